Source: an optimization exercise on an open RTL-to-GDS flow (aim: small area and few clock cycles). Production flows keep margins and buffers that such runs may drop.
Where RTL was checked, it was by simulation tests only, not by an equivalence proof against the original.
The runs stand in the order in which they began. Some may have run side by side, so a run need not build on the results above it, and the first need not be the original design.
Some runs may be left out. An edit can pass the tests and still lose a function that they never use.
No functional check of the RTL was part of run 3.
Power is estimated from default activity; no workload was simulated.

==> flow/design.v <==
module progCount(addressIn, addressOut, clk, rst);
  input logic clk;
  input logic rst;
  input logic [31:0] addressIn;
  output logic [31:0] addressOut;
  always @(posedge clk) begin
    if (rst)
      addressOut <= 32'h0;
    else
      addressOut <= addressIn;
  end
endmodule
module addInst(address, newAddress);
  input logic [31:0] address;
  output logic [31:0] newAddress;
  always @(*)
    newAddress = address + 32'h4;
endmodule
module Mux2t1(data0, data1, select, dataOut);
  input logic select;
  input logic [31:0] data0;
  input logic [31:0] data1;
  output logic [31:0] dataOut;
  always @(*) begin
    if (select == 1) dataOut = data1;
    else dataOut = data0;
  end
endmodule
module Mux3t1(data0, data1, data2, select, dataOut);
  input logic [1:0] select;
  input logic [31:0] data0;
  input logic [31:0] data1;
  input logic [31:0] data2;
  output logic [31:0] dataOut;
  always @(*) begin
    case(select)
      2'b00: dataOut = data0;
      2'b01: dataOut = data1;
      default: dataOut = data2;
    endcase
  end
endmodule
module RegUnit (
    input logic clk,            
    input logic rst,            
    input logic we,             
    input logic [4:0] wrAddr,   
    input logic [4:0] rdAddr1,  
    input logic [4:0] rdAddr2,  
    input logic [31:0] wrData,  
    output logic [31:0] rdData1,
    output logic [31:0] rdData2 
);
logic [31:0] regFile [31:0];
always_ff @(posedge clk) begin
    if (rst)  
        for (int i = 0; i < 32; i++) regFile[i] <= 32'b0;
    else if (we && wrAddr != 5'b0)  
        regFile[wrAddr] <= wrData;
end
assign rdData1 = (rdAddr1 == 5'b0) ? 32'b0 : regFile[rdAddr1]; 
assign rdData2 = (rdAddr2 == 5'b0) ? 32'b0 : regFile[rdAddr2]; 
endmodule
module ImmGen(immSrc, data, immExt);
  input logic [2:0] immSrc;
  input logic [24:0] data;
  output logic [31:0] immExt;
  always@(*) begin
    case(immSrc)
        3'b000:immExt= {{20{data[24]}}, data[24:13]};  
        3'b001:immExt= {{20{data[24]}}, data[24:18], data[4:0]};  
        3'b101:immExt= {{19{data[24]}}, data[24], data[0], data[23:18], data[4:1],1'b0};  
        3'b010:immExt= {data[24:5], 12'b0};  
        3'b110:immExt= {{11{data[24]}}, data[24],data[12:5],data[13], data[23:14], 1'b0};  
        default:immExt= 32'b0;
      endcase
  end
endmodule
module ALU(ASrc, BSrc, aluOp, alures);
  input logic [31:0] ASrc;
  input logic [31:0] BSrc;
  input logic [3:0] aluOp;
  output logic [31:0] alures;
  always @(*) begin
    case (aluOp)
      4'b0000: alures = ASrc + BSrc;  
      4'b1000: alures = ASrc - BSrc;  
      4'b0001: alures = ASrc << BSrc[4:0];  
      4'b0010: alures = {31'b0, $signed(ASrc) < $signed(BSrc)};  
      4'b0011: alures = {31'b0, ASrc < BSrc};  
      4'b0100: alures = ASrc ^ BSrc;  
      4'b0101: alures = ASrc >> BSrc[4:0];  
      4'b1101: alures = $signed(ASrc) >>> BSrc[4:0];  
      4'b0111: alures = ASrc & BSrc;  
      4'b0110: alures = ASrc | BSrc;  
      4'b1111: alures = BSrc;  
      default: alures = ASrc + BSrc;
    endcase
  end
endmodule
module branchUnit(brOp, Ru1, Ru2, nextPcSrc);
  input logic [4:0] brOp;
  input logic [31:0] Ru1;
  input logic [31:0] Ru2;
  output logic nextPcSrc;
  always @(*)begin
    nextPcSrc = 0;
    if (brOp[4] == 1)
      nextPcSrc = 1;
    else if (brOp[4:3] == 2'b01) begin
      case(brOp[2:0])
        3'b000:
          if (Ru1 == Ru2)
            nextPcSrc = 1;
        3'b001:
          if (Ru1 != Ru2)
            nextPcSrc = 1;
        3'b100:
          if ($signed(Ru1) < $signed(Ru2))
            nextPcSrc = 1;
        3'b101:
          if ($signed(Ru1) >= $signed(Ru2))
            nextPcSrc = 1;
        3'b110:
          if (Ru1 < Ru2)
            nextPcSrc = 1;
        3'b111:
          if (Ru1 >= Ru2)
            nextPcSrc = 1;
        default: nextPcSrc = 0;
      endcase
    end
  end
endmodule
module controlUnit(opCode, funct3, funct7, RUWr, ALUOp, IMMSrc,	ALUASrc, ALUBSrc, DMWr, DMCtrl, BrOp,RUDataWrSrc);
  input logic [6:0] opCode;
  input logic [2:0] funct3;
  input logic [6:0] funct7;
  output logic RUWr;
  output logic [3:0] ALUOp;
  output logic [2:0] IMMSrc;
  output logic ALUASrc;
  output logic ALUBSrc;
  output logic DMWr;
  output logic [2:0] DMCtrl;
  output logic [4:0] BrOp;
  output logic [1:0] RUDataWrSrc;
  always @(*) begin
    RUWr= 0;
    ALUOp= 4'b0000;
    IMMSrc= 3'b000;
    ALUASrc= 0;
    ALUBSrc= 0;
    DMWr= 0;
    DMCtrl= funct3;
    BrOp= 5'b00000;
    RUDataWrSrc= 2'b00;
    case(opCode)
        7'b0110011: begin   
          RUWr= 1;
          ALUOp= {funct7[5],funct3};
  		  ALUASrc= 0;
  		  ALUBSrc= 0;
        end
        7'b0010011: begin   
          RUWr= 1;
          ALUOp= {(funct3 == 3'b101) & funct7[5], funct3};
  		  IMMSrc= 3'b000;
  		  ALUASrc= 0;
  		  ALUBSrc= 1;
        end
        7'b0000011: begin   
          RUWr= 1;
          ALUOp= 4'b0;
  		  IMMSrc= 3'b000;
  		  ALUASrc= 0;
  		  ALUBSrc= 1;
          RUDataWrSrc= 2'b01;
        end
        7'b0100011:begin   
          ALUOp= 4'b0000;
  		  IMMSrc= 3'b001;
  		  ALUASrc= 0;
  		  ALUBSrc= 1;
  		  DMWr= 1;
        end
        7'b1100011: begin   
          ALUOp= 4'b0000;
  		  IMMSrc= 3'b101;
  		  ALUASrc= 1;
  		  ALUBSrc= 1;
          BrOp= {2'b01, funct3};
        end
        7'b1101111: begin  
          RUWr= 1;
          ALUOp= 4'b0000;
  		  IMMSrc= 3'b110;
  		  ALUASrc= 1;
  		  ALUBSrc= 1;
          BrOp= 5'b10000;
          RUDataWrSrc= 2'b10;
        end
      7'b1100111: begin  
          RUWr= 1;
          ALUOp= 4'b0000;
  		  IMMSrc= 3'b000;
  		  ALUASrc= 0;
  		  ALUBSrc= 1;
          BrOp= 5'b10000;
          RUDataWrSrc= 2'b10;
        end
      7'b0110111: begin   
          RUWr= 1;
          ALUOp= 4'b1111;
  		  IMMSrc= 3'b010;
  		  ALUBSrc= 1;
        end
      7'b0010111: begin   
          RUWr= 1;
          ALUOp= 4'b0000;
  		  IMMSrc= 3'b010;
  		  ALUASrc= 1;
  		  ALUBSrc= 1;
        end
      default: ;
      endcase
  end
endmodule
module ram(dmCtrl, address, dataRd, dmWr, dataWr, busAddr, busSize, busWe, busWData, busRData);
  input logic [2:0] dmCtrl;
  input logic [31:0] address;
  input logic dmWr;
  input logic [31:0] dataWr;
  output logic [31:0] dataRd;
  output logic [31:0] busAddr;
  output logic [1:0] busSize;
  output logic busWe;
  output logic [31:0] busWData;
  input logic [31:0] busRData;
  assign busAddr = address;
  assign busSize = dmCtrl[1:0];
  assign busWe = dmWr;
  assign busWData = dataWr;
  always @(*)
      case(dmCtrl)
        3'b000: dataRd = {{24{busRData[7]}}, busRData[7:0]};
        3'b001: dataRd = {{16{busRData[15]}}, busRData[15:0]};
        3'b010: dataRd = busRData;
        3'b100: dataRd = {24'h0, busRData[7:0]};
        3'b101: dataRd = {16'h0, busRData[15:0]};
        default:dataRd = busRData;
      endcase
endmodule
module procMonoc(
    input logic clk,
    input logic rst,
    output logic [31:0] imem_addr,
    input logic [31:0] imem_rdata,
    output logic [31:0] dmem_addr,
    output logic [1:0] dmem_size,
    output logic dmem_we,
    output logic [31:0] dmem_wdata,
    input logic [31:0] dmem_rdata
);
    wire [31:0] addrPC;
    wire [31:0] addrOutPC;
    wire [31:0] addrOutAdd;
    wire [31:0] inst;
    wire RuWr;
    wire [3:0] ALUOp;
    wire [2:0] IMMSrc;
    wire ALUASrc;
    wire ALUBSrc;
    wire DMWr;
    wire [2:0] DMCtrl;
    wire [4:0] BrOp;
    wire [1:0] RUDataWrSrc;
    wire [31:0] DataRd;
    wire [31:0] RU1;
    wire [31:0] RU2;
    wire [31:0] immExt;
    wire [31:0] dataA;
    wire [31:0] dataB;
    wire [31:0] dataOutAlu;
    wire [31:0] dataWr;
    wire NextPcSrc;
    assign imem_addr = addrOutPC;
    assign inst = imem_rdata;
    progCount PC(.addressIn(addrPC), .addressOut(addrOutPC), .clk(clk), .rst(rst));
    controlUnit CU(.opCode(inst[6:0]), .funct3(inst[14:12]), .funct7(inst[31:25]), .RUWr(RuWr), .ALUOp(ALUOp), .IMMSrc(IMMSrc), .ALUASrc(ALUASrc), .ALUBSrc(ALUBSrc), .DMWr(DMWr), .DMCtrl(DMCtrl), .BrOp(BrOp), .RUDataWrSrc(RUDataWrSrc));
    addInst adder(.address(addrOutPC), .newAddress(addrOutAdd));
    Mux2t1 MUXNextPC(.data0(addrOutAdd), .data1({dataOutAlu[31:1], 1'b0}), .select(NextPcSrc), .dataOut(addrPC));
    RegUnit RU(.rdAddr1(inst[19:15]), .rdAddr2(inst[24:20]), .wrAddr(inst[11:7]), .wrData(dataWr), .we(RuWr), .clk(clk), .rst(rst), .rdData1(RU1), .rdData2(RU2));
    ALU ALU(.ASrc(dataA), .BSrc(dataB), .aluOp(ALUOp), .alures(dataOutAlu));
    ImmGen IG(.immSrc(IMMSrc), .data(inst[31:7]), .immExt(immExt));
    Mux2t1 MUXA(.data0(RU1), .data1(addrOutPC), .select(ALUASrc), .dataOut(dataA));
    Mux2t1 MUXB(.data0(RU2), .data1(immExt), .select(ALUBSrc), .dataOut(dataB));
    branchUnit BU(.brOp(BrOp), .Ru1(RU1), .Ru2(RU2), .nextPcSrc(NextPcSrc));
    ram DM(.dmCtrl(DMCtrl), .address(dataOutAlu), .dataRd(DataRd), .dmWr(DMWr), .dataWr(RU2),
           .busAddr(dmem_addr), .busSize(dmem_size), .busWe(dmem_we), .busWData(dmem_wdata), .busRData(dmem_rdata));
    Mux3t1 MUXWB(.data0(dataOutAlu), .data1(DataRd), .data2(addrOutAdd), .select(RUDataWrSrc), .dataOut(dataWr));
endmodule
==> flow/run.sh <==
#!/bin/bash
# synth_recipe.tcl (not shown) runs the flow's synth.tcl, then flattens the netlist and writes it again
# the make line also repeats each setting of config.mk as NAME=value (left out here)
make -C /OpenROAD-flow-scripts/flow DESIGN_CONFIG=/design/flow/config.mk WORK_HOME=/design/flow/orfs CLKGATE_MAP_FILE= SYNTH_SCRIPT=/design/flow/synth_recipe.tcl finish
==> flow/config.mk <==
export PLATFORM = sky130hd
export DESIGN_NAME = procMonoc
export DESIGN_NICKNAME = procMonoc
export VERILOG_FILES = /design/flow/design.v
export SDC_FILE = /design/flow/constraint.sdc
export NUM_CORES = 4
export LEC_CHECK = 0
export CAP_MARGIN = 20
export CORE_MARGIN = 2
export CORE_UTILIZATION = 40
export PLACE_DENSITY = 0.6
export SETUP_SLACK_MARGIN = 0.5
export SLEW_MARGIN = 20
==> flow/constraint.sdc <==
create_clock -name core_clock -period 12.0 [get_ports {clk}]
set_input_delay 2.4000 -clock core_clock [delete_from_list [all_inputs] [get_ports {clk}]]
set_output_delay 2.4000 -clock core_clock [all_outputs]
set_load 0.01 [all_outputs]
==> impl_results.rst, run 1 <==
.. list-table::
   :header-rows: 1

   * - Metric
     - Value
   * - Outcome
     - timing/DRC/antenna clean
   * - Clk Latency, worst-skew pair
     - 780 ps
   * - Die Y
     - 413 um
   * - Final antenna-violating net count
     - 0
   * - Sum of routed wire length over all layers
     - 301000 um
   * - Critical Path AT
     - about 9000 ps
   * - 1st-iter DRT viols
     - 8438
   * - Fraction of layout instances using a drive strength above 1
     - 17.2%
   * - Via-per-instance ratio
     - 6.64
   * - Critical Path Source Type
     - input pin
   * - PD cells
     - between 150 and 200 mW/mm^2
   * - Portion of total power attributed to sequential cells
     - between 30% and 40%
   * - Maxcap violations
     - 0
   * - Antenna violations before repair
     - 11
   * - Setup repair after global routing missed its margin
     - no
   * - Distinct cells, synth
     - 97
   * - Initial core utilization
     - 40.4%
   * - Synthesized area per cell
     - 10.9 sq um
   * - Biggest fanout along the worst timing path
     - 21
   * - Via count of the routed design
     - ~57000
   * - Cell Area, Synth
     - ~0.067 sq mm
   * - Synth Register Bits
     - 1055
   * - Placed Area
     - 0.0724 sq mm
   * - Worst r2r src
     - RU.regFile[22][30]$_SDFFCE_PN0P_
   * - Crit share post-route
     - 95.3%
   * - Worst reg2reg setup slack
     - 5080 ps
   * - IO Pins
     - 165
   * - Hold WC Path Type
     - reg -> reg
   * - First-pass iteration count of the detailed router
     - 6
   * - End of the worst register-to-register path
     - PC.addressOut[10]$_SDFF_PP0_
   * - Number of nets in the final layout
     - 6465
   * - Post-route DRC violation count
     - 0
   * - Max Buffers Root-to-Sink
     - 3
   * - Clock Skew
     - 60.7 ps
   * - Minimum clock period after layout
     - 11440 ps
   * - LEAKAGE
     - between 20 and 30 nW
   * - Row count
     - 149
   * - Cell with the most instances after synthesis
     - sky130_fd_sc_hd__nor2_1
   * - Register-to-Register Path Depth
     - 20
   * - Number of H-tree levels
     - 3
   * - Final-layout fill cell count
     - between 15000 and 20000
   * - HPWL after detailed placement
     - 209000 um
   * - Switching Power
     - 0.00432 W
   * - Global placement routability congestion
     - ~1.1
   * - Port Buffers
     - 163
   * - Most used standard cells in the synthesized netlist
     - sky130_fd_sc_hd__nor2_1 (1107), sky130_fd_sc_hd__edfxtp_1 (1024), sky130_fd_sc_hd__mux2i_1 (560)
   * - Multi-input gate area in the final layout
     - 0.0329 sq mm
   * - Global route overflow
     - 0
   * - Clock group share of total power
     - between 20% and 30%
   * - End point of the critical path
     - dmem_addr[31]
   * - Area used by sequential logic in the layout
     - 0.0314 sq mm
   * - Number of slew-limit violations in the final report
     - 0
   * - Setup slack after placement
     - 10.8 ps
   * - TritonCTS clock tree
     - done
   * - Sequential share of the synthesized area
     - 47.0%
   * - Most area-consuming cells after synthesis
     - sky130_fd_sc_hd__edfxtp_1 (46%), sky130_fd_sc_hd__mux4_2 (9.6%), sky130_fd_sc_hd__mux2i_1 (8.4%), sky130_fd_sc_hd__nor2_1 (6.2%), sky130_fd_sc_hd__a21oi_1 (3.3%)
   * - Required @ worst endpoint
     - 9600 ps
   * - Buffer type at the clock tree root
     - sky130_fd_sc_hd__clkbuf_16
   * - Switching part of the total
     - 37.2%
   * - Internal power summed over all cells
     - roughly 0.0073 W
   * - CTS Sinks
     - 1055
   * - Number of endpoints failing setup at the final stage
     - 0
   * - Core Box Area
     - 0.165 sq mm
   * - Highest attainable clock frequency
     - roughly 0.087 GHz
   * - Die Outline Area
     - 0.170 sq mm
   * - Post-synth EDFFs
     - 1024
   * - Wire length per cell after detailed routing
     - between 30 and 40 um
   * - Relative contribution of combinational cells to total power
     - 33.8%
   * - Hold Fails Final Rpt
     - 0
   * - Yosys warns
     - 10
   * - Clock transition at the registers of the reported paths
     - about 70 ps
   * - Synth-to-Final Area Change
     - 14.1%
   * - Cells after Synth
     - 6117
   * - Async set-reset flop share out of synthesis
     - 0%
   * - Cts bufs inserted
     - 111
   * - Crit Path Category
     - in -> out
   * - Largest net degree at the start of global routing
     - 70
   * - Layout Cell Area excl Fill
     - 0.0763 sq mm
   * - Post-route core utilization
     - 46.1%
   * - Total power draw
     - 0.0116 W
   * - Relative slew slack
     - 21.7%
   * - First-pass GRT wire length
     - 416000 um
   * - Biggest area consumer among synthesized cells
     - sky130_fd_sc_hd__edfxtp_1
   * - Least-Margin Pin Slew
     - between 1000 and 1500 ps
   * - Total routing resource utilization after global routing
     - between 30% and 40%
   * - Dominant register cell in the synthesized netlist
     - sky130_fd_sc_hd__edfxtp_1
   * - Max IR drop VDD
     - 122 uV
   * - Endpoint class of the critical path
     - primary output
   * - Die width
     - 413 um
   * - Final setup slack of the worst path
     - 560 ps
   * - Number of global-route vias before repair
     - 54094
   * - Portion of synthesized cell area occupied by the leading cell type
     - 46.0%
   * - Startpoint of the worst setup timing path
     - imem_rdata[17]
cell usage in the layout (no fill, tap or decap), drive strengths merged, types with 31 or more instances in the layout:
cell	n
clkinv	51
clkbuf	137
a31oi	48
a21oi	445
a211oi	116
nor2b	38
clkdlybuf4s50	153
dfxtp	31
nor4	45
mux2i	560
a22oi	239
inv	143
nor3	81
conb	33
nand2	274
xnor2	32
buf	437
a21o	36
edfxtp	1024
mux2	54
a221oi	43
o221ai	37
nand2b	37
mux4	284
o22ai	53
nor2	1108
o21ai	131
nand3	81
and2	63
ha	130
layout make-up:
| class | count | share of cell area [%] |
|---|---|---|
| Clock buffer | 136 | 3.77 |
| Timing Repair Buffer | 592 | 6.72 |
| Antenna cell | 7 | 0.0230 |
| Inverter | 141 | 0.702 |
| Clock inverter | 64 | 0.873 |
| Sequential cell | 1055 | 41.1 |
| Multi-Input combinational cell | 4366 | 43.2 |
| Tap cell | 2189 | 3.59 |
flip-flops by register name, indices dropped and copies added, names as in the netlist:
name / cells
PC.addressOut: 31
RU.regFile: 1024
stage by stage:
stage	hold WS [ps]	setup TNS (ps)	instances
floorplan	551	0	6149
detailed placement	562	0	8334
global route	614	0	8546
global placement	557	-47.7	8333
CTS	572	0	8535
finish	570	0	8550
kinds of logic (layout without fill, tap and decap cells):
group / after synthesis / count (layout) / share of synthesized area (%)
AO/OA/AOI/OAI: 1399 / 1399 / 14.0
XOR/XNOR: 56 / 56 / 0.734
adder cells (fa/ha/maj): 132 / 132 / 2.49
buffers and inverters: 731 / 933 / 4.93
flip-flops: 1055 / 1055 / 47.0
multiplexers: 898 / 898 / 18.9
other: 1 / 40 / 0.00561
AND/OR/NAND/NOR: 1845 / 1848 / 12.0
power by group through the flow:
stage | clock [W] | sequential [W] | combinational [W]
2_1_floorplan | 0 | 0.00428 | 0.00212
3_3_place_gp | 0 | 0.00430 | 0.00376
3_5_place_dp | 0 | 0.00431 | 0.00375
4_1_cts | 0.00345 | 0.00423 | 0.00377
5_1_grt | 0.00359 | 0.00425 | 0.00406
6_report | 0.00345 | 0.00424 | 0.00392
worst max-delay path: stages:
cell	delay (ps)
sky130_fd_sc_hd__buf_2	440
sky130_fd_sc_hd__nor2b_4	170
sky130_fd_sc_hd__buf_4	270
sky130_fd_sc_hd__a22oi_1	210
sky130_fd_sc_hd__a21oi_1	180
sky130_fd_sc_hd__nor4_1	950
sky130_fd_sc_hd__a21oi_1	260
sky130_fd_sc_hd__inv_1	200
sky130_fd_sc_hd__ha_1	210
sky130_fd_sc_hd__a21oi_1	90
sky130_fd_sc_hd__o21ba_2	230
sky130_fd_sc_hd__o21ai_0	330
sky130_fd_sc_hd__a41oi_2	240
sky130_fd_sc_hd__a211oi_2	440
sky130_fd_sc_hd__nor4b_4	140
sky130_fd_sc_hd__buf_4	160
sky130_fd_sc_hd__o21ba_2	210
sky130_fd_sc_hd__buf_4	140
sky130_fd_sc_hd__and3_1	160
sky130_fd_sc_hd__o21a_1	180
sky130_fd_sc_hd__a2111o_1	390
sky130_fd_sc_hd__or3_1	490
sky130_fd_sc_hd__clkdlybuf4s50_1	530
routing by layer:
metal	vias to the layer above	wire, um	track usage, %
met2	3958	137000	54.6
met3	898	32400	7.14
li1	23446	-	-
met4	4	21400	20.4
met5	-	30	0
met1	28499	110000	43.4
how the worst min path moves through the flow:
stage                             startpoint                            end  slack [ps]  cells after the start
3_3_place_gp   PC.addressOut[1]$_SDFFE_PP0P_  PC.addressOut[1]$_SDFFE_PP0P_         560                      2
4_1_cts        PC.addressOut[1]$_SDFFE_PP0P_  PC.addressOut[1]$_SDFFE_PP0P_         570                      2
3_5_place_dp   PC.addressOut[1]$_SDFFE_PP0P_  PC.addressOut[1]$_SDFFE_PP0P_         560                      2
6_report       PC.addressOut[1]$_SDFFE_PP0P_  PC.addressOut[1]$_SDFFE_PP0P_         570                      2
5_1_grt        PC.addressOut[1]$_SDFFE_PP0P_  PC.addressOut[1]$_SDFFE_PP0P_         610                      2
2_1_floorplan  PC.addressOut[1]$_SDFFE_PP0P_  PC.addressOut[1]$_SDFFE_PP0P_         550                      2
repair_timing:
item / 4_1_cts / 5_1_grt
gates cloned: 1 / 3
pin swaps: 0 / 2
gates resized for setup: 10 / 29
hold buffers: 0 / 0
buffers inserted: 0 / 4
endpoints found under the setup margin: 6 / 10
Testbench counts, summed over its fixed seeds: cycles 43,719.
==> run 2: changes to the inputs <==
==> flow/design.v (replaced) <==
module rfBit (
    input  logic clk,
    input  logic we,
    input  logic wen,
    input  logic d,
    output logic q
);
  always_ff @(posedge clk) q <= (we & d) | (wen & q);
endmodule
module rfAoi3 (
    input  logic [2:0] sel,
    input  logic [2:0] data,
    output logic       outN
);
  assign outN = ~|(sel & data);
endmodule
module rfRead (
    input  logic [30:0] sel,
    input  logic [30:0] data,
    output logic        out
);
  logic [10:0] n;
  genvar g;
  generate
    for (g = 0; g < 10; g++) begin : g_aoi
      rfAoi3 a(.sel(sel[3*g +: 3]), .data(data[3*g +: 3]), .outN(n[g]));
    end
  endgenerate
  assign n[10] = ~(sel[30] & data[30]);
  assign out = ~&n;
endmodule
module RegUnit (
    input  logic        clk,
    input  logic        rst,
    input  logic        we,
    input  logic [4:0]  wrAddr,
    input  logic [4:0]  rdAddr1,
    input  logic [4:0]  rdAddr2,
    input  logic [31:0] wrData,
    output logic [31:0] rdData1,
    output logic [31:0] rdData2
);
  logic [30:0] q [0:31];      
  logic [31:1] wsel, sel1, sel2;
  logic [31:0] d;
  assign d = rst ? 32'b0 : wrData;
  genvar r, b;
  generate
    for (r = 1; r < 32; r++) begin : g_reg
      assign wsel[r] = rst || (we && (wrAddr == r));
      assign sel1[r] = (rdAddr1 == r);
      assign sel2[r] = (rdAddr2 == r);
      for (b = 0; b < 32; b++) begin : g_bit
        rfBit bc(.clk(clk), .we(wsel[r]), .wen(~wsel[r]), .d(d[b]), .q(q[b][r-1]));
      end
    end
    for (b = 0; b < 32; b++) begin : g_rd
      rfRead rd1(.sel(sel1), .data(q[b]), .out(rdData1[b]));
      rfRead rd2(.sel(sel2), .data(q[b]), .out(rdData2[b]));
    end
  endgenerate
endmodule
module procMonoc(
    input logic clk,
    input logic rst,
    output logic [31:0] imem_addr,
    input logic [31:0] imem_rdata,
    output logic [31:0] dmem_addr,
    output logic [1:0] dmem_size,
    output logic dmem_we,
    output logic [31:0] dmem_wdata,
    input logic [31:0] dmem_rdata
);
    logic [31:0] inst;
    assign inst = imem_rdata;
    logic [31:2] pc;
    assign imem_addr = {pc, 2'b00};
    logic i6, i5, i4, i3, i2;
    assign {i6, i5, i4, i3, i2} = inst[6:2];
    logic [2:0] f3;
    assign f3 = inst[14:12];
    logic isStore, isBranch, isJal, isJalr, isJump, isLoad, isLui, isUpper, isAlu, isOp, rfWe, useRs2;
    assign isStore  = ~i6 & i5 & ~i4;
    assign isBranch = i6 & ~i2;
    assign isJal    = i6 & i3;
    assign isJalr   = i6 & i2 & ~i3;
    assign isJump   = i6 & i2;
    assign isLoad   = ~i6 & ~i5 & ~i4;
    assign isLui    = i5 & i4 & i2;
    assign isUpper  = i4 & i2;
    assign isAlu    = i4 & ~i2;
    assign isOp     = i5 & i4 & ~i2;
    assign rfWe     = ~(i5 & ~i4 & ~i2);
    assign useRs2   = i5 & ~i2 & (i4 | i6);
    logic [31:0] rs1, rs2, wd;
    RegUnit RU(.clk(clk), .rst(rst), .we(rfWe), .wrAddr(inst[11:7]),
               .rdAddr1(inst[19:15]), .rdAddr2(inst[24:20]), .wrData(wd),
               .rdData1(rs1), .rdData2(rs2));
    logic [31:0] immIS, immT;
    assign immIS = {{21{inst[31]}}, inst[30:25], isStore ? inst[11:7] : inst[24:20]};
    always_comb begin
        if (isUpper)      immT = {inst[31:12], 12'b0};
        else if (isJal)   immT = {{12{inst[31]}}, inst[19:12], inst[20], inst[30:21], 1'b0};
        else              immT = {{20{inst[31]}}, inst[7], inst[30:25], inst[11:8], 1'b0};
    end
    logic [31:2] tgt, pcInc;
    assign tgt   = (isLui ? 30'b0 : pc) + immT[31:2];
    assign pcInc = pc + 30'd1;
    logic [31:0] a, b, bx, xorR, alu, sh;
    logic sub, cout, lt, ltu, eq;
    logic [31:0] sum;
    assign a   = rs1;
    assign b   = useRs2 ? rs2 : immIS;
    assign sub = isBranch | (isAlu & ~f3[2] & f3[1]) | (isOp & (f3 == 3'b000) & inst[30]);
    assign bx  = b ^ {32{sub}};
    assign {cout, sum} = {1'b0, a} + {1'b0, bx} + {32'b0, sub};
    assign ltu  = ~cout;
    assign lt   = (a[31] ^ b[31]) ? a[31] : sum[31];
    assign xorR = a ^ b;
    assign eq   = ~|xorR;
    logic [31:0] shIn, shOut;
    logic left;
    assign left = ~f3[2];
    always_comb begin
        for (int k = 0; k < 32; k++) shIn[k] = left ? a[31 - k] : a[k];
    end
    assign shOut = $signed({inst[30] & ~left & a[31], shIn}) >>> b[4:0];
    always_comb begin
        for (int k = 0; k < 32; k++) sh[k] = left ? shOut[31 - k] : shOut[k];
    end
    always_comb begin
        case (f3)
            3'b000: alu = sum;
            3'b010: alu = {31'b0, lt};
            3'b011: alu = {31'b0, ltu};
            3'b100: alu = xorR;
            3'b110: alu = a | b;
            3'b111: alu = a & b;
            default: alu = sh;
        endcase
    end
    logic cond, taken;
    assign cond  = f3[0] ^ (f3[2] ? (f3[1] ? ltu : lt) : eq);
    assign taken = (isBranch & cond) | isJal;
    always_ff @(posedge clk) begin
        if (rst)         pc <= 30'b0;
        else if (isJalr) pc <= sum[31:2];
        else if (taken)  pc <= tgt;
        else             pc <= pcInc;
    end
    logic [31:0] ld;
    logic sgn;
    assign sgn = ~f3[2] & (f3[0] ? dmem_rdata[15] : dmem_rdata[7]);
    assign ld[7:0]   = dmem_rdata[7:0];
    assign ld[15:8]  = (f3[0] | f3[1]) ? dmem_rdata[15:8] : {8{sgn}};
    assign ld[31:16] = f3[1] ? dmem_rdata[31:16] : {16{sgn}};
    always_comb begin
        if (isAlu)       wd = alu;
        else if (isLoad) wd = ld;
        else if (isJump) wd = {pcInc, 2'b00};
        else             wd = {tgt, 2'b00};
    end
    assign dmem_addr  = sum;
    assign dmem_size  = f3[1:0];
    assign dmem_we    = isStore;
    assign dmem_wdata = rs2;
endmodule
--- a/flow/config.mk
+++ b/flow/config.mk
@@ -11,3 +11,4 @@
 export PLACE_DENSITY = 0.6
 export SETUP_SLACK_MARGIN = 0.5
 export SLEW_MARGIN = 20
+export SYNTH_HIERARCHICAL = 1
==> run 2 against run 1 <==
Net effect: still clean; global-route usage up 4.2 points; via count down 6.7%; area after synthesis down 25%; combinational power down 15%; clock skew down 12 ps; power down 1.5%; cell area down 21%; flip-flop and latch count down 33; synthesized cell count down 21%; fmax down 2.1%; worst setup slack worse by 240 ps; largest power group unchanged.
==> impl_results.rst, run 2 <==
.. list-table::
   :header-rows: 1

   * - Metric
     - Value
   * - Biggest area consumer among synthesized cells
     - sky130_fd_sc_hd__dfxtp_1 (was sky130_fd_sc_hd__edfxtp_1)
   * - Die Y
     - 357 um (was 413 um)
   * - 1st-iter DRT viols
     - 11517 (was 8438)
   * - Number of flip-flops under the largest register name
     - 992 (was 1024)
   * - Cts bufs inserted
     - 108 (was 111)
   * - Maxcap violations
     - 0 (unchanged)
   * - Largest registers ranked by flip-flop count
     - RU.g.g_bit.bc.q: 992 flops, pc: 30 flops (was RU.regFile: 1024 flops, PC.addressOut: 31 flops)
   * - PD cells
     - 190 mW/mm^2 (was 152 mW/mm^2)
   * - HPWL after detailed placement
     - 167000 um (was 209000 um)
   * - Least-Margin Pin Slew
     - 1390 ps (was 1170 ps)
   * - Worst r2r src
     - RU.g_reg[28].g_bit[12].bc.q$_DFF_P_ (was RU.regFile[22][30]$_SDFFCE_PN0P_)
   * - LEAKAGE
     - 23.8 nW (was 28.6 nW)
   * - Core Box Area
     - 0.124 sq mm (was 0.165 sq mm)
   * - Dominant register cell in the synthesized netlist
     - sky130_fd_sc_hd__dfxtp_1 (was sky130_fd_sc_hd__edfxtp_1)
   * - Sequential share of the synthesized area
     - 41.1% (was 47.0%)
   * - Most used standard cells in the synthesized netlist
     - sky130_fd_sc_hd__dfxtp_1 (1022), sky130_fd_sc_hd__a22o_1 (994), sky130_fd_sc_hd__a222oi_1 (640) (was sky130_fd_sc_hd__nor2_1 (1107), sky130_fd_sc_hd__edfxtp_1 (1024), sky130_fd_sc_hd__mux2i_1 (560))
   * - Most area-consuming cells after synthesis
     - sky130_fd_sc_hd__dfxtp_1 (41%), sky130_fd_sc_hd__a22o_1 (17%), sky130_fd_sc_hd__a222oi_1 (13%), sky130_fd_sc_hd__ha_1 (3.1%), sky130_fd_sc_hd__a21oi_1 (2.1%) (was sky130_fd_sc_hd__edfxtp_1 (46%), sky130_fd_sc_hd__mux4_2 (9.6%), sky130_fd_sc_hd__mux2i_1 (8.4%), sky130_fd_sc_hd__nor2_1 (6.2%), sky130_fd_sc_hd__a21oi_1 (3.3%))
   * - Die width
     - 357 um (was 413 um)
   * - End point of the most critical hold path
     - RU.g_reg[2].g_bit[24].bc.q$_DFF_P_ (was PC.addressOut[1]$_SDFFE_PP0P_)
   * - Buffer type at the clock tree root
     - sky130_fd_sc_hd__clkbuf_16 (unchanged)
   * - Master of the slowest instance on the critical path
     - sky130_fd_sc_hd__clkdlybuf4s50_1 (was sky130_fd_sc_hd__nor4_1)
   * - Crit share post-route
     - 97.3% (was 95.3%)
   * - Fraction of synthesized cell area in xor and xnor cells
     - 1.88% (was 0.734%)
   * - Wire length per cell after detailed routing
     - 36.8 um (was 35.2 um)
   * - Register-to-Register Path Depth
     - 20 (unchanged)
   * - CTS Sinks
     - 1022 (was 1055)
   * - Register with the most flip-flops
     - RU.g.g_bit.bc.q (was RU.regFile)
   * - Row count
     - 129 (was 149)
   * - Post-Route Setup TNS
     - 0 ps (unchanged)
   * - Worst Hold Launch
     - RU.g_reg[2].g_bit[24].bc.q$_DFF_P_ (was PC.addressOut[1]$_SDFFE_PP0P_)
   * - Outcome
     - timing/DRC/antenna clean (unchanged)
   * - Combinational family with the most area after synthesis
     - compound AO/OA/AOI/OAI gates (was multiplexers)
   * - Portion of synthesized cell area occupied by the leading cell type
     - 41.1% (was 46.0%)
   * - Startpoint of the worst setup timing path
     - imem_rdata[18] (was imem_rdata[17])
   * - Sum of routed wire length over all layers
     - 259000 um (was 301000 um)
   * - Number of slew-limit violations in the final report
     - 0 (unchanged)
   * - Max IR drop VDD
     - 143 uV (was 122 uV)
   * - First-pass GRT wire length
     - 361000 um (was 416000 um)
   * - Yosys warns
     - 10 (unchanged)
   * - Number of nets in the final layout
     - 5487 (was 6465)
   * - Clk Latency, worst-skew pair
     - 780 ps (about the same)
   * - Die Outline Area
     - 0.127 sq mm (was 0.170 sq mm)
   * - End of the worst register-to-register path
     - RU.g_reg[16].g_bit[25].bc.q$_DFF_P_ (was PC.addressOut[10]$_SDFF_PP0_)
   * - Fraction of layout instances using a drive strength above 1
     - 13.5% (was 17.2%)
   * - Via count of the routed design
     - 53016 (was 56805)
   * - Post-synth EDFFs
     - 0 (was 1024)
   * - Required @ worst endpoint
     - 9600 ps (about the same)
   * - Hold Fails Final Rpt
     - 0 (unchanged)
   * - Highest attainable clock frequency
     - 0.0856 GHz (was 0.0874 GHz)
   * - Synthesized area per cell
     - 10.3 sq um (was 10.9 sq um)
   * - Minimum clock period after layout
     - 11680 ps (was 11440 ps)
   * - Largest net degree at the start of global routing
     - 83 (was 70)
   * - Crit Path Category
     - in -> out (unchanged)
   * - Synth Register Bits
     - 1022 (was 1055)
   * - IO Pins
     - 165 (unchanged)
   * - Most frequent standard cell in the layout excluding fill and tap cells
     - sky130_fd_sc_hd__dfxtp_1 (was sky130_fd_sc_hd__nor2_1)
   * - Clock Skew
     - 49.2 ps (was 60.7 ps)
   * - Synth Area in Compound Gates
     - 40.4% (was 14.0%)
   * - Initial core utilization
     - 40.3% (was 40.4%)
   * - Synth-to-Final Area Change
     - 20.9% (was 14.1%)
   * - Worst path max stage delay
     - 780 ps (was 950 ps)
   * - Cell with the most instances after synthesis
     - sky130_fd_sc_hd__dfxtp_1 (was sky130_fd_sc_hd__nor2_1)
   * - Placed Area
     - 0.0559 sq mm (was 0.0724 sq mm)
   * - Setup repair after global routing missed its margin
     - yes (was no)
   * - Async set-reset flop share out of synthesis
     - 0% (unchanged)
   * - Relative slew slack
     - 7.08% (was 21.7%)
   * - Global route overflow
     - 0 (unchanged)
   * - Number of endpoints failing setup at the final stage
     - 0 (unchanged)
   * - Worst reg2reg setup slack
     - 4630 ps (was 5080 ps)
   * - Critical Path Source Type
     - input pin (unchanged)
   * - Antenna violations before repair
     - 21 (was 11)
   * - Fraction of synthesized area in multiplexers
     - 2.20% (was 18.9%)
   * - Hold WC Path Type
     - reg -> reg (unchanged)
   * - Instance count along the most critical hold path
     - 1 (was 2)
   * - Via-per-instance ratio
     - 7.54 (was 6.64)
   * - Post-route DRC violation count
     - 0 (unchanged)
   * - Port Buffers
     - 160 (was 163)
   * - Area share of fa/ha/maj cells after synthesis
     - 3.22% (was 2.49%)
   * - Simple-gate area share of the yosys netlist
     - 9.13% (was 12.0%)
   * - Cells traversed along the worst timing path
     - clkdlybuf4s50_1, nand2b_2, nor3_2, buf_4, a222oi_1, nand4_1, a2111o_1, ha_1, nand4_1, or4b_1, a31oi_2, o21bai_1, a21oi_1, a21boi_0, xnor2_1, clkdlybuf4s50_1 (was buf_2, nor2b_4, buf_4, a22oi_1, a21oi_1, nor4_1, a21oi_1, inv_1, ha_1, a21oi_1, o21ba_2, o21ai_0, a41oi_2, a211oi_2, nor4b_4, buf_4, o21ba_2, buf_4, and3_1, o21a_1, a2111o_1, or3_1, clkdlybuf4s50_1)
   * - Max Buffers Root-to-Sink
     - 3 (unchanged)
   * - Critical Path AT
     - 9280 ps (was 9040 ps)
   * - Final antenna-violating net count
     - 0 (unchanged)
   * - Number of H-tree levels
     - 3 (unchanged)
   * - Cell Area, Synth
     - 0.0498 sq mm (was 0.0668 sq mm)
   * - Layout Cell Area excl Fill
     - 0.0602 sq mm (was 0.0763 sq mm)
   * - Distinct cells, synth
     - 95 (was 97)
   * - Total routing resource utilization after global routing
     - 38.6% (was 34.4%)
   * - Global placement routability congestion
     - 1.04 (was 1.06)
   * - Biggest fanout along the worst timing path
     - 32 (was 21)
   * - Number of global-route vias before repair
     - 48483 (was 54094)
   * - Post-route core utilization
     - 48.7% (was 46.1%)
   * - Leading cell types in the layout, fill and taps excluded
     - sky130_fd_sc_hd__dfxtp_1 (1022), sky130_fd_sc_hd__a22o_1 (994), sky130_fd_sc_hd__a222oi_1 (640) (was sky130_fd_sc_hd__nor2_1 (1102), sky130_fd_sc_hd__edfxtp_1 (1024), sky130_fd_sc_hd__mux2i_1 (560))
   * - Cells after Synth
     - 4853 (was 6117)
   * - Endpoint class of the critical path
     - primary output (unchanged)
   * - Clock transition at the registers of the reported paths
     - 60 ps (was 70 ps)
   * - TritonCTS clock tree
     - done (unchanged)
   * - First-pass iteration count of the detailed router
     - 14 (was 6)
==> run 2: power breakdown <==
| group | switching, W | leakage (nW) | total [W] | internal [W] |
|---|---|---|---|---|
| Combinational | 0.00206 | 13.5 | 0.00335 | 0.00129 |
| Sequential | 0.000490 | 8.46 | 0.00447 | 0.00398 |
| Clock | 0.00155 | 1.85 | 0.00362 | 0.00207 |
==> run 2: repair_timing <==
| action | 4_1_cts | 5_1_grt |
|---|---|---|
| gates resized for setup | 13 | 26 |
| hold buffers | 0 | 0 |
| endpoints found under the setup margin | 8 | 15 |
| gates cloned | 6 | 4 |
| pin swaps | 12 | 10 |
| buffers inserted | 15 | 11 |
==> run 2: metrics by stage <==
stage	std cells	setup WS, ps	hold slack (ps)	total power (W)
after floorplan	4854	1400	460	0.00615
after global placement	6785	247	473	0.00764
after detailed placement	6785	264	475	0.00767
after CTS	7008	505	494	0.0113
after global routing	7029	457	505	0.0117
final	7031	319	498	0.0114
==> run 2: layout make-up <==
| cell class | count | area (sq um) |
|---|---|---|
| clock buffers | 158 | 3150 |
| fillers | 11537 | 63400 |
| multi-input cells | 3600 | 29400 |
| diodes | 8 | 20.0 |
| well taps | 1637 | 2050 |
| inverters | 90 | 338 |
| flip-flops and latches | 1022 | 20500 |
| clock inverters | 44 | 639 |
| repair buffers | 472 | 4140 |
==> run 2: worst max-delay path by stage <==
stage                    endpoint  slack (ps)  depth (start not counted)
detailed placement  dmem_addr[23]         260                         18
CTS                 dmem_addr[22]         500                         23
global placement    dmem_addr[23]         250                         18
finish              dmem_addr[25]         320                         16
floorplan           dmem_addr[22]        1400                         20
global route        dmem_addr[22]         460                         26
==> run 2: logic make-up (layout without fill, tap and decap cells) <==
family / count (synthesis) / after routing
AO/OA/AOI/OAI: 2367 / 2367
flip-flops: 1022 / 1022
AND/OR/NAND/NOR: 884 / 894
buffers and inverters: 242 / 764
adder cells (fa/ha/maj): 127 / 127
XOR/XNOR: 107 / 107
multiplexers: 103 / 103
other: 1 / 10
==> run 2: per-layer routing <==
metal | up-vias | global-route usage, % | part of all wire (%)
met5 | - | 0.407 | 0.043
met1 | 25771 | 49.4 | 37
met4 | 8 | 26.5 | 8.4
met3 | 955 | 11.2 | 14
li1 | 21854 | - | -
met2 | 4428 | 55.9 | 41
==> run 2: per-module statistics from Yosys, one instance, submodules excluded <==
module / cells inside / copies in the design / cell area, sq um
procMonoc: 1749 / 1 / 11800
RegUnit: 224 / 1 / 1260
rfBit: 2 / 992 / 28.8
rfRead: 4 / 64 / 27.5
rfAoi3: 1 / 640 / 10.0
==> run 2: critical path: cells and delay by family <==
| kind | cells | cell delay (ps) |
|---|---|---|
| AOI/OAI and AO/OA | 6 | 2180 |
| xor gates and xnor gates | 1 | 480 |
| adders and majority gates | 1 | 440 |
| buffers and inverters | 3 | 1760 |
| and+or+nand+nor | 5 | 1980 |
Testbench counts for the RTL of run 2, summed over its fixed seeds: cycles 43,719.
==> run 3: changes to the inputs <==
--- a/flow/design.v
+++ b/flow/design.v
@@ -1,3 +1,265 @@
+module addBK32 (
+    input  logic [31:0] a,
+    input  logic [31:0] b,
+    input  logic        cin,
+    output logic [31:0] s,
+    output logic        cout,
+    output logic [31:0] p,
+    output logic [31:0] g
+);
+  assign p = a ^ b;
+  assign g = a & b;
+  logic g0c, gg0, gg1, pp1, gg2, pp2, gg3, pp3, gg4, pp4, gg5, pp5, gg6, pp6, gg7, pp7, gg8, pp8, gg9, pp9, gg10, pp10, gg11, pp11, gg12, pp12, gg13, pp13, gg14, pp14, gg15, pp15, gg16, gg17, pp17, gg18, pp18, gg19, pp19, gg20, pp20, gg21, pp21, gg22, pp22, gg23, pp23, gg24, gg25, pp25, gg26, pp26, gg27, pp27, gg28, gg29, pp29, gg30, gg31, gg32, gg33, gg34, gg35, gg36, gg37, gg38, gg39, gg40, gg41, gg42, gg43, gg44, gg45, gg46, gg47, gg48, gg49, gg50, gg51, gg52, gg53, gg54, gg55, gg56;
+  assign g0c = g[0] | (p[0] & cin);
+  assign gg0 = g[1] | (p[1] & g0c);
+  assign gg1 = g[3] | (p[3] & g[2]);
+  assign pp1 = p[3] & p[2];
+  assign gg2 = g[5] | (p[5] & g[4]);
+  assign pp2 = p[5] & p[4];
+  assign gg3 = g[7] | (p[7] & g[6]);
+  assign pp3 = p[7] & p[6];
+  assign gg4 = g[9] | (p[9] & g[8]);
+  assign pp4 = p[9] & p[8];
+  assign gg5 = g[11] | (p[11] & g[10]);
+  assign pp5 = p[11] & p[10];
+  assign gg6 = g[13] | (p[13] & g[12]);
+  assign pp6 = p[13] & p[12];
+  assign gg7 = g[15] | (p[15] & g[14]);
+  assign pp7 = p[15] & p[14];
+  assign gg8 = g[17] | (p[17] & g[16]);
+  assign pp8 = p[17] & p[16];
+  assign gg9 = g[19] | (p[19] & g[18]);
+  assign pp9 = p[19] & p[18];
+  assign gg10 = g[21] | (p[21] & g[20]);
+  assign pp10 = p[21] & p[20];
+  assign gg11 = g[23] | (p[23] & g[22]);
+  assign pp11 = p[23] & p[22];
+  assign gg12 = g[25] | (p[25] & g[24]);
+  assign pp12 = p[25] & p[24];
+  assign gg13 = g[27] | (p[27] & g[26]);
+  assign pp13 = p[27] & p[26];
+  assign gg14 = g[29] | (p[29] & g[28]);
+  assign pp14 = p[29] & p[28];
+  assign gg15 = g[31] | (p[31] & g[30]);
+  assign pp15 = p[31] & p[30];
+  assign gg16 = gg1 | (pp1 & gg0);
+  assign gg17 = gg3 | (pp3 & gg2);
+  assign pp17 = pp3 & pp2;
+  assign gg18 = gg5 | (pp5 & gg4);
+  assign pp18 = pp5 & pp4;
+  assign gg19 = gg7 | (pp7 & gg6);
+  assign pp19 = pp7 & pp6;
+  assign gg20 = gg9 | (pp9 & gg8);
+  assign pp20 = pp9 & pp8;
+  assign gg21 = gg11 | (pp11 & gg10);
+  assign pp21 = pp11 & pp10;
+  assign gg22 = gg13 | (pp13 & gg12);
+  assign pp22 = pp13 & pp12;
+  assign gg23 = gg15 | (pp15 & gg14);
+  assign pp23 = pp15 & pp14;
+  assign gg24 = gg17 | (pp17 & gg16);
+  assign gg25 = gg19 | (pp19 & gg18);
+  assign pp25 = pp19 & pp18;
+  assign gg26 = gg21 | (pp21 & gg20);
+  assign pp26 = pp21 & pp20;
+  assign gg27 = gg23 | (pp23 & gg22);
+  assign pp27 = pp23 & pp22;
+  assign gg28 = gg25 | (pp25 & gg24);
+  assign gg29 = gg27 | (pp27 & gg26);
+  assign pp29 = pp27 & pp26;
+  assign gg30 = gg29 | (pp29 & gg28);
+  assign gg31 = gg26 | (pp26 & gg28);
+  assign gg32 = gg18 | (pp18 & gg24);
+  assign gg33 = gg20 | (pp20 & gg28);
+  assign gg34 = gg22 | (pp22 & gg31);
+  assign gg35 = gg2 | (pp2 & gg16);
+  assign gg36 = gg4 | (pp4 & gg24);
+  assign gg37 = gg6 | (pp6 & gg32);
+  assign gg38 = gg8 | (pp8 & gg28);
+  assign gg39 = gg10 | (pp10 & gg33);
+  assign gg40 = gg12 | (pp12 & gg31);
+  assign gg41 = gg14 | (pp14 & gg34);
+  assign gg42 = g[2] | (p[2] & gg0);
+  assign gg43 = g[4] | (p[4] & gg16);
+  assign gg44 = g[6] | (p[6] & gg35);
+  assign gg45 = g[8] | (p[8] & gg24);
+  assign gg46 = g[10] | (p[10] & gg36);
+  assign gg47 = g[12] | (p[12] & gg32);
+  assign gg48 = g[14] | (p[14] & gg37);
+  assign gg49 = g[16] | (p[16] & gg28);
+  assign gg50 = g[18] | (p[18] & gg38);
+  assign gg51 = g[20] | (p[20] & gg33);
+  assign gg52 = g[22] | (p[22] & gg39);
+  assign gg53 = g[24] | (p[24] & gg31);
+  assign gg54 = g[26] | (p[26] & gg40);
+  assign gg55 = g[28] | (p[28] & gg34);
+  assign gg56 = g[30] | (p[30] & gg41);
+  assign s[0] = p[0] ^ cin;
+  assign s[1] = p[1] ^ g0c;
+  assign s[2] = p[2] ^ gg0;
+  assign s[3] = p[3] ^ gg42;
+  assign s[4] = p[4] ^ gg16;
+  assign s[5] = p[5] ^ gg43;
+  assign s[6] = p[6] ^ gg35;
+  assign s[7] = p[7] ^ gg44;
+  assign s[8] = p[8] ^ gg24;
+  assign s[9] = p[9] ^ gg45;
+  assign s[10] = p[10] ^ gg36;
+  assign s[11] = p[11] ^ gg46;
+  assign s[12] = p[12] ^ gg32;
+  assign s[13] = p[13] ^ gg47;
+  assign s[14] = p[14] ^ gg37;
+  assign s[15] = p[15] ^ gg48;
+  assign s[16] = p[16] ^ gg28;
+  assign s[17] = p[17] ^ gg49;
+  assign s[18] = p[18] ^ gg38;
+  assign s[19] = p[19] ^ gg50;
+  assign s[20] = p[20] ^ gg33;
+  assign s[21] = p[21] ^ gg51;
+  assign s[22] = p[22] ^ gg39;
+  assign s[23] = p[23] ^ gg52;
+  assign s[24] = p[24] ^ gg31;
+  assign s[25] = p[25] ^ gg53;
+  assign s[26] = p[26] ^ gg40;
+  assign s[27] = p[27] ^ gg54;
+  assign s[28] = p[28] ^ gg34;
+  assign s[29] = p[29] ^ gg55;
+  assign s[30] = p[30] ^ gg41;
+  assign s[31] = p[31] ^ gg56;
+  assign cout = gg30;
+endmodule
+module addBK30 (
+    input  logic [29:0] a,
+    input  logic [29:0] b,
+    input  logic        cin,
+    output logic [29:0] s,
+    output logic        cout,
+    output logic [29:0] p,
+    output logic [29:0] g
+);
+  assign p = a ^ b;
+  assign g = a & b;
+  logic g0c, gg0, gg1, pp1, gg2, pp2, gg3, pp3, gg4, pp4, gg5, pp5, gg6, pp6, gg7, pp7, gg8, pp8, gg9, pp9, gg10, pp10, gg11, pp11, gg12, pp12, gg13, pp13, gg14, pp14, gg15, gg16, pp16, gg17, pp17, gg18, pp18, gg19, pp19, gg20, pp20, gg21, pp21, gg22, gg23, pp23, gg24, pp24, gg25, gg26, gg27, gg28, gg29, gg30, gg31, gg32, gg33, gg34, gg35, gg36, gg37, gg38, gg39, gg40, gg41, gg42, gg43, gg44, gg45, gg46, gg47, gg48, gg49, gg50;
+  assign g0c = g[0] | (p[0] & cin);
+  assign gg0 = g[1] | (p[1] & g0c);
+  assign gg1 = g[3] | (p[3] & g[2]);
+  assign pp1 = p[3] & p[2];
+  assign gg2 = g[5] | (p[5] & g[4]);
+  assign pp2 = p[5] & p[4];
+  assign gg3 = g[7] | (p[7] & g[6]);
+  assign pp3 = p[7] & p[6];
+  assign gg4 = g[9] | (p[9] & g[8]);
+  assign pp4 = p[9] & p[8];
+  assign gg5 = g[11] | (p[11] & g[10]);
+  assign pp5 = p[11] & p[10];
+  assign gg6 = g[13] | (p[13] & g[12]);
+  assign pp6 = p[13] & p[12];
+  assign gg7 = g[15] | (p[15] & g[14]);
+  assign pp7 = p[15] & p[14];
+  assign gg8 = g[17] | (p[17] & g[16]);
+  assign pp8 = p[17] & p[16];
+  assign gg9 = g[19] | (p[19] & g[18]);
+  assign pp9 = p[19] & p[18];
+  assign gg10 = g[21] | (p[21] & g[20]);
+  assign pp10 = p[21] & p[20];
+  assign gg11 = g[23] | (p[23] & g[22]);
+  assign pp11 = p[23] & p[22];
+  assign gg12 = g[25] | (p[25] & g[24]);
+  assign pp12 = p[25] & p[24];
+  assign gg13 = g[27] | (p[27] & g[26]);
+  assign pp13 = p[27] & p[26];
+  assign gg14 = g[29] | (p[29] & g[28]);
+  assign pp14 = p[29] & p[28];
+  assign gg15 = gg1 | (pp1 & gg0);
+  assign gg16 = gg3 | (pp3 & gg2);
+  assign pp16 = pp3 & pp2;
+  assign gg17 = gg5 | (pp5 & gg4);
+  assign pp17 = pp5 & pp4;
+  assign gg18 = gg7 | (pp7 & gg6);
+  assign pp18 = pp7 & pp6;
+  assign gg19 = gg9 | (pp9 & gg8);
+  assign pp19 = pp9 & pp8;
+  assign gg20 = gg11 | (pp11 & gg10);
+  assign pp20 = pp11 & pp10;
+  assign gg21 = gg13 | (pp13 & gg12);
+  assign pp21 = pp13 & pp12;
+  assign gg22 = gg16 | (pp16 & gg15);
+  assign gg23 = gg18 | (pp18 & gg17);
+  assign pp23 = pp18 & pp17;
+  assign gg24 = gg20 | (pp20 & gg19);
+  assign pp24 = pp20 & pp19;
+  assign gg25 = gg23 | (pp23 & gg22);
+  assign gg26 = gg24 | (pp24 & gg25);
+  assign gg27 = gg17 | (pp17 & gg22);
+  assign gg28 = gg19 | (pp19 & gg25);
+  assign gg29 = gg21 | (pp21 & gg26);
+  assign gg30 = gg2 | (pp2 & gg15);
+  assign gg31 = gg4 | (pp4 & gg22);
+  assign gg32 = gg6 | (pp6 & gg27);
+  assign gg33 = gg8 | (pp8 & gg25);
+  assign gg34 = gg10 | (pp10 & gg28);
+  assign gg35 = gg12 | (pp12 & gg26);
+  assign gg36 = gg14 | (pp14 & gg29);
+  assign gg37 = g[2] | (p[2] & gg0);
+  assign gg38 = g[4] | (p[4] & gg15);
+  assign gg39 = g[6] | (p[6] & gg30);
+  assign gg40 = g[8] | (p[8] & gg22);
+  assign gg41 = g[10] | (p[10] & gg31);
+  assign gg42 = g[12] | (p[12] & gg27);
+  assign gg43 = g[14] | (p[14] & gg32);
+  assign gg44 = g[16] | (p[16] & gg25);
+  assign gg45 = g[18] | (p[18] & gg33);
+  assign gg46 = g[20] | (p[20] & gg28);
+  assign gg47 = g[22] | (p[22] & gg34);
+  assign gg48 = g[24] | (p[24] & gg26);
+  assign gg49 = g[26] | (p[26] & gg35);
+  assign gg50 = g[28] | (p[28] & gg29);
+  assign s[0] = p[0] ^ cin;
+  assign s[1] = p[1] ^ g0c;
+  assign s[2] = p[2] ^ gg0;
+  assign s[3] = p[3] ^ gg37;
+  assign s[4] = p[4] ^ gg15;
+  assign s[5] = p[5] ^ gg38;
+  assign s[6] = p[6] ^ gg30;
+  assign s[7] = p[7] ^ gg39;
+  assign s[8] = p[8] ^ gg22;
+  assign s[9] = p[9] ^ gg40;
+  assign s[10] = p[10] ^ gg31;
+  assign s[11] = p[11] ^ gg41;
+  assign s[12] = p[12] ^ gg27;
+  assign s[13] = p[13] ^ gg42;
+  assign s[14] = p[14] ^ gg32;
+  assign s[15] = p[15] ^ gg43;
+  assign s[16] = p[16] ^ gg25;
+  assign s[17] = p[17] ^ gg44;
+  assign s[18] = p[18] ^ gg33;
+  assign s[19] = p[19] ^ gg45;
+  assign s[20] = p[20] ^ gg28;
+  assign s[21] = p[21] ^ gg46;
+  assign s[22] = p[22] ^ gg34;
+  assign s[23] = p[23] ^ gg47;
+  assign s[24] = p[24] ^ gg26;
+  assign s[25] = p[25] ^ gg48;
+  assign s[26] = p[26] ^ gg35;
+  assign s[27] = p[27] ^ gg49;
+  assign s[28] = p[28] ^ gg29;
+  assign s[29] = p[29] ^ gg50;
+  assign cout = gg36;
+endmodule
+module inc30 (
+    input  logic [29:0] a,
+    output logic [29:0] s
+);
+  logic [30:0] c;
+  assign c[0] = 1'b1;
+  genvar i;
+  generate
+    for (i = 0; i < 30; i++) begin : g_ha
+      assign s[i] = a[i] ^ c[i];
+      assign c[i+1] = a[i] & c[i];
+    end
+  endgenerate
+endmodule
 module rfBit (
     input  logic clk,
     input  logic we,
@@ -79,7 +341,7 @@
     assign {i6, i5, i4, i3, i2} = inst[6:2];
     logic [2:0] f3;
     assign f3 = inst[14:12];
-    logic isStore, isBranch, isJal, isJalr, isJump, isLoad, isLui, isUpper, isAlu, isOp, rfWe, useRs2;
+    logic isStore, isBranch, isJal, isJalr, isJump, isLoad, isLui, isAuipc, isAlu, isOp, rfWe, useRs2;
     assign isStore  = ~i6 & i5 & ~i4;
     assign isBranch = i6 & ~i2;
     assign isJal    = i6 & i3;
@@ -87,7 +349,7 @@
     assign isJump   = i6 & i2;
     assign isLoad   = ~i6 & ~i5 & ~i4;
     assign isLui    = i5 & i4 & i2;
-    assign isUpper  = i4 & i2;
+    assign isAuipc  = ~i5 & i4 & i2;
     assign isAlu    = i4 & ~i2;
     assign isOp     = i5 & i4 & ~i2;
     assign rfWe     = ~(i5 & ~i4 & ~i2);
@@ -99,45 +361,58 @@
     logic [31:0] immIS, immT;
     assign immIS = {{21{inst[31]}}, inst[30:25], isStore ? inst[11:7] : inst[24:20]};
     always_comb begin
-        if (isUpper)      immT = {inst[31:12], 12'b0};
+        if (isAuipc)      immT = {inst[31:12], 12'b0};
         else if (isJal)   immT = {{12{inst[31]}}, inst[19:12], inst[20], inst[30:21], 1'b0};
         else              immT = {{20{inst[31]}}, inst[7], inst[30:25], inst[11:8], 1'b0};
     end
     logic [31:2] tgt, pcInc;
-    assign tgt   = (isLui ? 30'b0 : pc) + immT[31:2];
-    assign pcInc = pc + 30'd1;
-    logic [31:0] a, b, bx, xorR, alu, sh;
+    logic [29:0] tgtP, tgtG;
+    logic tgtCout;
+    addBK30 tgtAdd(.a(pc), .b(immT[31:2]), .cin(1'b0), .s(tgt), .cout(tgtCout), .p(tgtP), .g(tgtG));
+    inc30 pcAdd(.a(pc), .s(pcInc));
+    logic [31:0] b, bx, sum, p, g;
     logic sub, cout, lt, ltu, eq;
-    logic [31:0] sum;
-    assign a   = rs1;
     assign b   = useRs2 ? rs2 : immIS;
     assign sub = isBranch | (isAlu & ~f3[2] & f3[1]) | (isOp & (f3 == 3'b000) & inst[30]);
     assign bx  = b ^ {32{sub}};
-    assign {cout, sum} = {1'b0, a} + {1'b0, bx} + {32'b0, sub};
-    assign ltu  = ~cout;
-    assign lt   = (a[31] ^ b[31]) ? a[31] : sum[31];
-    assign xorR = a ^ b;
-    assign eq   = ~|xorR;
+    addBK32 aluAdd(.a(rs1), .b(bx), .cin(sub), .s(sum), .cout(cout), .p(p), .g(g));
+    assign ltu = ~cout;
+    assign lt  = (rs1[31] ^ b[31]) ? rs1[31] : sum[31];
+    assign eq  = &p;
     logic [31:0] shIn, shOut;
     logic left;
     assign left = ~f3[2];
     always_comb begin
-        for (int k = 0; k < 32; k++) shIn[k] = left ? a[31 - k] : a[k];
-    end
-    assign shOut = $signed({inst[30] & ~left & a[31], shIn}) >>> b[4:0];
+        for (int k = 0; k < 32; k++) shIn[k] = left ? rs1[31 - k] : rs1[k];
+    end
+    assign shOut = $signed({inst[30] & ~left & rs1[31], shIn}) >>> b[4:0];
+    logic [31:0] ld;
+    logic sgn;
+    assign sgn = ~f3[2] & (f3[0] ? dmem_rdata[15] : dmem_rdata[7]);
+    assign ld[7:0]   = dmem_rdata[7:0];
+    assign ld[15:8]  = (f3[0] | f3[1]) ? dmem_rdata[15:8] : {8{sgn}};
+    assign ld[31:16] = f3[1] ? dmem_rdata[31:16] : {16{sgn}};
+    logic selSum, selSl, selSr, selLt, selLtu, selP, selG, selLd, selInc, selTgt, selLui;
+    assign selSum = isAlu & (f3 == 3'b000);
+    assign selSl  = isAlu & (f3 == 3'b001);
+    assign selSr  = isAlu & (f3 == 3'b101);
+    assign selLt  = isAlu & (f3 == 3'b010);
+    assign selLtu = isAlu & (f3 == 3'b011);
+    assign selP   = isAlu & f3[2] & ~f3[0];            
+    assign selG   = isAlu & f3[2] & f3[1];             
+    assign selLd  = isLoad;
+    assign selInc = isJump;
+    assign selTgt = isAuipc;
+    assign selLui = isLui;
     always_comb begin
-        for (int k = 0; k < 32; k++) sh[k] = left ? shOut[31 - k] : shOut[k];
-    end
-    always_comb begin
-        case (f3)
-            3'b000: alu = sum;
-            3'b010: alu = {31'b0, lt};
-            3'b011: alu = {31'b0, ltu};
-            3'b100: alu = xorR;
-            3'b110: alu = a | b;
-            3'b111: alu = a & b;
-            default: alu = sh;
-        endcase
+        for (int k = 0; k < 32; k++)
+            wd[k] = (selSum & sum[k]) | (selSr & shOut[k]) | (selSl & shOut[31 - k]) |
+                    (selP & p[k]) | (selG & g[k]) | (selLd & ld[k]);
+        for (int k = 2; k < 32; k++)
+            wd[k] = wd[k] | (selInc & pcInc[k]) | (selTgt & tgt[k]);
+        for (int k = 12; k < 32; k++)
+            wd[k] = wd[k] | (selLui & inst[k]);
+        wd[0] = wd[0] | (selLt & lt) | (selLtu & ltu);
     end
     logic cond, taken;
     assign cond  = f3[0] ^ (f3[2] ? (f3[1] ? ltu : lt) : eq);
@@ -148,18 +423,6 @@
         else if (taken)  pc <= tgt;
         else             pc <= pcInc;
     end
-    logic [31:0] ld;
-    logic sgn;
-    assign sgn = ~f3[2] & (f3[0] ? dmem_rdata[15] : dmem_rdata[7]);
-    assign ld[7:0]   = dmem_rdata[7:0];
-    assign ld[15:8]  = (f3[0] | f3[1]) ? dmem_rdata[15:8] : {8{sgn}};
-    assign ld[31:16] = f3[1] ? dmem_rdata[31:16] : {16{sgn}};
-    always_comb begin
-        if (isAlu)       wd = alu;
-        else if (isLoad) wd = ld;
-        else if (isJump) wd = {pcInc, 2'b00};
-        else             wd = {tgt, 2'b00};
-    end
     assign dmem_addr  = sum;
     assign dmem_size  = f3[1:0];
     assign dmem_we    = isStore;
==> flow/flow/run.sh (new file) <==
#!/bin/bash
set -euo pipefail
export BUFFER_PORTS_ARGS="-buffer_cell sky130_fd_sc_hd__buf_1"
export CTS_ARGS="-sink_clustering_enable -repair_clock_nets -dont_use_dummy_load"
bash standard.sh > standard.log 2>&1
==> flow/standard.sh (new file) <==
#!/bin/bash
# synth_recipe.tcl (not shown) runs the flow's synth.tcl, then flattens the netlist and writes it again
# the make line also repeats each setting of config.mk as NAME=value (left out here)
make -C /OpenROAD-flow-scripts/flow DESIGN_CONFIG=/design/flow/config.mk WORK_HOME=/design/flow/orfs CLKGATE_MAP_FILE= SYNTH_SCRIPT=/design/flow/synth_recipe.tcl "${@:-finish}"
==> flow/config.mk (replaced) <==
export PLATFORM = sky130hd
export DESIGN_NAME = procMonoc
export DESIGN_NICKNAME = procMonoc
export VERILOG_FILES = /design/flow/design.v
export SDC_FILE = /design/flow/constraint.sdc
export NUM_CORES = 4
export LEC_CHECK = 0
export CAP_MARGIN = 10
export CORE_MARGIN = 2
export CORE_UTILIZATION = 40
export PLACE_DENSITY = 0.6
export SETUP_SLACK_MARGIN = 0.2
export SLEW_MARGIN = 10
export SYNTH_HIERARCHICAL = 1
removed: flow/run.sh
==> run 3 against run 2 <==
Net effect: largest cell class unchanged; sequential power shrank 6.5%; power is 18% lower; via count fell by 4.2%; cell count is 8.4% lower.
==> impl_results.rst, run 3 <==
.. list-table::
   :header-rows: 1

   * - Metric
     - Value
   * - First-pass iteration count of the detailed router
     - 14 (unchanged)
   * - Die Y
     - 351 um (was 357 um)
   * - 1st-iter DRT viols
     - 11510 (was 11517)
   * - Least-Margin Pin Slew
     - 1380 ps (was 1390 ps)
   * - Initial core utilization
     - 40.2% (was 40.3%)
   * - TritonCTS clock tree
     - done (unchanged)
   * - Most frequent standard cell in the layout excluding fill and tap cells
     - sky130_fd_sc_hd__dfxtp_1 (unchanged)
   * - Port Buffers
     - 160 (unchanged)
   * - Highest attainable clock frequency
     - 0.0852 GHz (was 0.0856 GHz)
   * - Relative slew slack
     - 8.01% (was 7.08%)
   * - Maxcap violations
     - 0 (unchanged)
   * - Placed Area
     - 0.0529 sq mm (was 0.0559 sq mm)
   * - Family with the most delay on the worst path
     - compound AO/OA/AOI/OAI gates (unchanged)
   * - Largest registers ranked by flip-flop count
     - RU.g.g_bit.bc.q: 992 flops, pc: 30 flops (unchanged)
   * - Internal power summed over all cells
     - 0.00616 W (was 0.00734 W)
   * - Endpoint class of the critical path
     - primary output (unchanged)
   * - Outcome
     - timing/DRC/antenna clean (unchanged)
   * - Fraction of layout instances using a drive strength above 1
     - 10.8% (was 13.5%)
   * - Clk Latency, worst-skew pair
     - 770 ps (was 780 ps)
   * - LEAKAGE
     - 21.2 nW (was 23.8 nW)
   * - Max IR drop VDD
     - 125 uV (was 143 uV)
   * - Biggest fanout along the worst timing path
     - 12 (was 32)
   * - Largest net degree at the start of global routing
     - 95 (was 83)
   * - Post-route core utilization
     - 46.4% (was 48.7%)
   * - Relative contribution of combinational cells to total power
     - 24.9% (was 29.2%)
   * - Wire length per cell after detailed routing
     - 39.3 um (was 36.8 um)
   * - Global placement routability congestion
     - 1.03 (was 1.04)
   * - Row count
     - 127 (was 129)
   * - Critical Path Source Type
     - input pin (unchanged)
   * - Die Outline Area
     - 0.123 sq mm (was 0.127 sq mm)
   * - Yosys warns
     - 10 (unchanged)
   * - Switching part of the total
     - 34.5% (was 35.8%)
   * - Leading cell types in the layout, fill and taps excluded
     - sky130_fd_sc_hd__dfxtp_1 (1022), sky130_fd_sc_hd__a22o_1 (1004), sky130_fd_sc_hd__a222oi_1 (669) (was sky130_fd_sc_hd__dfxtp_1 (1022), sky130_fd_sc_hd__a22o_1 (994), sky130_fd_sc_hd__a222oi_1 (640))
   * - Number of nets in the final layout
     - 5013 (was 5487)
   * - Number of H-tree levels
     - 3 (unchanged)
   * - Number of flip-flops under the largest register name
     - 992 (unchanged)
   * - Global route overflow
     - 0 (unchanged)
   * - Via count of the routed design
     - 50785 (was 53016)
   * - Worst path max stage delay
     - 590 ps (was 780 ps)
   * - Cells after Synth
     - 4473 (was 4853)
   * - Switching Power
     - 0.00325 W (was 0.00409 W)
   * - IO Pins
     - 165 (unchanged)
   * - Core Box Area
     - 0.120 sq mm (was 0.124 sq mm)
   * - HPWL after detailed placement
     - 164000 um (was 167000 um)
   * - Sum of routed wire length over all layers
     - 253000 um (was 259000 um)
   * - Cts bufs inserted
     - 107 (was 108)
   * - Number of hold-repair buffers added at the cts stage
     - 0 (unchanged)
   * - Clock transition at the registers of the reported paths
     - 50 ps (was 60 ps)
   * - Total power draw
     - 0.00941 W (was 0.0114 W)
   * - Setup repair after global routing missed its margin
     - no (was yes)
   * - Buffer type at the clock tree root
     - sky130_fd_sc_hd__clkbuf_16 (unchanged)
   * - Max Buffers Root-to-Sink
     - 3 (unchanged)
   * - Multi-input gate area in the final layout
     - 0.0279 sq mm (was 0.0294 sq mm)
   * - Required @ worst endpoint
     - 9600 ps (about the same)
   * - Hold WC Path Type
     - reg -> reg (unchanged)
   * - Number of global-route vias before repair
     - 45944 (was 48483)
   * - Minimum clock period after layout
     - 11740 ps (was 11680 ps)
   * - Total routing resource utilization after global routing
     - 39.3% (was 38.6%)
   * - Clock Skew
     - 102 ps (was 49.2 ps)
   * - Antenna violations before repair
     - 23 (was 21)
   * - Number of slew-limit violations in the final report
     - 0 (unchanged)
   * - Cell Area, Synth
     - 0.0481 sq mm (was 0.0498 sq mm)
   * - Critical Path AT
     - 9340 ps (was 9280 ps)
   * - Master of the slowest instance on the critical path
     - sky130_fd_sc_hd__nand2_1 (was sky130_fd_sc_hd__clkdlybuf4s50_1)
   * - Synthesized area per cell
     - 10.8 sq um (was 10.3 sq um)
   * - Die width
     - 351 um (was 357 um)
   * - First-pass GRT wire length
     - 352000 um (was 361000 um)
   * - Area used by sequential logic in the layout
     - 0.0205 sq mm (unchanged)
   * - Via-per-instance ratio
     - 7.88 (was 7.54)
   * - Hold Fails Final Rpt
     - 0 (unchanged)
   * - Crit share post-route
     - 97.8% (was 97.3%)
   * - Final antenna-violating net count
     - 0 (unchanged)
   * - Gates resized, CTS repair
     - 0 (was 13)
   * - Post-Route Setup TNS
     - 0 ps (unchanged)
   * - Register with the most flip-flops
     - RU.g.g_bit.bc.q (unchanged)
   * - PD cells
     - 169 mW/mm^2 (was 190 mW/mm^2)
   * - Post-route DRC violation count
     - 0 (unchanged)
   * - Final-layout fill cell count
     - 11206 (was 11537)
   * - Portion of total power attributed to sequential cells
     - 44.4% (was 39.1%)
   * - Clock group share of total power
     - 30.6% (was 31.6%)
   * - Synth-to-Final Area Change
     - 15.5% (was 20.9%)
   * - CTS Sinks
     - 1022 (unchanged)
   * - Layout Cell Area excl Fill
     - 0.0555 sq mm (was 0.0602 sq mm)
   * - Bufs and invs on worst path
     - 7 (was 3)
   * - Crit Path Category
     - in -> out (unchanged)
   * - Number of setup buffers added after CTS
     - 0 (was 15)
   * - Number of endpoints failing setup at the final stage
     - 0 (unchanged)
==> run 3: final cells by class <==
class / count / area share (%)
Tap cell: 1612 / 3.63
Clock buffer: 107 / 4.82
Antenna cell: 6 / 0.0270
Multi-Input combinational cell: 3272 / 50.3
Timing Repair Buffer: 385 / 4.16
Inverter: 39 / 0.264
Sequential cell: 1022 / 36.8
==> run 3: per-layer routing <==
metal  global-route usage [%]  routed length (um)
met5                    0.667                 279
met4                     21.4               16900
met3                     13.2               37500
met2                     56.2              103000
met1                     51.6               96000
==> run 3: metrics by stage <==
stage / cells / setup slack [ps] / hold slack (ps)
5_1_grt: 6438 / 244 / 507
4_1_cts: 6437 / 545 / 495
6_report: 6443 / 261 / 493
3_5_place_dp: 6330 / 551 / 478
3_3_place_gp: 6330 / 597 / 473
2_1_floorplan: 4475 / 1300 / 460
==> run 3: worst paths after layout <==
check	start	end	slack, ps	cells past startpoint
worst min-delay path	RU.g_reg[11].g_bit[25].bc.q$_DFF_P_	RU.g_reg[11].g_bit[25].bc.q$_DFF_P_	490	1
worst max-delay path	imem_rdata[22]	dmem_addr[19]	260	25
worst min register to register	RU.g_reg[11].g_bit[25].bc.q$_DFF_P_	RU.g_reg[11].g_bit[25].bc.q$_DFF_P_	490	1
worst max register to register	pc[2]$_SDFF_PP0_	RU.g_reg[11].g_bit[29].bc.q$_DFF_P_	3270	33
==> run 3: power groups by stage <==
stage | Combinational (W) | Sequential (W) | Clock, W
final | 0.00235 | 0.00418 | 0.00288
after global routing | 0.00240 | 0.00422 | 0.00300
after CTS | 0.00223 | 0.00416 | 0.00288
after detailed placement | 0.00222 | 0.00422 | 0
after global placement | 0.00221 | 0.00421 | 0
after floorplan | 0.00129 | 0.00414 | 0
==> run 3: worst register-to-register path: cells and delay by family, from the launching register on <==
family,cells,cell delay (ps)
AOI/OAI and AO/OA,3,2180
DFF,1,340
and+or+nand+nor,3,770
adders and majority gates,27,5280
==> run 4: changes to the inputs <==
==> flow/design.v (replaced) <==
module cHa (input logic a, input logic b, output logic s, output logic c);
  assign s = a ^ b;
  assign c = a & b;
endmodule
module cAoi21 (input logic a1, input logic a2, input logic b1, output logic y);
  assign y = ~((a1 & a2) | b1);
endmodule
module cOai21 (input logic a1, input logic a2, input logic b1, output logic y);
  assign y = ~((a1 | a2) & b1);
endmodule
module cNand2 (input logic a, input logic b, output logic y);
  assign y = ~(a & b);
endmodule
module cNor2 (input logic a, input logic b, output logic y);
  assign y = ~(a | b);
endmodule
module cInv (input logic a, output logic y);
  assign y = ~a;
endmodule
module cXor2 (input logic a, input logic b, output logic y);
  assign y = a ^ b;
endmodule
module cXnor2 (input logic a, input logic b, output logic y);
  assign y = ~(a ^ b);
endmodule
module addBK32 (
    input  logic [31:0] a,
    input  logic [31:0] b,
    input  logic        cin,
    output logic [31:0] s,
    output logic        cout,
    output logic [31:0] p,
    output logic [31:0] g
);
  logic x32, n34, G36, G38, P40, G42, P44, G46, P48, G50, P52, G54, P56, G58, P60, G62, P64, G66, P68, G70, P72, G74, P76, G78, P80, G82, P84, G86, P88, G90, P92, G94, P96, G98, G100, P102, G104, P106, G108, P110, G112, P114, G116, P118, G120, P122, G124, P126, G128, G130, P132, G134, P136, G138, P140, G142, G144, P146, G148, n150, G152, n154, G156, G158, G160, n162, G164, G166, G168, G170, G172, n174, G176, G178, n180, G182, G184, G186, G188, G190, n192, G194, G196, G198, G200, n202, G204, G206, G208, G210, n212, G214, G216;
  cHa u0(.a(a[0]), .b(b[0]), .s(p[0]), .c(g[0]));
  cHa u1(.a(a[1]), .b(b[1]), .s(p[1]), .c(g[1]));
  cHa u2(.a(a[2]), .b(b[2]), .s(p[2]), .c(g[2]));
  cHa u3(.a(a[3]), .b(b[3]), .s(p[3]), .c(g[3]));
  cHa u4(.a(a[4]), .b(b[4]), .s(p[4]), .c(g[4]));
  cHa u5(.a(a[5]), .b(b[5]), .s(p[5]), .c(g[5]));
  cHa u6(.a(a[6]), .b(b[6]), .s(p[6]), .c(g[6]));
  cHa u7(.a(a[7]), .b(b[7]), .s(p[7]), .c(g[7]));
  cHa u8(.a(a[8]), .b(b[8]), .s(p[8]), .c(g[8]));
  cHa u9(.a(a[9]), .b(b[9]), .s(p[9]), .c(g[9]));
  cHa u10(.a(a[10]), .b(b[10]), .s(p[10]), .c(g[10]));
  cHa u11(.a(a[11]), .b(b[11]), .s(p[11]), .c(g[11]));
  cHa u12(.a(a[12]), .b(b[12]), .s(p[12]), .c(g[12]));
  cHa u13(.a(a[13]), .b(b[13]), .s(p[13]), .c(g[13]));
  cHa u14(.a(a[14]), .b(b[14]), .s(p[14]), .c(g[14]));
  cHa u15(.a(a[15]), .b(b[15]), .s(p[15]), .c(g[15]));
  cHa u16(.a(a[16]), .b(b[16]), .s(p[16]), .c(g[16]));
  cHa u17(.a(a[17]), .b(b[17]), .s(p[17]), .c(g[17]));
  cHa u18(.a(a[18]), .b(b[18]), .s(p[18]), .c(g[18]));
  cHa u19(.a(a[19]), .b(b[19]), .s(p[19]), .c(g[19]));
  cHa u20(.a(a[20]), .b(b[20]), .s(p[20]), .c(g[20]));
  cHa u21(.a(a[21]), .b(b[21]), .s(p[21]), .c(g[21]));
  cHa u22(.a(a[22]), .b(b[22]), .s(p[22]), .c(g[22]));
  cHa u23(.a(a[23]), .b(b[23]), .s(p[23]), .c(g[23]));
  cHa u24(.a(a[24]), .b(b[24]), .s(p[24]), .c(g[24]));
  cHa u25(.a(a[25]), .b(b[25]), .s(p[25]), .c(g[25]));
  cHa u26(.a(a[26]), .b(b[26]), .s(p[26]), .c(g[26]));
  cHa u27(.a(a[27]), .b(b[27]), .s(p[27]), .c(g[27]));
  cHa u28(.a(a[28]), .b(b[28]), .s(p[28]), .c(g[28]));
  cHa u29(.a(a[29]), .b(b[29]), .s(p[29]), .c(g[29]));
  cHa u30(.a(a[30]), .b(b[30]), .s(p[30]), .c(g[30]));
  cHa u31(.a(a[31]), .b(b[31]), .s(p[31]), .c(g[31]));
  cAoi21 u33(.a1(p[0]), .a2(cin), .b1(g[0]), .y(x32));
  cInv u35(.a(x32), .y(n34));
  cAoi21 u37(.a1(p[1]), .a2(n34), .b1(g[1]), .y(G36));
  cAoi21 u39(.a1(p[3]), .a2(g[2]), .b1(g[3]), .y(G38));
  cNand2 u41(.a(p[3]), .b(p[2]), .y(P40));
  cAoi21 u43(.a1(p[5]), .a2(g[4]), .b1(g[5]), .y(G42));
  cNand2 u45(.a(p[5]), .b(p[4]), .y(P44));
  cAoi21 u47(.a1(p[7]), .a2(g[6]), .b1(g[7]), .y(G46));
  cNand2 u49(.a(p[7]), .b(p[6]), .y(P48));
  cAoi21 u51(.a1(p[9]), .a2(g[8]), .b1(g[9]), .y(G50));
  cNand2 u53(.a(p[9]), .b(p[8]), .y(P52));
  cAoi21 u55(.a1(p[11]), .a2(g[10]), .b1(g[11]), .y(G54));
  cNand2 u57(.a(p[11]), .b(p[10]), .y(P56));
  cAoi21 u59(.a1(p[13]), .a2(g[12]), .b1(g[13]), .y(G58));
  cNand2 u61(.a(p[13]), .b(p[12]), .y(P60));
  cAoi21 u63(.a1(p[15]), .a2(g[14]), .b1(g[15]), .y(G62));
  cNand2 u65(.a(p[15]), .b(p[14]), .y(P64));
  cAoi21 u67(.a1(p[17]), .a2(g[16]), .b1(g[17]), .y(G66));
  cNand2 u69(.a(p[17]), .b(p[16]), .y(P68));
  cAoi21 u71(.a1(p[19]), .a2(g[18]), .b1(g[19]), .y(G70));
  cNand2 u73(.a(p[19]), .b(p[18]), .y(P72));
  cAoi21 u75(.a1(p[21]), .a2(g[20]), .b1(g[21]), .y(G74));
  cNand2 u77(.a(p[21]), .b(p[20]), .y(P76));
  cAoi21 u79(.a1(p[23]), .a2(g[22]), .b1(g[23]), .y(G78));
  cNand2 u81(.a(p[23]), .b(p[22]), .y(P80));
  cAoi21 u83(.a1(p[25]), .a2(g[24]), .b1(g[25]), .y(G82));
  cNand2 u85(.a(p[25]), .b(p[24]), .y(P84));
  cAoi21 u87(.a1(p[27]), .a2(g[26]), .b1(g[27]), .y(G86));
  cNand2 u89(.a(p[27]), .b(p[26]), .y(P88));
  cAoi21 u91(.a1(p[29]), .a2(g[28]), .b1(g[29]), .y(G90));
  cNand2 u93(.a(p[29]), .b(p[28]), .y(P92));
  cAoi21 u95(.a1(p[31]), .a2(g[30]), .b1(g[31]), .y(G94));
  cNand2 u97(.a(p[31]), .b(p[30]), .y(P96));
  cOai21 u99(.a1(P40), .a2(G36), .b1(G38), .y(G98));
  cOai21 u101(.a1(P48), .a2(G42), .b1(G46), .y(G100));
  cNor2 u103(.a(P48), .b(P44), .y(P102));
  cOai21 u105(.a1(P56), .a2(G50), .b1(G54), .y(G104));
  cNor2 u107(.a(P56), .b(P52), .y(P106));
  cOai21 u109(.a1(P64), .a2(G58), .b1(G62), .y(G108));
  cNor2 u111(.a(P64), .b(P60), .y(P110));
  cOai21 u113(.a1(P72), .a2(G66), .b1(G70), .y(G112));
  cNor2 u115(.a(P72), .b(P68), .y(P114));
  cOai21 u117(.a1(P80), .a2(G74), .b1(G78), .y(G116));
  cNor2 u119(.a(P80), .b(P76), .y(P118));
  cOai21 u121(.a1(P88), .a2(G82), .b1(G86), .y(G120));
  cNor2 u123(.a(P88), .b(P84), .y(P122));
  cOai21 u125(.a1(P96), .a2(G90), .b1(G94), .y(G124));
  cNor2 u127(.a(P96), .b(P92), .y(P126));
  cAoi21 u129(.a1(P102), .a2(G98), .b1(G100), .y(G128));
  cAoi21 u131(.a1(P110), .a2(G104), .b1(G108), .y(G130));
  cNand2 u133(.a(P110), .b(P106), .y(P132));
  cAoi21 u135(.a1(P118), .a2(G112), .b1(G116), .y(G134));
  cNand2 u137(.a(P118), .b(P114), .y(P136));
  cAoi21 u139(.a1(P126), .a2(G120), .b1(G124), .y(G138));
  cNand2 u141(.a(P126), .b(P122), .y(P140));
  cOai21 u143(.a1(P132), .a2(G128), .b1(G130), .y(G142));
  cOai21 u145(.a1(P140), .a2(G134), .b1(G138), .y(G144));
  cNor2 u147(.a(P140), .b(P136), .y(P146));
  cAoi21 u149(.a1(P146), .a2(G142), .b1(G144), .y(G148));
  cInv u151(.a(G142), .y(n150));
  cOai21 u153(.a1(P136), .a2(n150), .b1(G134), .y(G152));
  cInv u155(.a(G128), .y(n154));
  cAoi21 u157(.a1(P106), .a2(n154), .b1(G104), .y(G156));
  cAoi21 u159(.a1(P114), .a2(G142), .b1(G112), .y(G158));
  cAoi21 u161(.a1(P122), .a2(G152), .b1(G120), .y(G160));
  cInv u163(.a(G98), .y(n162));
  cOai21 u165(.a1(P44), .a2(n162), .b1(G42), .y(G164));
  cOai21 u167(.a1(P52), .a2(G128), .b1(G50), .y(G166));
  cOai21 u169(.a1(P60), .a2(G156), .b1(G58), .y(G168));
  cOai21 u171(.a1(P68), .a2(n150), .b1(G66), .y(G170));
  cOai21 u173(.a1(P76), .a2(G158), .b1(G74), .y(G172));
  cInv u175(.a(G152), .y(n174));
  cOai21 u177(.a1(P84), .a2(n174), .b1(G82), .y(G176));
  cOai21 u179(.a1(P92), .a2(G160), .b1(G90), .y(G178));
  cInv u181(.a(G36), .y(n180));
  cAoi21 u183(.a1(p[2]), .a2(n180), .b1(g[2]), .y(G182));
  cAoi21 u185(.a1(p[4]), .a2(G98), .b1(g[4]), .y(G184));
  cAoi21 u187(.a1(p[6]), .a2(G164), .b1(g[6]), .y(G186));
  cAoi21 u189(.a1(p[8]), .a2(n154), .b1(g[8]), .y(G188));
  cAoi21 u191(.a1(p[10]), .a2(G166), .b1(g[10]), .y(G190));
  cInv u193(.a(G156), .y(n192));
  cAoi21 u195(.a1(p[12]), .a2(n192), .b1(g[12]), .y(G194));
  cAoi21 u197(.a1(p[14]), .a2(G168), .b1(g[14]), .y(G196));
  cAoi21 u199(.a1(p[16]), .a2(G142), .b1(g[16]), .y(G198));
  cAoi21 u201(.a1(p[18]), .a2(G170), .b1(g[18]), .y(G200));
  cInv u203(.a(G158), .y(n202));
  cAoi21 u205(.a1(p[20]), .a2(n202), .b1(g[20]), .y(G204));
  cAoi21 u207(.a1(p[22]), .a2(G172), .b1(g[22]), .y(G206));
  cAoi21 u209(.a1(p[24]), .a2(G152), .b1(g[24]), .y(G208));
  cAoi21 u211(.a1(p[26]), .a2(G176), .b1(g[26]), .y(G210));
  cInv u213(.a(G160), .y(n212));
  cAoi21 u215(.a1(p[28]), .a2(n212), .b1(g[28]), .y(G214));
  cAoi21 u217(.a1(p[30]), .a2(G178), .b1(g[30]), .y(G216));
  cXor2 u218(.a(p[0]), .b(cin), .y(s[0]));
  cXnor2 u219(.a(p[1]), .b(x32), .y(s[1]));
  cXnor2 u220(.a(p[2]), .b(G36), .y(s[2]));
  cXnor2 u221(.a(p[3]), .b(G182), .y(s[3]));
  cXor2 u222(.a(p[4]), .b(G98), .y(s[4]));
  cXnor2 u223(.a(p[5]), .b(G184), .y(s[5]));
  cXor2 u224(.a(p[6]), .b(G164), .y(s[6]));
  cXnor2 u225(.a(p[7]), .b(G186), .y(s[7]));
  cXnor2 u226(.a(p[8]), .b(G128), .y(s[8]));
  cXnor2 u227(.a(p[9]), .b(G188), .y(s[9]));
  cXor2 u228(.a(p[10]), .b(G166), .y(s[10]));
  cXnor2 u229(.a(p[11]), .b(G190), .y(s[11]));
  cXnor2 u230(.a(p[12]), .b(G156), .y(s[12]));
  cXnor2 u231(.a(p[13]), .b(G194), .y(s[13]));
  cXor2 u232(.a(p[14]), .b(G168), .y(s[14]));
  cXnor2 u233(.a(p[15]), .b(G196), .y(s[15]));
  cXor2 u234(.a(p[16]), .b(G142), .y(s[16]));
  cXnor2 u235(.a(p[17]), .b(G198), .y(s[17]));
  cXor2 u236(.a(p[18]), .b(G170), .y(s[18]));
  cXnor2 u237(.a(p[19]), .b(G200), .y(s[19]));
  cXnor2 u238(.a(p[20]), .b(G158), .y(s[20]));
  cXnor2 u239(.a(p[21]), .b(G204), .y(s[21]));
  cXor2 u240(.a(p[22]), .b(G172), .y(s[22]));
  cXnor2 u241(.a(p[23]), .b(G206), .y(s[23]));
  cXor2 u242(.a(p[24]), .b(G152), .y(s[24]));
  cXnor2 u243(.a(p[25]), .b(G208), .y(s[25]));
  cXor2 u244(.a(p[26]), .b(G176), .y(s[26]));
  cXnor2 u245(.a(p[27]), .b(G210), .y(s[27]));
  cXnor2 u246(.a(p[28]), .b(G160), .y(s[28]));
  cXnor2 u247(.a(p[29]), .b(G214), .y(s[29]));
  cXor2 u248(.a(p[30]), .b(G178), .y(s[30]));
  cXnor2 u249(.a(p[31]), .b(G216), .y(s[31]));
  cInv u250(.a(G148), .y(cout));
endmodule
module addBK30 (
    input  logic [29:0] a,
    input  logic [29:0] b,
    output logic [29:0] s,
    output logic        cout,
    output logic [29:0] p,
    output logic [29:0] g
);
  logic G30, G32, P34, G36, P38, G40, P42, G44, P46, G48, P50, G52, P54, G56, P58, G60, P62, G64, P66, G68, P70, G72, P74, G76, P78, G80, P82, G84, P86, G88, G90, P92, G94, P96, G98, P100, G102, P104, G106, P108, G110, P112, G114, G116, P118, G120, P122, G124, n126, G128, n130, G132, G134, G136, n138, G140, G142, G144, G146, G148, n150, G152, G154, n156, G158, G160, G162, G164, G166, n168, G170, G172, G174, G176, n178, G180, G182, G184, G186, n188, G190;
  cHa u0(.a(a[0]), .b(b[0]), .s(p[0]), .c(g[0]));
  cHa u1(.a(a[1]), .b(b[1]), .s(p[1]), .c(g[1]));
  cHa u2(.a(a[2]), .b(b[2]), .s(p[2]), .c(g[2]));
  cHa u3(.a(a[3]), .b(b[3]), .s(p[3]), .c(g[3]));
  cHa u4(.a(a[4]), .b(b[4]), .s(p[4]), .c(g[4]));
  cHa u5(.a(a[5]), .b(b[5]), .s(p[5]), .c(g[5]));
  cHa u6(.a(a[6]), .b(b[6]), .s(p[6]), .c(g[6]));
  cHa u7(.a(a[7]), .b(b[7]), .s(p[7]), .c(g[7]));
  cHa u8(.a(a[8]), .b(b[8]), .s(p[8]), .c(g[8]));
  cHa u9(.a(a[9]), .b(b[9]), .s(p[9]), .c(g[9]));
  cHa u10(.a(a[10]), .b(b[10]), .s(p[10]), .c(g[10]));
  cHa u11(.a(a[11]), .b(b[11]), .s(p[11]), .c(g[11]));
  cHa u12(.a(a[12]), .b(b[12]), .s(p[12]), .c(g[12]));
  cHa u13(.a(a[13]), .b(b[13]), .s(p[13]), .c(g[13]));
  cHa u14(.a(a[14]), .b(b[14]), .s(p[14]), .c(g[14]));
  cHa u15(.a(a[15]), .b(b[15]), .s(p[15]), .c(g[15]));
  cHa u16(.a(a[16]), .b(b[16]), .s(p[16]), .c(g[16]));
  cHa u17(.a(a[17]), .b(b[17]), .s(p[17]), .c(g[17]));
  cHa u18(.a(a[18]), .b(b[18]), .s(p[18]), .c(g[18]));
  cHa u19(.a(a[19]), .b(b[19]), .s(p[19]), .c(g[19]));
  cHa u20(.a(a[20]), .b(b[20]), .s(p[20]), .c(g[20]));
  cHa u21(.a(a[21]), .b(b[21]), .s(p[21]), .c(g[21]));
  cHa u22(.a(a[22]), .b(b[22]), .s(p[22]), .c(g[22]));
  cHa u23(.a(a[23]), .b(b[23]), .s(p[23]), .c(g[23]));
  cHa u24(.a(a[24]), .b(b[24]), .s(p[24]), .c(g[24]));
  cHa u25(.a(a[25]), .b(b[25]), .s(p[25]), .c(g[25]));
  cHa u26(.a(a[26]), .b(b[26]), .s(p[26]), .c(g[26]));
  cHa u27(.a(a[27]), .b(b[27]), .s(p[27]), .c(g[27]));
  cHa u28(.a(a[28]), .b(b[28]), .s(p[28]), .c(g[28]));
  cHa u29(.a(a[29]), .b(b[29]), .s(p[29]), .c(g[29]));
  cAoi21 u31(.a1(p[1]), .a2(g[0]), .b1(g[1]), .y(G30));
  cAoi21 u33(.a1(p[3]), .a2(g[2]), .b1(g[3]), .y(G32));
  cNand2 u35(.a(p[3]), .b(p[2]), .y(P34));
  cAoi21 u37(.a1(p[5]), .a2(g[4]), .b1(g[5]), .y(G36));
  cNand2 u39(.a(p[5]), .b(p[4]), .y(P38));
  cAoi21 u41(.a1(p[7]), .a2(g[6]), .b1(g[7]), .y(G40));
  cNand2 u43(.a(p[7]), .b(p[6]), .y(P42));
  cAoi21 u45(.a1(p[9]), .a2(g[8]), .b1(g[9]), .y(G44));
  cNand2 u47(.a(p[9]), .b(p[8]), .y(P46));
  cAoi21 u49(.a1(p[11]), .a2(g[10]), .b1(g[11]), .y(G48));
  cNand2 u51(.a(p[11]), .b(p[10]), .y(P50));
  cAoi21 u53(.a1(p[13]), .a2(g[12]), .b1(g[13]), .y(G52));
  cNand2 u55(.a(p[13]), .b(p[12]), .y(P54));
  cAoi21 u57(.a1(p[15]), .a2(g[14]), .b1(g[15]), .y(G56));
  cNand2 u59(.a(p[15]), .b(p[14]), .y(P58));
  cAoi21 u61(.a1(p[17]), .a2(g[16]), .b1(g[17]), .y(G60));
  cNand2 u63(.a(p[17]), .b(p[16]), .y(P62));
  cAoi21 u65(.a1(p[19]), .a2(g[18]), .b1(g[19]), .y(G64));
  cNand2 u67(.a(p[19]), .b(p[18]), .y(P66));
  cAoi21 u69(.a1(p[21]), .a2(g[20]), .b1(g[21]), .y(G68));
  cNand2 u71(.a(p[21]), .b(p[20]), .y(P70));
  cAoi21 u73(.a1(p[23]), .a2(g[22]), .b1(g[23]), .y(G72));
  cNand2 u75(.a(p[23]), .b(p[22]), .y(P74));
  cAoi21 u77(.a1(p[25]), .a2(g[24]), .b1(g[25]), .y(G76));
  cNand2 u79(.a(p[25]), .b(p[24]), .y(P78));
  cAoi21 u81(.a1(p[27]), .a2(g[26]), .b1(g[27]), .y(G80));
  cNand2 u83(.a(p[27]), .b(p[26]), .y(P82));
  cAoi21 u85(.a1(p[29]), .a2(g[28]), .b1(g[29]), .y(G84));
  cNand2 u87(.a(p[29]), .b(p[28]), .y(P86));
  cOai21 u89(.a1(P34), .a2(G30), .b1(G32), .y(G88));
  cOai21 u91(.a1(P42), .a2(G36), .b1(G40), .y(G90));
  cNor2 u93(.a(P42), .b(P38), .y(P92));
  cOai21 u95(.a1(P50), .a2(G44), .b1(G48), .y(G94));
  cNor2 u97(.a(P50), .b(P46), .y(P96));
  cOai21 u99(.a1(P58), .a2(G52), .b1(G56), .y(G98));
  cNor2 u101(.a(P58), .b(P54), .y(P100));
  cOai21 u103(.a1(P66), .a2(G60), .b1(G64), .y(G102));
  cNor2 u105(.a(P66), .b(P62), .y(P104));
  cOai21 u107(.a1(P74), .a2(G68), .b1(G72), .y(G106));
  cNor2 u109(.a(P74), .b(P70), .y(P108));
  cOai21 u111(.a1(P82), .a2(G76), .b1(G80), .y(G110));
  cNor2 u113(.a(P82), .b(P78), .y(P112));
  cAoi21 u115(.a1(P92), .a2(G88), .b1(G90), .y(G114));
  cAoi21 u117(.a1(P100), .a2(G94), .b1(G98), .y(G116));
  cNand2 u119(.a(P100), .b(P96), .y(P118));
  cAoi21 u121(.a1(P108), .a2(G102), .b1(G106), .y(G120));
  cNand2 u123(.a(P108), .b(P104), .y(P122));
  cOai21 u125(.a1(P118), .a2(G114), .b1(G116), .y(G124));
  cInv u127(.a(G124), .y(n126));
  cOai21 u129(.a1(P122), .a2(n126), .b1(G120), .y(G128));
  cInv u131(.a(G114), .y(n130));
  cAoi21 u133(.a1(P96), .a2(n130), .b1(G94), .y(G132));
  cAoi21 u135(.a1(P104), .a2(G124), .b1(G102), .y(G134));
  cAoi21 u137(.a1(P112), .a2(G128), .b1(G110), .y(G136));
  cInv u139(.a(G88), .y(n138));
  cOai21 u141(.a1(P38), .a2(n138), .b1(G36), .y(G140));
  cOai21 u143(.a1(P46), .a2(G114), .b1(G44), .y(G142));
  cOai21 u145(.a1(P54), .a2(G132), .b1(G52), .y(G144));
  cOai21 u147(.a1(P62), .a2(n126), .b1(G60), .y(G146));
  cOai21 u149(.a1(P70), .a2(G134), .b1(G68), .y(G148));
  cInv u151(.a(G128), .y(n150));
  cOai21 u153(.a1(P78), .a2(n150), .b1(G76), .y(G152));
  cOai21 u155(.a1(P86), .a2(G136), .b1(G84), .y(G154));
  cInv u157(.a(G30), .y(n156));
  cAoi21 u159(.a1(p[2]), .a2(n156), .b1(g[2]), .y(G158));
  cAoi21 u161(.a1(p[4]), .a2(G88), .b1(g[4]), .y(G160));
  cAoi21 u163(.a1(p[6]), .a2(G140), .b1(g[6]), .y(G162));
  cAoi21 u165(.a1(p[8]), .a2(n130), .b1(g[8]), .y(G164));
  cAoi21 u167(.a1(p[10]), .a2(G142), .b1(g[10]), .y(G166));
  cInv u169(.a(G132), .y(n168));
  cAoi21 u171(.a1(p[12]), .a2(n168), .b1(g[12]), .y(G170));
  cAoi21 u173(.a1(p[14]), .a2(G144), .b1(g[14]), .y(G172));
  cAoi21 u175(.a1(p[16]), .a2(G124), .b1(g[16]), .y(G174));
  cAoi21 u177(.a1(p[18]), .a2(G146), .b1(g[18]), .y(G176));
  cInv u179(.a(G134), .y(n178));
  cAoi21 u181(.a1(p[20]), .a2(n178), .b1(g[20]), .y(G180));
  cAoi21 u183(.a1(p[22]), .a2(G148), .b1(g[22]), .y(G182));
  cAoi21 u185(.a1(p[24]), .a2(G128), .b1(g[24]), .y(G184));
  cAoi21 u187(.a1(p[26]), .a2(G152), .b1(g[26]), .y(G186));
  cInv u189(.a(G136), .y(n188));
  cAoi21 u191(.a1(p[28]), .a2(n188), .b1(g[28]), .y(G190));
  assign s[0] = p[0];
  cXor2 u192(.a(p[1]), .b(g[0]), .y(s[1]));
  cXnor2 u193(.a(p[2]), .b(G30), .y(s[2]));
  cXnor2 u194(.a(p[3]), .b(G158), .y(s[3]));
  cXor2 u195(.a(p[4]), .b(G88), .y(s[4]));
  cXnor2 u196(.a(p[5]), .b(G160), .y(s[5]));
  cXor2 u197(.a(p[6]), .b(G140), .y(s[6]));
  cXnor2 u198(.a(p[7]), .b(G162), .y(s[7]));
  cXnor2 u199(.a(p[8]), .b(G114), .y(s[8]));
  cXnor2 u200(.a(p[9]), .b(G164), .y(s[9]));
  cXor2 u201(.a(p[10]), .b(G142), .y(s[10]));
  cXnor2 u202(.a(p[11]), .b(G166), .y(s[11]));
  cXnor2 u203(.a(p[12]), .b(G132), .y(s[12]));
  cXnor2 u204(.a(p[13]), .b(G170), .y(s[13]));
  cXor2 u205(.a(p[14]), .b(G144), .y(s[14]));
  cXnor2 u206(.a(p[15]), .b(G172), .y(s[15]));
  cXor2 u207(.a(p[16]), .b(G124), .y(s[16]));
  cXnor2 u208(.a(p[17]), .b(G174), .y(s[17]));
  cXor2 u209(.a(p[18]), .b(G146), .y(s[18]));
  cXnor2 u210(.a(p[19]), .b(G176), .y(s[19]));
  cXnor2 u211(.a(p[20]), .b(G134), .y(s[20]));
  cXnor2 u212(.a(p[21]), .b(G180), .y(s[21]));
  cXor2 u213(.a(p[22]), .b(G148), .y(s[22]));
  cXnor2 u214(.a(p[23]), .b(G182), .y(s[23]));
  cXor2 u215(.a(p[24]), .b(G128), .y(s[24]));
  cXnor2 u216(.a(p[25]), .b(G184), .y(s[25]));
  cXor2 u217(.a(p[26]), .b(G152), .y(s[26]));
  cXnor2 u218(.a(p[27]), .b(G186), .y(s[27]));
  cXnor2 u219(.a(p[28]), .b(G136), .y(s[28]));
  cXnor2 u220(.a(p[29]), .b(G190), .y(s[29]));
  assign cout = G154;
endmodule
module inc30 (
    input  logic [29:0] a,
    output logic [29:0] s
);
  logic [30:0] c;
  assign c[0] = 1'b1;
  genvar i;
  generate
    for (i = 0; i < 30; i++) begin : g_ha
      assign s[i] = a[i] ^ c[i];
      assign c[i+1] = a[i] & c[i];
    end
  endgenerate
endmodule
module rfBit (
    input  logic clk,
    input  logic we,
    input  logic wen,
    input  logic d,
    output logic q
);
  always_ff @(posedge clk) q <= (we & d) | (wen & q);
endmodule
module rfAoi3 (
    input  logic [2:0] sel,
    input  logic [2:0] data,
    output logic       outN
);
  assign outN = ~|(sel & data);
endmodule
module aoList #(parameter int N = 4) (
    input  logic [N-1:0] sel,
    input  logic [N-1:0] data,
    output logic         out
);
  localparam int G = (N + 2) / 3;
  logic [G-1:0] n;
  genvar i;
  generate
    for (i = 0; i < N / 3; i++) begin : g_aoi
      rfAoi3 a(.sel(sel[3*i +: 3]), .data(data[3*i +: 3]), .outN(n[i]));
    end
    if (N % 3 == 1) begin : g_one
      assign n[G-1] = ~(sel[N-1] & data[N-1]);
    end else if (N % 3 == 2) begin : g_two
      assign n[G-1] = ~((sel[N-1] & data[N-1]) | (sel[N-2] & data[N-2]));
    end
  endgenerate
  assign out = ~&n;
endmodule
module rfRead (
    input  logic [30:0] sel,
    input  logic [30:0] data,
    output logic        out
);
  logic [10:0] n;
  genvar g;
  generate
    for (g = 0; g < 10; g++) begin : g_aoi
      rfAoi3 a(.sel(sel[3*g +: 3]), .data(data[3*g +: 3]), .outN(n[g]));
    end
  endgenerate
  assign n[10] = ~(sel[30] & data[30]);
  assign out = ~&n;
endmodule
module RegUnit (
    input  logic        clk,
    input  logic        rst,
    input  logic        we,
    input  logic [4:0]  wrAddr,
    input  logic [4:0]  rdAddr1,
    input  logic [4:0]  rdAddr2,
    input  logic [31:0] wrData,
    output logic [31:0] rdData1,
    output logic [31:0] rdData2
);
  logic [30:0] q [0:31];      
  logic [31:1] wsel, sel1, sel2;
  logic [31:0] d;
  assign d = rst ? 32'b0 : wrData;
  genvar r, b;
  generate
    for (r = 1; r < 32; r++) begin : g_reg
      assign wsel[r] = rst || (we && (wrAddr == r));
      assign sel1[r] = (rdAddr1 == r);
      assign sel2[r] = (rdAddr2 == r);
      for (b = 0; b < 32; b++) begin : g_bit
        rfBit bc(.clk(clk), .we(wsel[r]), .wen(~wsel[r]), .d(d[b]), .q(q[b][r-1]));
      end
    end
    for (b = 0; b < 32; b++) begin : g_rd
      rfRead rd1(.sel(sel1), .data(q[b]), .out(rdData1[b]));
      rfRead rd2(.sel(sel2), .data(q[b]), .out(rdData2[b]));
    end
  endgenerate
endmodule
module mux2i (
    input  logic a,
    input  logic b,
    input  logic s,
    output logic y
);
    assign y = ~(s ? b : a);
endmodule
module shifter (
    input  logic [31:0] a,
    input  logic [4:0]  s,
    input  logic        left,
    input  logic        arith,
    output logic [31:0] y
);
    logic [31:0] x [0:5];
    logic f;
    assign f = arith & a[31];
    genvar k, i;
    generate
        for (i = 0; i < 32; i++) begin : g_rev
            mux2i m(.a(a[i]), .b(a[31 - i]), .s(left), .y(x[0][i]));
        end
        for (k = 0; k < 5; k++) begin : g_lvl
            for (i = 0; i < 32; i++) begin : g_bit
                if (i + (1 << k) < 32) begin : g_in
                    mux2i m(.a(x[k][i]), .b(x[k][i + (1 << k)]), .s(s[k]), .y(x[k+1][i]));
                end else begin : g_fill
                    mux2i m(.a(x[k][i]), .b((k % 2 == 0) ? ~f : f), .s(s[k]), .y(x[k+1][i]));
                end
            end
        end
    endgenerate
    assign y = x[5];
endmodule
module procMonoc(
    input logic clk,
    input logic rst,
    output logic [31:0] imem_addr,
    input logic [31:0] imem_rdata,
    output logic [31:0] dmem_addr,
    output logic [1:0] dmem_size,
    output logic dmem_we,
    output logic [31:0] dmem_wdata,
    input logic [31:0] dmem_rdata
);
    logic [31:0] inst;
    assign inst = imem_rdata;
    logic [31:2] pc;
    assign imem_addr = {pc, 2'b00};
    logic i6, i5, i4, i3, i2;
    assign {i6, i5, i4, i3, i2} = inst[6:2];
    logic [2:0] f3;
    assign f3 = inst[14:12];
    logic isStore, isBranch, isJal, isJalr, isJump, isLoad, isLui, isAuipc, isAlu, isOp, rfWe, useRs2;
    assign isStore  = ~i6 & i5 & ~i4;
    assign isBranch = i6 & ~i2;
    assign isJal    = i6 & i3;
    assign isJalr   = i6 & i2 & ~i3;
    assign isJump   = i6 & i2;
    assign isLoad   = ~i6 & ~i5 & ~i4;
    assign isLui    = i5 & i4 & i2;
    assign isAuipc  = ~i5 & i4 & i2;
    assign isAlu    = i4 & ~i2;
    assign isOp     = i5 & i4 & ~i2;
    assign rfWe     = ~(i5 & ~i4 & ~i2);
    assign useRs2   = i5 & ~i2 & (i4 | i6);
    logic [31:0] rs1, rs2, wd;
    RegUnit RU(.clk(clk), .rst(rst), .we(rfWe), .wrAddr(inst[11:7]),
               .rdAddr1(inst[19:15]), .rdAddr2(inst[24:20]), .wrData(wd),
               .rdData1(rs1), .rdData2(rs2));
    logic [31:0] immIS, immT;
    assign immIS = {{21{inst[31]}}, inst[30:25], isStore ? inst[11:7] : inst[24:20]};
    always_comb begin
        if (isAuipc)      immT = {inst[31:12], 12'b0};
        else if (isJal)   immT = {{12{inst[31]}}, inst[19:12], inst[20], inst[30:21], 1'b0};
        else              immT = {{20{inst[31]}}, inst[7], inst[30:25], inst[11:8], 1'b0};
    end
    logic [31:2] tgt, pcInc;
    logic [29:0] tgtP, tgtG;
    logic tgtCout;
    addBK30 tgtAdd(.a(pc), .b(immT[31:2]), .s(tgt), .cout(tgtCout), .p(tgtP), .g(tgtG));
    inc30 pcAdd(.a(pc), .s(pcInc));
    logic [31:0] b, bx, sum, p, g;
    logic sub, cout, lt, ltu, eq;
    assign b   = useRs2 ? rs2 : immIS;
    assign sub = isBranch | (isAlu & ~f3[2] & f3[1]) | (isOp & (f3 == 3'b000) & inst[30]);
    assign bx  = b ^ {32{sub}};
    addBK32 aluAdd(.a(rs1), .b(bx), .cin(sub), .s(sum), .cout(cout), .p(p), .g(g));
    assign ltu = ~cout;
    assign lt  = (rs1[31] ^ b[31]) ? rs1[31] : sum[31];
    assign eq  = &p;
    logic [31:0] shOut;
    shifter SH(.a(rs1), .s(b[4:0]), .left(~f3[2]), .arith(inst[30]), .y(shOut));
    logic sgn;
    assign sgn = ~f3[2] & (f3[0] ? dmem_rdata[15] : dmem_rdata[7]);
    logic selSum, selSl, selSr, selLt, selLtu, selP, selG, selInc, selTgt, selLui;
    logic selLdB, selLdH, selLdW, selSgnH, selSgnW;
    assign selSum  = isAlu & (f3 == 3'b000);
    assign selSl   = isAlu & (f3 == 3'b001);
    assign selSr   = isAlu & (f3 == 3'b101);
    assign selLt   = isAlu & (f3 == 3'b010);
    assign selLtu  = isAlu & (f3 == 3'b011);
    assign selP    = isAlu & f3[2] & ~f3[0];            
    assign selG    = isAlu & f3[2] & f3[1];             
    assign selInc  = isJump;
    assign selTgt  = isAuipc;
    assign selLui  = isLui;
    assign selLdB  = isLoad;                            
    assign selLdH  = isLoad & (f3[1] | f3[0]);          
    assign selLdW  = isLoad & f3[1];                    
    assign selSgnH = isLoad & ~(f3[1] | f3[0]);
    assign selSgnW = isLoad & ~f3[1];
    genvar k;
    generate
        for (k = 0; k < 32; k++) begin : g_wb
            if (k == 0) begin : g_b0
                aoList #(8) m(
                    .sel ({selSum, selSr, selSl, selP, selG, selLdB, selLt, selLtu}),
                    .data({sum[k], shOut[k], shOut[31-k], p[k], g[k], dmem_rdata[k], lt, ltu}),
                    .out (wd[k]));
            end else if (k == 1) begin : g_b1
                aoList #(6) m(
                    .sel ({selSum, selSr, selSl, selP, selG, selLdB}),
                    .data({sum[k], shOut[k], shOut[31-k], p[k], g[k], dmem_rdata[k]}),
                    .out (wd[k]));
            end else if (k < 8) begin : g_lo
                aoList #(8) m(
                    .sel ({selSum, selSr, selSl, selP, selG, selLdB, selInc, selTgt}),
                    .data({sum[k], shOut[k], shOut[31-k], p[k], g[k], dmem_rdata[k], pcInc[k], tgt[k]}),
                    .out (wd[k]));
            end else if (k < 12) begin : g_mid
                aoList #(9) m(
                    .sel ({selSum, selSr, selSl, selP, selG, selLdH, selSgnH, selInc, selTgt}),
                    .data({sum[k], shOut[k], shOut[31-k], p[k], g[k], dmem_rdata[k], sgn, pcInc[k], tgt[k]}),
                    .out (wd[k]));
            end else begin : g_hi
                aoList #(10) m(
                    .sel ({selSum, selSr, selSl, selP, selG, (k < 16) ? selLdH : selLdW,
                           (k < 16) ? selSgnH : selSgnW, selInc, selTgt, selLui}),
                    .data({sum[k], shOut[k], shOut[31-k], p[k], g[k], dmem_rdata[k], sgn,
                           pcInc[k], tgt[k], inst[k]}),
                    .out (wd[k]));
            end
        end
    endgenerate
    logic cond, taken;
    assign cond  = f3[0] ^ (f3[2] ? (f3[1] ? ltu : lt) : eq);
    assign taken = (isBranch & cond) | isJal;
    logic [2:0] pcSel;
    logic [31:2] npcN;
    assign pcSel[0] = ~rst & isJalr;
    assign pcSel[1] = ~rst & ~isJalr & taken;
    assign pcSel[2] = ~rst & ~isJalr & ~taken;
    generate
        for (k = 2; k < 32; k++) begin : g_npc
            rfAoi3 m(.sel(pcSel), .data({pcInc[k], tgt[k], sum[k]}), .outN(npcN[k]));
        end
    endgenerate
    always_ff @(posedge clk) pc <= ~npcN;
    assign dmem_addr  = sum;
    assign dmem_size  = f3[1:0];
    assign dmem_we    = isStore;
    assign dmem_wdata = rs2;
endmodule
==> flow/flow/run.sh (replaced) <==
#!/bin/bash
set -euo pipefail
export BUFFER_PORTS_ARGS="-buffer_cell sky130_fd_sc_hd__buf_1"
export CTS_ARGS="-sink_clustering_enable -repair_clock_nets -dont_use_dummy_load -sink_clustering_size 20 -sink_clustering_max_diameter 100"
bash standard.sh > standard.log 2>&1
--- a/flow/config.mk
+++ b/flow/config.mk
@@ -7,8 +7,8 @@
 export LEC_CHECK = 0
 export CAP_MARGIN = 10
 export CORE_MARGIN = 2
-export CORE_UTILIZATION = 40
-export PLACE_DENSITY = 0.6
+export CORE_UTILIZATION = 50
+export PLACE_DENSITY = 0.65
 export SETUP_SLACK_MARGIN = 0.2
 export SLEW_MARGIN = 10
 export SYNTH_HIERARCHICAL = 1
==> run 4 against run 3 <==
Net effect: first-iteration DRC count decreased by 6.5%; largest power group unchanged; fmax increased by 5.7%; combinational power is 3% lower; worst hold slack better by 10 ps; still clean; non-clock buffer count fell by 26; power down 9.1%.
==> impl_results.rst, run 4 <==
.. list-table::
   :header-rows: 1

   * - Metric
     - Value
   * - TritonCTS clock tree
     - done (unchanged)
   * - First-pass iteration count of the detailed router
     - 14 (unchanged)
   * - Crit Path Category
     - in -> out (unchanged)
   * - Setup slack after placement
     - 1250 ps (was 551 ps)
   * - Highest attainable clock frequency
     - 0.0900 GHz (was 0.0852 GHz)
   * - Via-per-instance ratio
     - 8.30 (was 7.88)
   * - Number of setup buffers added after CTS
     - 0 (unchanged)
   * - Cell Area, Synth
     - 0.0463 sq mm (was 0.0481 sq mm)
   * - Die Y
     - 308 um (was 351 um)
   * - Fraction of layout instances using a drive strength above 1
     - 11.1% (was 10.8%)
   * - HPWL after detailed placement
     - 143000 um (was 164000 um)
   * - Number of standard cells in the layout, taps in and fillers out
     - 5630 (was 6443)
   * - Maxcap violations
     - 0 (unchanged)
   * - Setup repair after global routing missed its margin
     - no (unchanged)
   * - Number of H-tree levels
     - 2 (was 3)
   * - Max IR drop VDD
     - 130 uV (was 125 uV)
   * - Synthesized area per cell
     - 11.3 sq um (was 10.8 sq um)
   * - Die width
     - 308 um (was 351 um)
   * - Relative slew slack
     - 10.6% (was 8.01%)
   * - Least-Margin Pin Slew
     - 1340 ps (was 1380 ps)
   * - Critical Path AT
     - 8710 ps (was 9340 ps)
   * - 1st-iter DRT viols
     - 10765 (was 11510)
   * - Critical Path Source Type
     - input pin (unchanged)
   * - Gates resized, CTS repair
     - 0 (unchanged)
   * - Register with the most flip-flops
     - RU.g.g_bit.bc.q (unchanged)
   * - Crit share post-route
     - 92.6% (was 97.8%)
   * - Endpoint class of the critical path
     - primary output (unchanged)
   * - Final setup slack of the worst path
     - 892 ps (was 261 ps)
   * - Number of slew-limit violations in the final report
     - 0 (unchanged)
   * - Global route overflow
     - 0 (unchanged)
   * - Hold WC Path Type
     - reg -> reg (unchanged)
   * - Max Buffers Root-to-Sink
     - 3 (unchanged)
   * - Yosys warns
     - 12 (was 10)
   * - Required @ worst endpoint
     - 9600 ps (about the same)
   * - Post-route core utilization
     - 56.7% (was 46.4%)
   * - Die Outline Area
     - 0.0950 sq mm (was 0.123 sq mm)
   * - Core Box Area
     - 0.0917 sq mm (was 0.120 sq mm)
   * - LEAKAGE
     - 20.3 nW (was 21.2 nW)
   * - Row count
     - 111 (was 127)
   * - Number of global-route vias before repair
     - 43224 (was 45944)
   * - Number of placed instances with taps included
     - 5571 (was 6330)
   * - Cells after Synth
     - 4079 (was 4473)
   * - Largest registers ranked by flip-flop count
     - RU.g.g_bit.bc.q: 992 flops, pc: 30 flops (unchanged)
   * - Number of nets in the final layout
     - 4600 (was 5013)
   * - Hold Fails Final Rpt
     - 0 (unchanged)
   * - Leading cell types in the layout, fill and taps excluded
     - sky130_fd_sc_hd__dfxtp_1 (1022), sky130_fd_sc_hd__a22o_1 (992), sky130_fd_sc_hd__a222oi_1 (758) (was sky130_fd_sc_hd__dfxtp_1 (1022), sky130_fd_sc_hd__a22o_1 (1004), sky130_fd_sc_hd__a222oi_1 (669))
   * - Number of hold-repair buffers added at the cts stage
     - 0 (unchanged)
   * - Outcome
     - timing/DRC/antenna clean (unchanged)
   * - Antenna violations before repair
     - 3 (was 23)
   * - Initial core utilization
     - 50.5% (was 40.2%)
   * - Hold slack final
     - 503 ps (was 493 ps)
   * - Clk Latency, worst-skew pair
     - 720 ps (was 770 ps)
   * - Largest net degree at the start of global routing
     - 61 (was 95)
   * - Via count of the routed design
     - 46718 (was 50785)
   * - Biggest fanout along the worst timing path
     - 32 (was 12)
   * - Post-route DRC violation count
     - 0 (unchanged)
   * - Buffer type at the clock tree root
     - sky130_fd_sc_hd__clkbuf_16 (unchanged)
   * - Cts bufs inserted
     - 57 (was 107)
   * - Synth-to-Final Area Change
     - 12.3% (was 15.5%)
   * - Wire length per cell after detailed routing
     - 39.3 um (about the same)
   * - IO Pins
     - 165 (unchanged)
   * - Number of flip-flops under the largest register name
     - 992 (unchanged)
   * - Port Buffers
     - 160 (unchanged)
   * - Sum of routed wire length over all layers
     - 221000 um (was 253000 um)
   * - Most frequent standard cell in the layout excluding fill and tap cells
     - sky130_fd_sc_hd__dfxtp_1 (unchanged)
   * - Number of endpoints failing setup at the final stage
     - 0 (unchanged)
   * - Minimum clock period after layout
     - 11110 ps (was 11740 ps)
   * - Final antenna-violating net count
     - 0 (unchanged)
   * - Post-Route Setup TNS
     - 0 ps (unchanged)
   * - Global placement routability congestion
     - 1.05 (was 1.03)
   * - Clock Skew
     - 71.3 ps (was 102 ps)
   * - Clock transition at the registers of the reported paths
     - 80 ps (was 50 ps)
   * - CTS Sinks
     - 1022 (unchanged)
   * - Total routing resource utilization after global routing
     - 44.3% (was 39.3%)
   * - First-pass GRT wire length
     - 309000 um (was 352000 um)
   * - PD cells
     - 165 mW/mm^2 (was 169 mW/mm^2)
==> run 4: worst max-delay path, stage by stage <==
cell and delay, ps:
sky130_fd_sc_hd__buf_1 400, sky130_fd_sc_hd__nand2b_1 610, sky130_fd_sc_hd__nor3_2 90, sky130_fd_sc_hd__buf_4 350
sky130_fd_sc_hd__a222oi_1 450, sky130_fd_sc_hd__nand4_1 370, sky130_fd_sc_hd__a2111o_1 560, sky130_fd_sc_hd__o22ai_1 270
sky130_fd_sc_hd__a21oi_4 120, sky130_fd_sc_hd__xnor2_1 190, sky130_fd_sc_hd__ha_1 400, sky130_fd_sc_hd__a21oi_2 250
sky130_fd_sc_hd__o21ai_1 110, sky130_fd_sc_hd__buf_4 170, sky130_fd_sc_hd__a21oi_2 270, sky130_fd_sc_hd__o21ai_1 120
sky130_fd_sc_hd__buf_4 170, sky130_fd_sc_hd__inv_1 90, sky130_fd_sc_hd__o21ai_1 80, sky130_fd_sc_hd__buf_4 170
sky130_fd_sc_hd__a21oi_2 200, sky130_fd_sc_hd__o21ai_1 160, sky130_fd_sc_hd__xor2_1 490, sky130_fd_sc_hd__buf_1 210
==> run 4: layout make-up <==
cell class	count	area, sq um
antenna	2	5.00
clock buffer	57	1430
fill	7981	39700
inverter	54	203
multi-input combinational	2950	26300
sequential	1022	20500
tap	1186	1480
timing repair buffer	359	2100
==> run 4: per-layer routing <==
| metal | vias to the layer above | GRT usage, % | share of wire [%] |
|---|---|---|---|
| li1 | 19131 | - | - |
| met2 | 4169 | 59.7 | 39 |
| met4 | 0 | 31.6 | 8.3 |
| met1 | 22617 | 57.1 | 36 |
| met3 | 801 | 17.3 | 17 |
| met5 | - | 0 | 0 |
==> run 4: path summary, 6_finish.rpt <==
check                                                         from                                   to  slack, ps  cells past startpoint
worst max-delay path                                imem_rdata[23]                        dmem_addr[30]        890                     24
worst min register to register  RU.g_reg[11].g_bit[6].bc.q$_DFF_P_   RU.g_reg[11].g_bit[6].bc.q$_DFF_P_        500                      1
worst min-delay path            RU.g_reg[11].g_bit[6].bc.q$_DFF_P_   RU.g_reg[11].g_bit[6].bc.q$_DFF_P_        500                      1
worst max register to register                       pc[2]$_DFF_P_  RU.g_reg[28].g_bit[30].bc.q$_DFF_P_       4570                     32
==> run 4: per-stage QoR <==
step           power, W  area [sq um]
6_report        0.00855         52000
5_1_grt         0.00878         51900
4_1_cts         0.00842         51900
3_5_place_dp    0.00649         50500
3_3_place_gp    0.00645         50500
2_1_floorplan   0.00559         46300
==> run 4: report_power, final <==
| group | switching (W) | internal (W) |
|---|---|---|
| Clock | 0.00117 | 0.000840 |
| Combinational | 0.00147 | 0.000814 |
| Sequential | 0.000390 | 0.00388 |
Testbench counts for the RTL of run 4, summed over its fixed seeds: cycles 43,719.
==> run 5: changes to the inputs <==
==> flow/flow/run.sh (replaced) <==
#!/bin/bash
set -euo pipefail
export BUFFER_PORTS_ARGS="-buffer_cell sky130_fd_sc_hd__buf_1"
export CTS_ARGS="-sink_clustering_enable -repair_clock_nets -dont_use_dummy_load"
bash standard.sh > standard.log 2>&1
==> run 5 against run 4 <==
Net effect: flip-flop and latch count unchanged; worst hold slack worse by 8.4 ps; cell area up 2.4%; cell count up 0.89%; critical path type unchanged; combinational power about the same; largest power group unchanged; power up 9.9%.
==> impl_results.rst, run 5 <==
.. list-table::
   :header-rows: 1

   * - Metric
     - Value
   * - Clock Skew
     - 91.0 ps (was 71.3 ps)
   * - Cells after Synth
     - 4079 (unchanged)
   * - Cell Area, Synth
     - 0.0463 sq mm (unchanged)
   * - Antenna violations before repair
     - 7 (was 3)
   * - Synth-to-Final Area Change
     - 14.9% (was 12.3%)
   * - Post-Route Setup TNS
     - 0 ps (unchanged)
   * - Number of slew-limit violations in the final report
     - 0 (unchanged)
   * - Maxcap violations
     - 0 (unchanged)
   * - Relative slew slack
     - 12.1% (was 10.6%)
   * - Least-Margin Pin Slew
     - 1320 ps (was 1340 ps)
   * - Number of hold-repair buffers added at the cts stage
     - 0 (unchanged)
   * - Outcome
     - timing/DRC/antenna clean (unchanged)
   * - Register with the most flip-flops
     - RU.g.g_bit.bc.q (unchanged)
   * - Crit share post-route
     - 92.4% (was 92.6%)
   * - Via-per-instance ratio
     - 8.27 (was 8.30)
   * - Number of flip-flops under the largest register name
     - 992 (unchanged)
   * - Number of H-tree levels
     - 3 (was 2)
   * - Row count
     - 111 (unchanged)
   * - Leading cell types in the layout, fill and taps excluded
     - sky130_fd_sc_hd__dfxtp_1 (1022), sky130_fd_sc_hd__a22o_1 (992), sky130_fd_sc_hd__a222oi_1 (758) (unchanged)
   * - Biggest fanout along the worst timing path
     - 32 (unchanged)
   * - Hold WC Path Type
     - reg -> reg (unchanged)
   * - Wire length per cell after detailed routing
     - 39.2 um (was 39.3 um)
   * - First-pass iteration count of the detailed router
     - 17 (was 14)
   * - Endpoint class of the critical path
     - primary output (unchanged)
   * - Sum of routed wire length over all layers
     - 223000 um (was 221000 um)
   * - Buffer type at the clock tree root
     - sky130_fd_sc_hd__clkbuf_16 (unchanged)
   * - Number of nets in the final layout
     - 4649 (was 4600)
   * - IO Pins
     - 165 (unchanged)
   * - Synthesized area per cell
     - 11.3 sq um (unchanged)
   * - Die Y
     - 308 um (unchanged)
   * - Largest net degree at the start of global routing
     - 61 (unchanged)
   * - Number of global-route vias before repair
     - 43675 (was 43224)
   * - Minimum clock period after layout
     - 11080 ps (was 11110 ps)
   * - Highest attainable clock frequency
     - 0.0902 GHz (was 0.0900 GHz)
   * - Setup repair after global routing missed its margin
     - no (unchanged)
   * - CTS Sinks
     - 1022 (unchanged)
   * - Worst path max stage delay
     - 620 ps (was 610 ps)
   * - Total routing resource utilization after global routing
     - 44.6% (was 44.3%)
   * - Max IR drop VDD
     - 112 uV (was 130 uV)
   * - Fraction of layout instances using a drive strength above 1
     - 12.0% (was 11.1%)
   * - Number of setup buffers added after CTS
     - 0 (unchanged)
   * - Crit Path Category
     - in -> out (unchanged)
   * - Gates resized, CTS repair
     - 0 (unchanged)
   * - Max Buffers Root-to-Sink
     - 3 (unchanged)
   * - Initial core utilization
     - 50.5% (unchanged)
   * - Cts bufs inserted
     - 106 (was 57)
   * - Most frequent standard cell in the layout excluding fill and tap cells
     - sky130_fd_sc_hd__dfxtp_1 (unchanged)
   * - Die Outline Area
     - 0.0950 sq mm (unchanged)
   * - Required @ worst endpoint
     - 9600 ps (about the same)
   * - Post-route DRC violation count
     - 0 (unchanged)
   * - Yosys warns
     - 12 (unchanged)
   * - TritonCTS clock tree
     - done (unchanged)
   * - Master of the slowest instance on the critical path
     - sky130_fd_sc_hd__nand2b_1 (unchanged)
   * - Core Box Area
     - 0.0917 sq mm (unchanged)
   * - Critical Path Source Type
     - input pin (unchanged)
   * - Via count of the routed design
     - 46953 (was 46718)
   * - Final antenna-violating net count
     - 0 (unchanged)
   * - Port Buffers
     - 160 (unchanged)
   * - Clk Latency, worst-skew pair
     - 730 ps (was 720 ps)
   * - LEAKAGE
     - 20.9 nW (was 20.3 nW)
   * - Largest registers ranked by flip-flop count
     - RU.g.g_bit.bc.q: 992 flops, pc: 30 flops (unchanged)
   * - Cells traversed along the worst timing path
     - buf_1, nand2b_1, nor3_2, buf_4, a222oi_1, nand4_1, a2111o_1, o22ai_1, a21oi_4, xnor2_1, ha_1, a21oi_2, o21ai_1, buf_4, a21oi_2, o21ai_1, buf_4, inv_1, o21ai_1, buf_4, a21oi_2, o21ai_1, xor2_1, buf_1 (unchanged)
   * - Bufs and invs on worst path
     - 7 (unchanged)
   * - Global route overflow
     - 0 (unchanged)
   * - Final-layout fill cell count
     - 7864 (was 7981)
   * - Die width
     - 308 um (unchanged)
   * - First-pass GRT wire length
     - 311000 um (was 309000 um)
   * - Family with the most delay on the worst path
     - compound AO/OA/AOI/OAI gates (unchanged)
   * - Number of endpoints failing setup at the final stage
     - 0 (unchanged)
   * - PD cells
     - 177 mW/mm^2 (was 165 mW/mm^2)
   * - HPWL after detailed placement
     - 143000 um (unchanged)
   * - Post-route core utilization
     - 58.0% (was 56.7%)
   * - Worst reg2reg setup slack
     - 4570 ps (about the same)
   * - Clock transition at the registers of the reported paths
     - 50 ps (was 80 ps)
   * - 1st-iter DRT viols
     - 10846 (was 10765)
   * - Global placement routability congestion
     - 1.05 (unchanged)
   * - Critical Path AT
     - 8680 ps (was 8710 ps)
   * - Hold Fails Final Rpt
     - 0 (unchanged)
-- run 5: through the flow --
step	power [W]	std cells	setup slack, ps	cell area, sq um	hold WS (ps)
global placement	0.00645	5571	1250	50500	473
CTS	0.00927	5677	1220	53200	494
finish	0.00940	5680	915	53200	494
global route	0.00964	5678	838	53200	504
floorplan	0.00559	4080	286	46300	460
detailed placement	0.00649	5571	1250	50500	477
-- run 5: per-layer routing --
metal	vias to the layer above	share of wire (%)	track usage (%)
li1	19251	-	-
met1	22617	36	57.7
met2	4166	39	59.9
met3	907	16	17.5
met4	12	8.5	31.8
met5	-	0.036	0.620
-- run 5: worst paths after layout --
kind / from / to / depth (start not counted)
setup / recovery: imem_rdata[23] / dmem_addr[30] / 24
hold / removal: RU.g_reg[25].g_bit[7].bc.q$_DFF_P_ / RU.g_reg[25].g_bit[7].bc.q$_DFF_P_ / 1
setup reg to reg: pc[2]$_DFF_P_ / RU.g_reg[10].g_bit[30].bc.q$_DFF_P_ / 32
hold reg to reg: RU.g_reg[25].g_bit[7].bc.q$_DFF_P_ / RU.g_reg[25].g_bit[7].bc.q$_DFF_P_ / 1
-- run 5: layout make-up --
class / instances / area [sq um] / share of cell area (%)
multi-input cells: 2950 / 26300 / 49.4
inverters: 54 / 203 / 0.381
repair buffers: 359 / 2100 / 3.95
well taps: 1186 / 1480 / 2.79
flip-flops and latches: 1022 / 20500 / 38.5
clock buffers: 106 / 2650 / 4.99
diodes: 3 / 7.51 / 0.0141
-- run 5: power by group --
group,total [W],internal (W),switching [W]
clock,0.00284,0.00154,0.00131
combinational,0.00228,0.000814,0.00147
sequential,0.00427,0.00388,0.000390
total,0.00940,0.00623,0.00317
-- run 5: worst reg2reg max path, delay by kind of cell (launching register included) --
family | cells | cell delay, ps
AO/OA/AOI/OAI | 2 | 460
adder cells (fa/ha/maj) | 28 | 5420
AND/OR/NAND/NOR | 2 | 1150
flip-flops | 1 | 350
==> run 6: changes to the inputs <==
==> flow/flow/run.sh (replaced) <==
#!/bin/bash
set -euo pipefail
export BUFFER_PORTS_ARGS="-buffer_cell sky130_fd_sc_hd__buf_1"
export CTS_ARGS="-sink_clustering_enable -repair_clock_nets -dont_use_dummy_load -sink_clustering_size 20 -sink_clustering_max_diameter 100"
bash standard.sh > standard.log 2>&1
--- a/flow/config.mk
+++ b/flow/config.mk
@@ -7,8 +7,8 @@
 export LEC_CHECK = 0
 export CAP_MARGIN = 10
 export CORE_MARGIN = 2
-export CORE_UTILIZATION = 50
-export PLACE_DENSITY = 0.65
-export SETUP_SLACK_MARGIN = 0.2
+export CORE_UTILIZATION = 60
+export PLACE_DENSITY = 0.72
+export SETUP_SLACK_MARGIN = 0.1
 export SLEW_MARGIN = 10
 export SYNTH_HIERARCHICAL = 1
==> run 6 against run 5 <==
Net effect: still clean on timing, DRC and antenna; clock power decreased by about 30%; wire length increased by 0.81%; cell count decreased by 3.6%; flip-flop and latch count unchanged; sequential share of layout area increased by 1.1 points; die area decreased by 16%; first-iteration DRC count increased by 17%; cell area decreased by 2.7%; critical path type unchanged.
==> impl_results.rst, run 6 <==
.. list-table::
   :header-rows: 1

   * - Metric
     - Value
   * - Buffer type at the clock tree root
     - sky130_fd_sc_hd__clkbuf_16 (unchanged)
   * - Most frequent standard cell in the layout excluding fill and tap cells
     - sky130_fd_sc_hd__dfxtp_1 (unchanged)
   * - TritonCTS clock tree
     - done (unchanged)
   * - Total routing resource utilization after global routing
     - 54.0% (was 44.6%)
   * - Number of flip-flops under the largest register name
     - 992 (unchanged)
   * - Initial core utilization
     - 60.7% (was 50.5%)
   * - PD cells
     - 166 mW/mm^2 (was 177 mW/mm^2)
   * - Synthesized area per cell
     - 11.3 sq um (unchanged)
   * - IO Pins
     - 165 (unchanged)
   * - Number of setup buffers added after CTS
     - 0 (unchanged)
   * - LEAKAGE
     - 20.3 nW (was 20.9 nW)
   * - Sum of routed wire length over all layers
     - 224000 um (was 223000 um)
   * - Relative slew slack
     - 12.1% (about the same)
   * - Critical Path AT
     - 9070 ps (was 8680 ps)
   * - Global route overflow
     - 0 (unchanged)
   * - Required @ worst endpoint
     - 9600 ps (about the same)
   * - Crit share post-route
     - 95.6% (was 92.4%)
   * - Port Buffers
     - 160 (unchanged)
   * - Minimum clock period after layout
     - 11470 ps (was 11080 ps)
   * - Cells after Synth
     - 4079 (unchanged)
   * - Register with the most flip-flops
     - RU.g.g_bit.bc.q (unchanged)
   * - Wire length per cell after detailed routing
     - 41.0 um (was 39.2 um)
   * - Crit Path Category
     - in -> out (unchanged)
   * - Number of global-route vias before repair
     - 44670 (was 43675)
   * - Cts bufs inserted
     - 58 (was 106)
   * - Outcome
     - timing/DRC/antenna clean (unchanged)
   * - Final antenna-violating net count
     - 0 (unchanged)
   * - Highest attainable clock frequency
     - 0.0872 GHz (was 0.0902 GHz)
   * - Biggest fanout along the worst timing path
     - 32 (unchanged)
   * - Maxcap violations
     - 0 (unchanged)
   * - Number of slew-limit violations in the final report
     - 0 (unchanged)
   * - Hold WC Path Type
     - reg -> reg (unchanged)
   * - Number of placed instances with taps included
     - 5409 (was 5571)
   * - Post-Route Setup TNS
     - 0 ps (unchanged)
   * - Number of H-tree levels
     - 2 (was 3)
   * - Final-layout fill cell count
     - 6138 (was 7864)
   * - Die Outline Area
     - 0.0793 sq mm (was 0.0950 sq mm)
   * - Relative contribution of combinational cells to total power
     - 27.0% (was 24.3%)
   * - Via-per-instance ratio
     - 8.75 (was 8.27)
   * - Portion of total power attributed to sequential cells
     - 49.7% (was 45.5%)
   * - Internal power summed over all cells
     - 0.00554 W (was 0.00623 W)
   * - Clock group share of total power
     - 23.3% (was 30.3%)
   * - Switching part of the total
     - 35.5% (was 33.7%)
   * - Max Buffers Root-to-Sink
     - 3 (unchanged)
   * - Clk Latency, worst-skew pair
     - 720 ps (was 730 ps)
   * - Fraction of layout instances using a drive strength above 1
     - 10.9% (was 12.0%)
   * - Number of endpoints failing setup at the final stage
     - 0 (unchanged)
   * - Row count
     - 101 (was 111)
   * - Synth-to-Final Area Change
     - 11.9% (was 14.9%)
   * - Multi-input gate area in the final layout
     - 0.0263 sq mm (about the same)
   * - Setup repair after global routing missed its margin
     - no (unchanged)
   * - Max IR drop VDD
     - 142 uV (was 112 uV)
   * - Number of standard cells in the layout, taps in and fillers out
     - 5473 (was 5680)
   * - Core Box Area
     - 0.0762 sq mm (was 0.0917 sq mm)
   * - Clock Skew
     - 147 ps (was 91.0 ps)
   * - Gates resized, CTS repair
     - 0 (unchanged)
   * - Die Y
     - 282 um (was 308 um)
   * - Endpoint class of the critical path
     - primary output (unchanged)
   * - Leading cell types in the layout, fill and taps excluded
     - sky130_fd_sc_hd__dfxtp_1 (1022), sky130_fd_sc_hd__a22o_1 (992), sky130_fd_sc_hd__a222oi_1 (758) (unchanged)
   * - Hold Fails Final Rpt
     - 0 (unchanged)
   * - Die width
     - 282 um (was 308 um)
   * - Via count of the routed design
     - 47885 (was 46953)
   * - Switching Power
     - 0.00305 W (was 0.00317 W)
   * - Clock transition at the registers of the reported paths
     - 80 ps (was 50 ps)
   * - Largest registers ranked by flip-flop count
     - RU.g.g_bit.bc.q: 992 flops, pc: 30 flops (unchanged)
   * - Yosys warns
     - 12 (unchanged)
   * - Antenna violations before repair
     - 9 (was 7)
   * - Least-Margin Pin Slew
     - 1320 ps (about the same)
   * - 1st-iter DRT viols
     - 12696 (was 10846)
   * - Number of nets in the final layout
     - 4596 (was 4649)
   * - First-pass GRT wire length
     - 314000 um (was 311000 um)
   * - CTS Sinks
     - 1022 (unchanged)
   * - Largest net degree at the start of global routing
     - 44 (was 61)
   * - Post-route DRC violation count
     - 0 (unchanged)
   * - Number of hold-repair buffers added at the cts stage
     - 0 (unchanged)
   * - HPWL after detailed placement
     - 144000 um (was 143000 um)
   * - Global placement routability congestion
     - 1.08 (was 1.05)
   * - Critical Path Source Type
     - input pin (unchanged)
   * - First-pass iteration count of the detailed router
     - 15 (was 17)
   * - Cell Area, Synth
     - 0.0463 sq mm (unchanged)
   * - Area used by sequential logic in the layout
     - 0.0205 sq mm (unchanged)
-- run 6: changes by cell type in the layout (fill, tap and decap cells not counted), moves of 8 or more --
| cell | change |
|---|---|
| sky130_fd_sc_hd__buf_4 | -8 |
| sky130_fd_sc_hd__nor2b_2 | +20 |
| sky130_fd_sc_hd__nor2_4 | +12 |
| sky130_fd_sc_hd__clkbuf_16 | -48 |
| sky130_fd_sc_hd__nor2_2 | -13 |
| sky130_fd_sc_hd__nor2b_4 | -20 |
-- run 6: final timing paths --
kind	from	to	slack, ps	depth (start not counted)
max	imem_rdata[20]	dmem_addr[30]	530	24
min	RU.g_reg[23].g_bit[31].bc.q$_DFF_P_	RU.g_reg[23].g_bit[31].bc.q$_DFF_P_	500	1
max reg2reg	pc[2]$_DFF_P_	RU.g_reg[20].g_bit[31].bc.q$_DFF_P_	4020	34
min reg2reg	RU.g_reg[23].g_bit[31].bc.q$_DFF_P_	RU.g_reg[23].g_bit[31].bc.q$_DFF_P_	500	1
-- run 6: metal layers --
metal,vias to the layer above,wire (um),global-route usage [%]
met5,-,112,0
met4,10,22400,40.3
met3,1343,40700,25.1
met2,4771,86400,74.8
met1,22649,74600,65.0
li1,19112,-,-
-- run 6: through the flow --
step	instance area, sq um	worst slack [ps]	hold WS (ps)	total power (W)	utilization (%)
after floorplan	46300	286	460	0.00559	-
after global placement	50300	1230	473	0.00644	66.0
after detailed placement	50300	1130	477	0.00649	66.0
after CTS	51700	1120	502	0.00840	67.9
after global routing	51800	507	515	0.00876	67.9
final	51800	529	499	0.00859	67.9
-- run 6: cell type report --
cell class,count,share of cell area (%)
antenna,5,0.0242
clock buffer,58,2.80
inverter,54,0.392
multi-input combinational,2950,50.7
sequential,1022,39.5
tap,1030,2.49
timing repair buffer,354,4.04
-- run 6: power groups by stage --
stage          sequential [W]  combinational, W  clock (W)
2_1_floorplan         0.00423           0.00136          0
3_3_place_gp          0.00430           0.00214          0
3_5_place_dp          0.00431           0.00218          0
4_1_cts               0.00425           0.00218    0.00197
5_1_grt               0.00432           0.00236    0.00208
6_report              0.00427           0.00232    0.00200
-- run 6: worst max-delay path, stage by stage --
cell                       delay [ps]
sky130_fd_sc_hd__buf_1            280
sky130_fd_sc_hd__buf_4            300
sky130_fd_sc_hd__or3b_1           400
sky130_fd_sc_hd__nor3_2            70
sky130_fd_sc_hd__buf_4            350
sky130_fd_sc_hd__a222oi_1         520
sky130_fd_sc_hd__nand4_1          540
sky130_fd_sc_hd__a2111o_1         530
sky130_fd_sc_hd__o22ai_1          240
sky130_fd_sc_hd__a21oi_4          110
sky130_fd_sc_hd__xnor2_1          190
sky130_fd_sc_hd__ha_1             400
sky130_fd_sc_hd__a21oi_2           90
sky130_fd_sc_hd__inv_1             70
sky130_fd_sc_hd__a21oi_2           70
sky130_fd_sc_hd__o21ai_1          420
sky130_fd_sc_hd__a21oi_2          220
sky130_fd_sc_hd__o21ai_1          210
sky130_fd_sc_hd__inv_1            140
sky130_fd_sc_hd__o21ai_1          480
sky130_fd_sc_hd__a21oi_2          150
sky130_fd_sc_hd__o21ai_1          250
sky130_fd_sc_hd__xor2_1           420
sky130_fd_sc_hd__buf_1            200

what the ideal ports hide:
Ports are ideal in the flow. The routed layouts listed here were re-timed in OpenROAD.
Step 1 (the two cells are an assumption about what drives the block):
set clk [get_ports {clk}]
set_driving_cell -lib_cell sky130_fd_sc_hd__clkbuf_16 $clk
set_driving_cell -lib_cell sky130_fd_sc_hd__buf_2 [delete_from_list [all_inputs] $clk]
Step 2 also shifts input and output timing later by t, the mid clock arrival at the registers, as if the neighbouring blocks saw the same clock.
Three values: no drivers, after step 1, after step 2; two values: the first two.
| run | t, ns | setup WS [ns] | slew at the worst register clock pin (ns) |
|---|---|---|---|
| run 1 | 0.831 | 0.560 / 0.347 / 0.347 | 0.07 / 0.07 |
| run 2 | 0.836 | 0.319 / 0.203 / 0.203 | 0.09 / 0.09 |
| run 3 | 0.808 | 0.261 / 0.201 / 0.201 | 0.06 / 0.06 |
| run 4 | 0.756 | 0.892 / 0.854 / 0.854 | 0.10 / 0.10 |
| run 5 | 0.762 | 0.915 / 0.877 / 0.877 | 0.07 / 0.07 |
| run 6 | 0.719 | 0.529 / 0.507 / 0.507 | 0.09 / 0.09 |
After both steps setup and hold are still met in every run listed. The setup slack of run 1, which loses most, moves by -0.213 ns with the drivers and by -0.213 ns with both steps.
